Context: an optimization exercise on an open-source flow, tuned for small area, a short achievable clock period and few clock cycles per item. The choices shown serve that exercise and are no tape-out recipe. At most, simulation tests tie the RTL to the original design; equivalence was not proved. Runs are listed by start time; runs that overlapped did not see each other's results, and the first one shown may already differ from the original design. The series may have gaps, and a smaller design here may also do less where the tests do not look. For runs 3 to 5, 7 and 8, only the layout was checked, not whether the RTL still works.

`config.mk`:
```
export PLATFORM = sky130hd
export DESIGN_NAME = viterDecode
export DESIGN_NICKNAME = viterDecode
export VERILOG_FILES = /design/flow/design.v
export SDC_FILE = /design/flow/constraint.sdc
export NUM_CORES = 4
export LEC_CHECK = 0
export CAP_MARGIN = 20
export CORE_MARGIN = 2
export CORE_UTILIZATION = 40
export SLEW_MARGIN = 20
```
`constraint.sdc`:
```
create_clock -name core_clock -period 11.0 [get_ports {clk}]
set_input_delay 2.2000 -clock core_clock [delete_from_list [all_inputs] [get_ports {clk}]]
set_output_delay 2.2000 -clock core_clock [all_outputs]
set_load 0.01 [all_outputs]
```
`design.v`:
```
`timescale 1ns / 1ps
module serialToVector( input bitIn,
							  input clk,
							  input reset,
							  input en,
							  input [3:0]rate,
							  output reg [1:0]vecOut,
							  output reg punct,
							  output reg done
    );
	reg [1:0] counter;
	reg m;
	always @(posedge clk)
	begin
		if (reset)
		begin
			counter <= 0;
			done <= 0;
		end
		else
			begin
				done <= 1'b0;
				if (en)
				case (counter)
					2'b00 : begin
									m <= bitIn;
									counter <= 2'b01;
							  end
					2'b01 : begin
									vecOut <= {bitIn, m};
									punct <= 1'b0;
									done <= 1'b1;
									counter <= 2'b10;
							  end
					2'b10 : begin
									if ( rate == 4'b1001)
									begin
										vecOut <= {1'b0, bitIn};
										punct <= 1'b1;
										done <= 1'b1;
										counter <= 2'b00;
									end
									else
									begin
										m <= bitIn;
										counter <= 2'b11;
									end
							  end
					2'b11 : begin
									vecOut <= {bitIn, m};
									punct <= 1'b0;
									done <= 1'b1;
									counter <= 2'b00;
							  end
				endcase
			end
	end
endmodule
`timescale 1ns / 1ps
module branchMetric(input [1:0]vecBits,
						  input clk,
						  input reset,
						  input dataReady,
						  input punct,
						  output reg [7:0]metrics,
						  output reg done
    );
		always @(posedge clk)
		begin
			if (reset)
				done <= 1'b0;
			else if (dataReady)
				begin
					if (punct)
						begin
							metrics[1:0] <= {1'b0, 1'b0 ^ vecBits[0]};
							metrics[3:2] <= {1'b0, 1'b1 ^ vecBits[0]};
							metrics[5:4] <= {1'b0, 1'b0 ^ vecBits[0]};
							metrics[7:6] <= {1'b0, 1'b1 ^ vecBits[0]};
						end
					else
						begin
							metrics[1:0] <= (1'b0 ^ vecBits[0]) + (1'b0 ^ vecBits[1]);
							metrics[3:2] <= (1'b1 ^ vecBits[0]) + (1'b0 ^ vecBits[1]);
							metrics[5:4] <= (1'b0 ^ vecBits[0]) + (1'b1 ^ vecBits[1]);
							metrics[7:6] <= (1'b1 ^ vecBits[0]) + (1'b1 ^ vecBits[1]);
						end
					done <= 1'b1;
				end
			else
				done <= 1'b0;
		end
endmodule
`timescale 1ns / 1ps
module stateDecider(input [6:0]cost1,
						  input [6:0]cost0,
						  input [1:0]mcost1,
						  input [1:0]mcost0,
						  output [6:0] cost,
						  output decision
    );
	 wire [6:0] sum1, sum0;
	 assign sum1 = cost1 + mcost1;
	 assign sum0 = cost0 + mcost0;
	 assign decision = sum0 > sum1 ? 1'b1 : 1'b0;
	 assign cost = decision ? sum1 : sum0;
endmodule
`timescale 1ns / 1ps
module pathDecider(input [7:0] metrics,
						 input clk,
						 input reset,
						 input dataReady,
						 output [63:0]decisions,
						 output [447:0] costs,
						 output reg done
    );
			reg [447:0]pathCost;
			wire [447:0]tempCost;
			assign costs = pathCost;
			always @(posedge clk)
			begin
				if (reset)
					begin
						pathCost <= 448'd0;
						done <= 1'b0;
					end
				else
					begin
						if (dataReady)
							begin
									done <= 1'b1;
									pathCost <= tempCost;
							end
						else
							done <= 1'b0;
					end
			end
			genvar i;
			generate
				for (i = 0; i < 64; i = i + 1) begin : deciders
						stateDecider sd (
							.cost1(pathCost[{1'b1,i[5:1]}*7+6:{1'b1,i[5:1]}*7]),
							.cost0(pathCost[{1'b0,i[5:1]}*7+6:{1'b0,i[5:1]}*7]),
							.mcost1(metrics[{i[0]^i[1]^i[2]^i[3]^1'b1,i[0]^i[2]^i[3]^i[5]^1'b1}*2+1:{i[0]^i[1]^i[2]^i[3]^1'b1,i[0]^i[2]^i[3]^i[5]^1'b1}*2]),
							.mcost0(metrics[{i[0]^i[1]^i[2]^i[3]^1'b0,i[0]^i[2]^i[3]^i[5]^1'b0}*2+1:{i[0]^i[1]^i[2]^i[3]^1'b0,i[0]^i[2]^i[3]^i[5]^1'b0}*2]),
							.cost(tempCost[i*7+6:i*7]),
							.decision(decisions[i])
						);
					end
			endgenerate
endmodule
`timescale 1ns / 1ps
module pathMemory(input [63:0]decisions,
						input clk,
						input memRst,
						input we,
						input [4:0] raddr,
						output [63:0]memOut,
						output reg ready
    );
	 reg [63:0]pathMem[0:31];
	 reg [4:0] counter;
	 assign memOut = pathMem[raddr];
	 always @(posedge clk)
		begin
			if (we)
				pathMem[counter] <= decisions;
		end
	 always @(posedge clk)
		begin
			if (memRst)
				begin
					counter <= 5'd0;
					ready <= 1'b0;
				end
			else if (we)
				begin
					counter <= counter + 1'b1;
					if (&counter == 1'b1)
						ready <= 1'b1;
				end
		end
endmodule
`timescale 1ns / 1ps
module minCost( input [447:0]costs,
					 output [5:0] index
    );
	 wire [5:0] in1[0:31];		 
	 wire [5:0] in2[0:15];		 
	 wire [5:0] in3[0:7];		 
	 wire [5:0] in4[0:3];		 
	 wire [5:0] in5[0:1];		 
	 wire [6:0] value1 [0:31];
	 wire [6:0] value2 [0:15];
	 wire [6:0] value3 [0:7];
	 wire [6:0] value4 [0:3];
	 wire [6:0] value5 [0:1];
		genvar i;
		generate
			for (i = 0; i < 32; i = i + 1) begin: comparators_32
				assign in1[i] = costs[(2*(i+1))*7-1:(2*(i+1)-1)*7] < costs[(2*(i+1)-1)*7-1:2*i*7]? 2*(i+1)-1 : 2*i;
				assign value1[i] = costs[(2*(i+1))*7-1:(2*(i+1)-1)*7] < costs[(2*(i+1)-1)*7-1:2*i*7]? costs[(2*(i+1))*7-1:(2*(i+1)-1)*7] : costs[(2*(i+1)-1)*7-1:2*i*7];
			end
			for (i = 0; i < 16; i = i + 1) begin: comparators_16
				assign in2[i] =  value1[(2*i)+1] < value1[2*i] ? in1[(2*i)+1] : in1[2*i];
				assign value2[i] = value1[(2*i)+1] < value1[2*i] ? value1[(2*i)+1] :value1[2*i];
			end
			for (i = 0; i < 8; i = i + 1) begin: comparators_8
				assign in3[i] =  value2[(2*i)+1] < value2[2*i] ? in2[(2*i)+1] : in2[2*i];
				assign value3[i] = value2[(2*i)+1] < value2[2*i] ? value2[(2*i)+1] :value2[2*i];
			end
			for (i = 0; i < 4; i = i + 1) begin: comparators_4
				assign in4[i] =  value3[(2*i)+1] < value3[2*i] ? in3[(2*i)+1] : in3[2*i];
				assign value4[i] = value3[(2*i)+1] < value3[2*i] ? value3[(2*i)+1] :value3[2*i];
			end
			for (i = 0; i < 2; i = i + 1) begin: comparators_2
				assign in5[i] =  value4[(2*i)+1] < value4[2*i] ? in4[(2*i)+1] : in4[2*i];
				assign value5[i] = value4[(2*i)+1] < value4[2*i] ? value4[(2*i)+1] :value4[2*i];
			end
		endgenerate
		assign index = value5[1] < value5[0] ? in5[1] : in5[0];
endmodule
`timescale 1ns / 1ps
module restoreBits(input [63:0] decisions,
						 input clk,
						 input reset,
						 input [5:0]minCost,
						 input start,
						 output [4:0] row,
						 output last,
						 output reg[31:0] bitOut,
						 output reg done
    );
	 reg [4:0] counter;
	 reg [5:0] state;
	 reg busy;
	 assign row = counter;
	 assign last = busy & (counter == 5'd0);
	 always @(posedge clk)
		begin
			if (reset)
				begin
					busy <= 1'b0;
					done <= 1'b0;
				end
			else if (start)
				begin
					busy <= 1'b1;
					done <= 1'b0;
					state <= minCost;
					counter <= 5'b11111;
				end
			else if (busy)
				begin
					bitOut[counter] <= state[0];
					state <= {decisions[state], state[5:1]};
					counter <= counter - 1'b1;
					if (counter == 5'd0)
						begin
							busy <= 1'b0;
							done <= 1'b1;
						end
					else
						done <= 1'b0;
				end
			else
				done <= 1'b0;
		end
endmodule
`timescale 1ns / 1ps
module viterDecode(input bitIn,
						 input clk,
						 input reset,
						 input [3:0]rate,
						 output [31:0]bitsOut,
						 output done,
						 output reg ready
    );
	 wire [1:0] vecOut;
     wire SVdone, SVpunct, BMdone, PDdone, RBlast, memReady;
	  wire rst;
	  reg tbStart;
     wire [7:0] metrics;
     wire [63:0]decisions, memOut;
     wire [447:0]costs;
     wire [5:0]index;
     wire [4:0]row;
	 localparam RECV = 2'd0, WAIT = 2'd1, TB = 2'd2;
	 reg [1:0] phase;
	 reg [5:0] counter;
	 wire lastBit = (rate == 4'b1001) ? (counter == 6'd47) : (counter == 6'd63);
	 assign rst = ~reset;
	 always @(posedge clk)
		begin
			if (rst)
				begin
					counter <= 6'd0;
					ready <= 1'b0;
					tbStart <= 1'b0;
					phase <= RECV;
				end
			else
				begin
					tbStart <= 1'b0;
					case (phase)
						RECV : begin
									if (ready)
										begin
											counter <= counter + 1'b1;
											if (lastBit)
												begin
													ready <= 1'b0;
													phase <= WAIT;
												end
										end
									else
										ready <= 1'b1;
								 end
						WAIT : begin
									if (memReady)
										begin
											tbStart <= 1'b1;
											phase <= TB;
										end
								 end
						default : begin
									if (RBlast)
										begin
											counter <= 6'd0;
											ready <= 1'b1;
											phase <= RECV;
										end
								 end
					endcase
				end
		end
	 serialToVector SV (
    .bitIn(bitIn),
    .clk(clk),
    .reset(rst),
    .en(ready),
    .rate(rate), 				 
    .vecOut(vecOut),        
    .punct(SVpunct),
    .done(SVdone)
    );
	 branchMetric BM (
    .vecBits(vecOut), 		 
    .clk(clk),
    .reset(rst),
    .dataReady(SVdone),
    .punct(SVpunct),
    .metrics(metrics), 		 
    .done(BMdone)
    );
	 pathDecider PD (
    .metrics(metrics), 		 
    .clk(clk),
    .reset(rst | tbStart),
    .dataReady(BMdone),
    .decisions(decisions),  
    .costs(costs), 			 
    .done(PDdone)
    );
	 pathMemory PM (
    .decisions(decisions),  
    .clk(clk),
    .memRst(rst | tbStart),
    .we(BMdone),
    .raddr(row),
    .memOut(memOut),         
	 .ready(memReady)
    );
	 minCost MC (
    .costs(costs), 			 
    .index(index) 			 
    );
	 restoreBits RB (
    .decisions(memOut),  
    .clk(clk),
    .reset(rst),
    .minCost(index), 		 
    .start(tbStart),
    .row(row),
    .last(RBlast),
    .bitOut(bitsOut), 		 
    .done(done)
    );
endmodule
```
`run.sh`:
```
#!/bin/bash
# synth_recipe.tcl (not shown) runs the flow's synth.tcl, then flattens the netlist and writes it again
# the make line also repeats each setting of config.mk as NAME=value (left out here)
make -C /OpenROAD-flow-scripts/flow DESIGN_CONFIG=/design/flow/config.mk WORK_HOME=/design/flow/orfs CLKGATE_MAP_FILE= SYNTH_SCRIPT=/design/flow/synth_recipe.tcl finish
```
==> results.cfg, run 1 <==
[run_status]
outcome = no timing/DRC/antenna violations

[worst_setup_path]
rr_worst_depth = 52
worst_path_largest_cell_delay_ns = 0.49
critPathSlowestCell = mux2i_1
worstPathMaxFanout = 8
timing_worst_setup_path_type = reg -> reg
critical_path_rt_ns = 11.55
start_kind = flop
endpoint_type_of_the_worst_setup_path = flop
crit_top_cell = ha_1
worstPathArrival_ns = 11.16

[timing]
hold-worst-slack_ns = 0.460
period_share = 0.965
final_hold_viol_count = 0
finalWorstPathRequiredPeriod_ns = 10.61
worst_slew_margin_rel = 0.248
final_setup_vio_count = 0
timing_worst_slew_pin_value_ns = 1.12
finalMaxSlewViolations = 0
max_freq_ghz = 0.0942
setup-tns-final_ns = 0
fin_worst_skew_ns = 0.0890

[cells_and_area]
fin_cells = 16900
layout.nets = 13100
layout-area-overhead-vs-synth_pct = 14.7
drive_above_1_share = 0.181
fin_util = 0.460
fill_cells = 31800

[routing]
met2RoutedLength_mm = 219
drcViolationCount = 0
detailedRoute.firstIterationViolations = 8599
via_count = 97700
drt_pass1_iterations = 5
wl_met3_mm = 27.7
detail_route.wirelength_mm = 460
routedWlPerCell_um = 27.1
ant_nets = 0
top_layer_used = met5
drt-met1-wl_mm = 193
viasPerCell = 5.76

[synthesis]
synth_simple_gate_area_frac = 0.0987
synthMostInstantiatedCell = edfxtp_1
synthTopCellsByCount = edfxtp_1 (2,103), nor2_1 (1,179), ha_1 (1,027)
synthArstFlopShare = 0
flip_flop_and_latch_count_after_synthesis = 2578
synthFlopType = edfxtp_1
ys_seq_area_frac = 0.505
top_cell_type_s_share_of_synthesized_area = 0.439
netlist_instances = 11400
synth_compound_gate_area_share = 0.0844
synth_xor_xnor_area_share = 0.0404
synth_edf_count = 2103
synthDistinctLibCells = 99
synth_top_cells_by_area = edfxtp_1 (44%), mux4_2 (11%), ha_1 (8.9%)
number_of_warnings_reported_in_the_yosys_synthesis_log = 7
yosys.area_share.adder = 0.108
synth_top_family_by_area = multiplexers
syn-mean-instance-area_um2 = 12.6
postSynthNetCount = 12600
muxShareOfSynthArea = 0.135
yosys.area.top_type = edfxtp_1
syn-cell-area_um2 = 144000

[global_routing]
global_route.overflow_total = 0
first_global_vias = 98400
grt_start_max_net_pins = 167
grt_antenna_before_repair = 12
grt_first_pass_wirelength_mm = 666
grt_util_all_layers = 0.248

[place]
dp.cells = 16400
hpwlAfterDp_mm = 318
port_buffers = 40
rd_place_congestion = 0.971

[clocking]
clk_transition_reported_paths_ns = 0.06
clock_sink_total = 2578
h-tree-depth = 5
number_of_buffers_inserted_during_clock_tree_synthesis = 285
cts_buffer_depth = 4
cts_hold_buffers = 0
cts_root_buf = clkbuf_16
clock_tree_from_tritoncts = yes
clk-insertion-delay-late_ns = 0.91

[min_path]
timing.hold.worst.class = reg -> reg
holdPathStages = 1

[floorplan]
floorplan.die_area_um2 = 364000
row_count = 220
pin_count = 41
die_y_um = 603
core_area_um2 = 358000
die_width_um = 603
floorplan.initialDensity = 0.401

[run]
cap_violations = 0
==> flip-flops by register name, indices dropped and copies added (netlist names), 5 cells and up, named ones only <==
| signal | cells |
|---|---|
| BM.metrics | 8 |
| PD.pathCost | 448 |
| PM.counter | 5 |
| PM.pathMem | 2048 |
| RB.bitOut | 32 |
| RB.counter | 5 |
| RB.state | 6 |
| counter | 6 |
==> final timing paths <==
check / slack, ns / end / start
setup / recovery: 0.39 / RB.state[2] / PD.pathCost[436]
hold / removal: 0.46 / BM.done / SV.done
hold reg to reg: 0.46 / BM.done / SV.done
setup reg to reg: 0.39 / RB.state[2] / PD.pathCost[436]
==> per-layer routing <==
metal,track usage,vias to the layer above
met3,0.0294,791
met4,0.0968,6
met5,0,-
met2,0.413,3237
li1,-,43900
met1,0.330,49800
==> worst max-delay path, delay by kind of cell (launching register included) <==
family / cells / cell delay [ns]
flops: 1 / 0.33
simple gates: 11 / 1.23
fa+ha+maj: 6 / 1.81
buf+inv: 7 / 0.98
mux: 4 / 1.22
compound gates: 24 / 4.69
==> through the flow <==
step / area (um^2) / setup WS (ns)
5_1_grt: 165000 / -0.140
6_report: 165000 / 0.389
4_1_cts: 164000 / 0.0114
3_5_place_dp: 154000 / -0.521
3_3_place_gp: 154000 / -0.463
2_1_floorplan: 144000 / 0.0407
==> cells in the final DEF (no fill, tap or decap), types with 40 or more instances in the layout <==
cell type / Yosys / final
a21oi_1: 475 / 439
clkinv_1: 1 / 50
o21a_1: 56 / 55
nor2_1: 1179 / 1141
clkdlybuf4s50_1: 0 / 40
clkbuf_16: 0 / 291
a21o_1: 130 / 128
and2_1: 295 / 294
dfxtp_1: 475 / 462
clkbuf_1: 530 / 47
ha_1: 1027 / 1023
o21ai_0: 405 / 381
clkinv_2: 0 / 48
nand2b_1: 115 / 115
mux4_2: 682 / 682
a211oi_1: 155 / 149
mux2i_1: 306 / 283
buf_4: 0 / 747
nor2b_1: 166 / 165
nor3_1: 48 / 48
xnor2_1: 500 / 500
and3_1: 44 / 44
o31a_1: 283 / 283
nand2_1: 713 / 710
and4_1: 50 / 49
xor2_1: 163 / 163
mux2_2: 88 / 88
nand3_1: 332 / 331
fa_1: 128 / 128
nand4_1: 62 / 62
inv_1: 462 / 455
edfxtp_1: 2103 / 2103
==> timing repair <==
item,4_1_cts,5_1_grt
buffers inserted,4,23
cloned,0,3
setup endpoints to repair,6,6
gates resized for setup,23,154
pin swaps,3,31
==> final cells by class <==
type                       instances  area (um^2)  area share
sequential                      2578        72700       0.441
multi-input combinational       7801        68600       0.416
clock buffer                     346         7570      0.0459
timing repair buffer             810         6500      0.0395
tap                             4773         5970      0.0362
clock inverter                   163         1760      0.0107
inverter                         464         1750      0.0106
antenna                            8         20.0    0.000121
==> cell families after synthesis <==
group | Yosys count
xor gates and xnor gates | 663
and+or+nand+nor | 3071
buffers and inverters | 1071
DFF | 2578
AOI/OAI and AO/OA | 1823
adders and majority gates | 1165
muxes | 1077
Testbench counts, summed over its fixed seeds: cycles 61,488, items 640.
Power of run 1 is not shown: the default activity estimate is doubtful for this run.
==> run 2: changes to the inputs <==
==> design.v (replaced) <==
`timescale 1ns / 1ps
module serialToVector( input bitIn,
							  input clk,
							  input reset,
							  input en,
							  input punctMode,
							  output reg valid,
							  output reg a,
							  output reg b,
							  output reg punct,
							  output reg [4:0] t
    );
	reg ph;
	reg m;
	reg [4:0] tin;
	always @(posedge clk)
	begin
		if (en)
			begin
				if (!ph)
					m <= bitIn;
				a <= ph ? m : bitIn;
				b <= bitIn;
				punct <= ~ph;
				t <= tin;
			end
		if (reset)
			begin
				ph <= 1'b0;
				tin <= 5'd0;
				valid <= 1'b0;
			end
		else
			begin
				valid <= 1'b0;
				if (en)
					begin
						if (ph)
							begin
								ph <= 1'b0;
								tin <= tin + 1'b1;
								valid <= 1'b1;
							end
						else if (punctMode & tin[0])
							begin
								tin <= tin + 1'b1;
								valid <= 1'b1;
							end
						else
							ph <= 1'b1;
					end
			end
	end
endmodule
`timescale 1ns / 1ps
module branchMetric(input clk,
						  input reset,
						  input valid,
						  input a,
						  input b,
						  input punct,
						  input [4:0] t,
						  output reg bmValid,
						  output reg [7:0] bmA,
						  output reg [7:0] bmB,
						  output reg [19:0] eSel,
						  output reg first,
						  output reg last,
						  output reg we,
						  output reg [4:0] wa,
						  output reg wdir
    );
	 integer c;
	 reg xa, xb;
	 reg [1:0] da, db;
	 reg [2:0] e;
	 always @(posedge clk)
		begin
			if (valid)
				begin
					for (c = 0; c < 4; c = c + 1)
						begin
							xa = c[1] ^ a;
							xb = ~punct & (c[0] ^ b);
							da = xa + xb;
							db = !xa + (~punct & !xb);
							bmA[2*c +: 2] <= da;
							bmB[2*c +: 2] <= db;
							e = {1'b0, db} - {1'b0, da};
							eSel[5*c +: 5] <= 5'b00001 << (e + 3'd2);
						end
					first <= (t == 5'd0);
					last <= (t == 5'd31);
					we <= (t >= 5'd6);
					wa <= wdir ? (5'd31 - t) : (t - 5'd6);
				end
			if (reset)
				begin
					bmValid <= 1'b0;
					wdir <= 1'b0;
				end
			else
				begin
					bmValid <= valid;
					if (valid & (t == 5'd31))
						wdir <= ~wdir;
				end
		end
endmodule
`timescale 1ns / 1ps
module stateDecider(input [4:0]cost0,
						  input [4:0]cost1,
						  input [1:0]bmA,
						  input [1:0]bmB,
						  input [4:0]eSel,
						  output [4:0] costEven,
						  output [4:0] costOdd,
						  output decEven,
						  output decOdd
    );
	 wire [4:0] d = cost0 - cost1;
	 wire pos = ~d[4];
	 wire [4:0] g;	 
	 assign g[0] = pos | (&d);
	 assign g[1] = pos;
	 assign g[2] = pos & (|d[3:0]);
	 assign g[3] = pos & (|d[3:1]);
	 assign g[4] = pos & ((|d[3:2]) | (d[1] & d[0]));
	 assign decEven = |(eSel & g);
	 assign decOdd = |(eSel & {g[0], g[1], g[2], g[3], g[4]});
	 wire [4:0] s0A = cost0 + bmA;
	 wire [4:0] s0B = cost0 + bmB;
	 wire [4:0] s1A = cost1 + bmA;
	 wire [4:0] s1B = cost1 + bmB;
	 assign costEven = decEven ? s1B : s0A;
	 assign costOdd = decOdd ? s1A : s0B;
endmodule
`timescale 1ns / 1ps
module pathDecider(input clk,
						 input en,
						 input first,
						 input [7:0] bmA,
						 input [7:0] bmB,
						 input [19:0] eSel,
						 output [63:0] decisions,
						 output [319:0] costs
    );
			reg [4:0] pm [0:63];
			wire [4:0] npm [0:63];
			genvar i;
			generate
				for (i = 0; i < 64; i = i + 1) begin : regs
					assign costs[5*i +: 5] = pm[i];
					always @(posedge clk)
						if (en)
							pm[i] <= npm[i];
				end
				for (i = 0; i < 32; i = i + 1) begin : butterflies
					localparam [1:0] C = {i[1]^i[2]^i[4], i[0]^i[1]^i[2]};
					stateDecider sd (
						.cost0(first ? 5'd0 : pm[i]),
						.cost1(first ? 5'd0 : pm[i+32]),
						.bmA(bmA[2*C +: 2]),
						.bmB(bmB[2*C +: 2]),
						.eSel(eSel[5*C +: 5]),
						.costEven(npm[2*i]),
						.costOdd(npm[2*i+1]),
						.decEven(decisions[2*i]),
						.decOdd(decisions[2*i+1])
					);
				end
			endgenerate
endmodule
`timescale 1ns / 1ps
module pathMemory(input clk,
						input [63:0] decisions,
						input we,
						input [4:0] waddr,
						input [4:0] raddr,
						output reg [63:0] rowOut
    );
	 reg [63:0] pathMem [0:25];
	 genvar r;
	 generate
		for (r = 0; r < 26; r = r + 1) begin : rows
			always @(posedge clk)
				if (we && waddr == r)
					pathMem[r] <= decisions;
		end
	 endgenerate
	 always @(posedge clk)
		rowOut <= pathMem[raddr];
endmodule
`timescale 1ns / 1ps
module minCost( input clk,
					 input [319:0] costs,
					 output [5:0] index
    );
	 function automatic rless(input [4:0] l, input [4:0] r);
		reg [4:0] df;
		begin
			df = r - l;
			rless = df[4];
		end
	 endfunction
	 reg [4:0] v1 [0:15];
	 reg [1:0] x1 [0:15];
	 reg [4:0] v2 [0:3];
	 reg [3:0] x2 [0:3];
	 genvar g;
	 generate
		for (g = 0; g < 16; g = g + 1) begin : st1
			wire [4:0] c0 = costs[5*(4*g)   +: 5];
			wire [4:0] c1 = costs[5*(4*g+1) +: 5];
			wire [4:0] c2 = costs[5*(4*g+2) +: 5];
			wire [4:0] c3 = costs[5*(4*g+3) +: 5];
			wire l0 = rless(c0, c1);
			wire l1 = rless(c2, c3);
			wire [4:0] a = l0 ? c1 : c0;
			wire [4:0] b = l1 ? c3 : c2;
			wire l2 = rless(a, b);
			always @(posedge clk)
				begin
					v1[g] <= l2 ? b : a;
					x1[g] <= l2 ? {1'b1, l1} : {1'b0, l0};
				end
		end
		for (g = 0; g < 4; g = g + 1) begin : st2
			wire l0 = rless(v1[4*g], v1[4*g+1]);
			wire l1 = rless(v1[4*g+2], v1[4*g+3]);
			wire [4:0] a = l0 ? v1[4*g+1] : v1[4*g];
			wire [4:0] b = l1 ? v1[4*g+3] : v1[4*g+2];
			wire [3:0] xa = l0 ? {2'd1, x1[4*g+1]} : {2'd0, x1[4*g]};
			wire [3:0] xb = l1 ? {2'd3, x1[4*g+3]} : {2'd2, x1[4*g+2]};
			wire l2 = rless(a, b);
			always @(posedge clk)
				begin
					v2[g] <= l2 ? b : a;
					x2[g] <= l2 ? xb : xa;
				end
		end
	 endgenerate
	 wire m0 = rless(v2[0], v2[1]);
	 wire m1 = rless(v2[2], v2[3]);
	 wire [4:0] fa = m0 ? v2[1] : v2[0];
	 wire [4:0] fb = m1 ? v2[3] : v2[2];
	 wire [5:0] ia = m0 ? {2'd1, x2[1]} : {2'd0, x2[0]};
	 wire [5:0] ib = m1 ? {2'd3, x2[3]} : {2'd2, x2[2]};
	 assign index = rless(fa, fb) ? ib : ia;
endmodule
`timescale 1ns / 1ps
module restoreBits(input clk,
						 input reset,
						 input portReset,
						 input load,
						 input start,
						 input wdir,
						 input [5:0] minCost,
						 input [63:0] row,
						 output reg [4:0] raddr,
						 output reg [31:0] bitOut,
						 output reg done
    );
	 reg [5:0] state;
	 reg [4:0] counter;
	 reg down;
	 reg busy;
	 wire nb = row[state];
	 always @(posedge clk)
		begin
			if (load)
				begin
					raddr <= wdir ? 5'd25 : 5'd0;
					down <= wdir;
				end
			else
				raddr <= down ? raddr - 1'b1 : raddr + 1'b1;
			bitOut[31:6] <= bitOut[30:5];
			if (start)
				begin
					state <= minCost;
					bitOut[5:0] <= {minCost[0], minCost[1], minCost[2], minCost[3], minCost[4], minCost[5]};
				end
			else
				begin
					state <= {nb, state[5:1]};
					bitOut[5:0] <= {bitOut[4:0], nb};
				end
			counter <= start ? 5'd0 : counter + 1'b1;
			if (reset)
				begin
					busy <= 1'b0;
					done <= 1'b0;
				end
			else
				begin
					done <= portReset & busy & (counter == 5'd25);
					if (start)
						busy <= 1'b1;
					else if (counter == 5'd25)
						busy <= 1'b0;
				end
		end
endmodule
`timescale 1ns / 1ps
module viterDecode(input bitIn,
						 input clk,
						 input reset,
						 input [3:0]rate,
						 output [31:0]bitsOut,
						 output done,
						 output reg ready
    );
	 reg rst;
	 reg is23;
	 always @(posedge clk)
		begin
			rst <= ~reset;
			is23 <= (rate == 4'b1001);
			ready <= reset & (rst | ready);
		end
	 wire symValid, symA, symB, symPunct;
	 wire [4:0] symT;
	 serialToVector SV (
    .bitIn(bitIn),
    .clk(clk),
    .reset(rst),
    .en(ready),
    .punctMode(is23),
    .valid(symValid),
    .a(symA),
    .b(symB),
    .punct(symPunct),
    .t(symT)
    );
	 wire bmValid, bmFirst, bmLast, bmWe, wdir;
	 wire [4:0] bmWa;
	 wire [7:0] bmA, bmB;
	 wire [19:0] eSel;
	 branchMetric BM (
    .clk(clk),
    .reset(rst),
    .valid(symValid),
    .a(symA),
    .b(symB),
    .punct(symPunct),
    .t(symT),
    .bmValid(bmValid),
    .bmA(bmA),
    .bmB(bmB),
    .eSel(eSel),
    .first(bmFirst),
    .last(bmLast),
    .we(bmWe),
    .wa(bmWa),
    .wdir(wdir)
    );
	 wire [63:0] decisions;
	 wire [319:0] costs;
	 pathDecider PD (
    .clk(clk),
    .en(bmValid),
    .first(bmFirst),
    .bmA(bmA),
    .bmB(bmB),
    .eSel(eSel),
    .decisions(decisions),
    .costs(costs)
    );
	 reg f1, f2, f3;
	 always @(posedge clk)
		begin
			if (rst)
				begin
					f1 <= 1'b0;
					f2 <= 1'b0;
					f3 <= 1'b0;
				end
			else
				begin
					f1 <= bmValid & bmLast;
					f2 <= f1;
					f3 <= f2;
				end
		end
	 wire [63:0] row;
	 wire [4:0] ra;
	 pathMemory PM (
    .clk(clk),
    .decisions(decisions),
    .we(bmValid & bmWe),
    .waddr(bmWa),
    .raddr(ra),
    .rowOut(row)
    );
	 wire [5:0] best;
	 minCost MC (
    .clk(clk),
    .costs(costs),
    .index(best)
    );
	 restoreBits RB (
    .clk(clk),
    .reset(rst),
    .portReset(reset),
    .load(f2),
    .start(f3),
    .wdir(wdir),
    .minCost(best),
    .row(row),
    .raddr(ra),
    .bitOut(bitsOut),
    .done(done)
    );
endmodule
==> run 2 against run 1 <==
  * Sequential share of layout area up 6.9 points
  * Register-to-register slack better by 5.0 ns
  * Clock skew up 0.031 ns
  * Global-route usage up 4.7 points
  * Count of clock-buffer cells in the layout down 28
  * Setup slack better by 5.0 ns
  * Maximum frequency up 91%
  * Routed wire length down 3.3%
  * Worst hold slack worse by 0.12 ns
  * Core utilization down 0.87 points
  * Critical path type unchanged
  * Highest routed layer unchanged
==> results.cfg, run 2 <==
[worst_setup_path]
rr_worst_depth = 12
critical_path.cell_chain = buf_12 > buf_12 > buf_4 > nor2b_1 > ha_1 > inv_1 > ha_1 > maj3_1 > nor3_1 > nor3_1 > a211oi_4 > inv_1
worstPathArrival_ns = 6.06
worst_path_largest_cell_delay_ns = 0.91
critical_path_rt_ns = 11.49
start_kind = flop
worstPathMaxFanout = 120
timing_worst_setup_path_type = reg -> reg
reg2reg_setup_slack_ns = 5.43
critPathSlowestCell = a211oi_4
endpoint_type_of_the_worst_setup_path = flop

[clocking]
cts_buffer_depth = 4
cts_root_buf = clkbuf_16
post_cts_buffers = 0
clk-insertion-delay-late_ns = 0.96
clock_sink_total = 2300
h-tree-depth = 4
clock_tree_from_tritoncts = yes
cts_hold_buffers = 0
post_cts.resized_instances = 0
clk_transition_reported_paths_ns = 0.06
number_of_buffers_inserted_during_clock_tree_synthesis = 239

[synthesis]
synth_edf_count = 2029
ys_seq_area_frac = 0.571
top_cell_type_s_share_of_synthesized_area = 0.525
synthTopCellsByCount = edfxtp_1 (2,029), nor2_1 (622), ha_1 (595)
number_of_warnings_reported_in_the_yosys_synthesis_log = 14
synthArstFlopShare = 0
synthDistinctLibCells = 110
netlist_instances = 9188
synth_top_cells_by_area = edfxtp_1 (52%), ha_1 (6.4%), mux2i_1 (5.0%)
syn-mean-instance-area_um2 = 12.6
synthMostInstantiatedCell = edfxtp_1
synthFlopType = edfxtp_1
flip_flop_and_latch_count_after_synthesis = 2300
syn-cell-area_um2 = 116000
postSynthNetCount = 9854
yosys.area.top_type = edfxtp_1

[routing]
viasPerCell = 6.22
routedWlPerCell_um = 33.5
detail_route.wirelength_mm = 444
detailedRoute.firstIterationViolations = 11000
drt_pass1_iterations = 8
via_count = 82500
ant_nets = 0
drcViolationCount = 0

[floorplan]
floorplan.die_area_um2 = 295000
row_count = 197
die_width_um = 543
die_y_um = 543
pin_count = 41
floorplan.initialDensity = 0.403
core_area_um2 = 288000

[timing]
timing_worst_slew_pin_value_ns = 1.29
hold-worst-slack_ns = 0.344
final_setup_vio_count = 0
worst_slew_margin_rel = 0.142
period_share = 0.506
max_freq_ghz = 0.180
setup-tns-final_ns = 0
fin_worst_skew_ns = 0.120
finalWorstPathRequiredPeriod_ns = 5.57
finalMaxSlewViolations = 0
final_hold_viol_count = 0
unrepaired_setup_endpoints_after_global_routing = no

[cells_and_area]
mostFrequentLayoutCell = edfxtp_1
drive_above_1_share = 0.102
largest_register_ff_count = 1664
mostFrequentLayoutCells = edfxtp_1 (2,029), ha_1 (593), mux2i_1 (582), nand2_1 (575), nor2_1 (562)
top_regs = PM.pathMem x1664, PD.pm x320, MC.v1 x80
layout-area-overhead-vs-synth_pct = 12.0
layout.nets = 9924
registers.top_by_ff_count = PM.pathMem

[place]
port_buffers = 40
rd_place_congestion = 0.944
hpwlAfterDp_mm = 283

[global_routing]
first_global_vias = 78800
grt_first_pass_wirelength_mm = 612
global_route.overflow_total = 0
grt_util_all_layers = 0.294
grt_antenna_before_repair = 33
grt_start_max_net_pins = 136

[min_path]
timing.hold.worst.class = reg -> reg
holdPathStages = 0

[run]
cap_violations = 0

[run_status]
outcome = no timing/DRC/antenna violations
==> run 2: cell types whose count changed after synthesis, moves of 252 or more <==
cell     delta
mux4_2    -657
and2_1    -286
mux2i_1   +276
ha_1      -432
o31a_1    -280
nand3_1   -252
nor2_1    -557
a22oi_1   +265
==> run 2: path summary, 6_finish.rpt <==
path / startpoint / endpoint
max reg2reg: BM.first / PM.pathMem[11][54]
min reg2reg: RB.bitOut[6] / RB.bitOut[7]
min: RB.bitOut[6] / RB.bitOut[7]
max: BM.first / PM.pathMem[11][54]
==> run 2: area by class of cell <==
| type | count | area, um^2 |
|---|---|---|
| antenna | 21 | 52.6 |
| clock buffer | 318 | 6650 |
| clock inverter | 126 | 1330 |
| fill | 25700 | 158000 |
| inverter | 525 | 1980 |
| multi-input combinational | 5933 | 46800 |
| sequential | 2300 | 66400 |
| tap | 3781 | 4730 |
| timing repair buffer | 259 | 2250 |
==> run 2: metal layers <==
metal / track usage / part of all wire / vias up / wire (um)
met3: 0.0577 / 0.11 / 1220 / 47300
met5: 0 / 0.00011 / - / 51
met1: 0.383 / 0.38 / 41400 / 168000
met4: 0.172 / 0.071 / 8 / 31400
met2: 0.458 / 0.44 / 5199 / 197000
li1: - / - / 34700 / -
==> run 2: critical path, delay by kind of cell (launching register included) <==
family,cells,cell delay [ns]
simple gates,3,0.54
fa+ha+maj,3,0.88
flops,1,0.38
buf+inv,5,2.29
compound gates,1,0.91
==> run 2: metrics by stage <==
step,area [um^2],cells,worst slack (ns),utilization
after floorplan,116000,9188,1.25,-
after global placement,122000,12800,5.57,0.423
after detailed placement,122000,12800,5.52,0.423
after CTS,130000,13200,5.50,0.450
after global routing,130000,13200,5.14,0.451
final,130000,13300,5.43,0.451
==> run 2: cells by family after synthesis <==
kind of cell,after synthesis,synth area share
flops,2300,0.571
compound gates,1969,0.122
simple gates,1885,0.0750
buf+inv,955,0.0319
fa+ha+maj,737,0.0819
mux,714,0.0654
xor+xnor,628,0.0529
Testbench counts for the RTL of run 2, summed over its fixed seeds: cycles 39,192, items 640.
Power of run 2 is not shown: the default activity estimate is doubtful for this run.
==> run 3: changes to the inputs <==
--- a/design.v
+++ b/design.v
@@ -65,5 +65,4 @@
 						  output reg [7:0] bmB,
 						  output reg [19:0] eSel,
-						  output reg first,
 						  output reg last,
 						  output reg we,
@@ -90,5 +89,4 @@
 							eSel[5*c +: 5] <= 5'b00001 << (e + 3'd2);
 						end
-					first <= (t == 5'd0);
 					last <= (t == 5'd31);
 					we <= (t >= 5'd6);
@@ -139,13 +137,16 @@
 module pathDecider(input clk,
 						 input en,
-						 input first,
+						 input clr,
 						 input [7:0] bmA,
 						 input [7:0] bmB,
 						 input [19:0] eSel,
-						 output [63:0] decisions,
+						 output reg [63:0] decisions,
 						 output [319:0] costs
     );
 			reg [4:0] pm [0:63];
 			wire [4:0] npm [0:63];
+			wire [63:0] dec;
+			always @(posedge clk)
+				decisions <= dec;
 			genvar i;
 			generate
@@ -153,5 +154,7 @@
 					assign costs[5*i +: 5] = pm[i];
 					always @(posedge clk)
-						if (en)
+						if (clr)
+							pm[i] <= 5'd0;
+						else if (en)
 							pm[i] <= npm[i];
 				end
@@ -159,6 +162,6 @@
 					localparam [1:0] C = {i[1]^i[2]^i[4], i[0]^i[1]^i[2]};
 					stateDecider sd (
-						.cost0(first ? 5'd0 : pm[i]),
-						.cost1(first ? 5'd0 : pm[i+32]),
+						.cost0(pm[i]),
+						.cost1(pm[i+32]),
 						.bmA(bmA[2*C +: 2]),
 						.bmB(bmB[2*C +: 2]),
@@ -166,6 +169,6 @@
 						.costEven(npm[2*i]),
 						.costOdd(npm[2*i+1]),
-						.decEven(decisions[2*i]),
-						.decOdd(decisions[2*i+1])
+						.decEven(dec[2*i]),
+						.decOdd(dec[2*i+1])
 					);
 				end
@@ -177,5 +180,5 @@
 						input we,
 						input [4:0] waddr,
-						input [4:0] raddr,
+						input [25:0] rsel,
 						output reg [63:0] rowOut
     );
@@ -189,6 +192,14 @@
 		end
 	 endgenerate
+	 reg [63:0] rd;
+	 integer k;
+	 always @*
+		begin
+			rd = 64'd0;
+			for (k = 0; k < 26; k = k + 1)
+				rd = rd | (pathMem[k] & {64{rsel[k]}});
+		end
 	 always @(posedge clk)
-		rowOut <= pathMem[raddr];
+		rowOut <= rd;
 endmodule
 `timescale 1ns / 1ps
@@ -258,5 +269,5 @@
 						 input [5:0] minCost,
 						 input [63:0] row,
-						 output reg [4:0] raddr,
+						 output reg [25:0] rsel,
 						 output reg [31:0] bitOut,
 						 output reg done
@@ -271,9 +282,9 @@
 			if (load)
 				begin
-					raddr <= wdir ? 5'd25 : 5'd0;
+					rsel <= wdir ? 26'h2000000 : 26'h1;
 					down <= wdir;
 				end
 			else
-				raddr <= down ? raddr - 1'b1 : raddr + 1'b1;
+				rsel <= down ? rsel >> 1 : rsel << 1;
 			bitOut[31:6] <= bitOut[30:5];
 			if (start)
@@ -334,5 +345,5 @@
     .t(symT)
     );
-	 wire bmValid, bmFirst, bmLast, bmWe, wdir;
+	 wire bmValid, bmLast, bmWe, wdir;
 	 wire [4:0] bmWa;
 	 wire [7:0] bmA, bmB;
@@ -350,5 +361,4 @@
     .bmB(bmB),
     .eSel(eSel),
-    .first(bmFirst),
     .last(bmLast),
     .we(bmWe),
@@ -361,5 +371,5 @@
     .clk(clk),
     .en(bmValid),
-    .first(bmFirst),
+    .clr(rst | f1),
     .bmA(bmA),
     .bmB(bmB),
@@ -384,12 +394,19 @@
 				end
 		end
+	 reg memWe;
+	 reg [4:0] memWa;
+	 always @(posedge clk)
+		begin
+			memWe <= bmValid & bmWe;
+			memWa <= bmWa;
+		end
 	 wire [63:0] row;
-	 wire [4:0] ra;
+	 wire [25:0] rsel;
 	 pathMemory PM (
     .clk(clk),
     .decisions(decisions),
-    .we(bmValid & bmWe),
-    .waddr(bmWa),
-    .raddr(ra),
+    .we(memWe),
+    .waddr(memWa),
+    .rsel(rsel),
     .rowOut(row)
     );
@@ -409,5 +426,5 @@
     .minCost(best),
     .row(row),
-    .raddr(ra),
+    .rsel(rsel),
     .bitOut(bitsOut),
     .done(done)
==> run 3 against run 2 <==
  * Via count down 3.4%
  * Core utilization down 0.18 points
  * Routed wire length down 7.2%
  * Global-route usage down 1.9 points
  * Flip-flop and latch count up 90
  * Critical path depth down 10
  * Die area down 0.99%
==> results.cfg, run 3 <==
[run_status]
outcome = no timing/DRC/antenna violations

[worst_setup_path]
critical-path-top-delay-family = buffers and inverters
count_of_cell_instances_traversed_by_the_critical_path = 2
setup.worst_path.start = RB.bitOut[5]
worst_path_largest_cell_delay_ns = 0.65
endpoint_type_of_the_worst_setup_path = output pin
critical_path_rt_ns = 8.80
worstPathMaxFanout = 13
worstReg2RegEnd = MC.v1[3][2]
critical_path.cell_chain = buf_4 > clkdlybuf4s50_1
crit-reg2reg-launch = PD.pm[14][1]
path_buf_inv = 2
timing_worst_setup_path_type = reg -> out
reg2reg_setup_slack_ns = 6.35
crit_path_end = bitsOut[5]
rr_worst_depth = 13
critPathSlowestCell = clkdlybuf4s50_1
worstPathArrival_ns = 2.63
start_kind = flop

[synthesis]
synthDistinctLibCells = 92
synthFlopType = edfxtp_1
yosys.area.top_type = edfxtp_1
synth_edf_count = 1708
synth_top_cells_by_area = edfxtp_1 (45%), dfxtp_1 (12%), ha_1 (6.4%)
syn-mean-instance-area_um2 = 12.7
synthArstFlopShare = 0
ys_seq_area_frac = 0.565
synthMostInstantiatedCell = edfxtp_1
number_of_warnings_reported_in_the_yosys_synthesis_log = 14
flip_flop_and_latch_count_after_synthesis = 2390
netlist_instances = 9022
postSynthNetCount = 9778
syn-cell-area_um2 = 115000
synthTopCellsByCount = edfxtp_1 (1,708), dfxtp_1 (682), ha_1 (589)
top_cell_type_s_share_of_synthesized_area = 0.446

[clocking]
cts_buffer_depth = 4
cts_root_buf = clkbuf_16
clock_tree_from_tritoncts = yes
post_cts.resized_instances = 0
number_of_buffers_inserted_during_clock_tree_synthesis = 266
cts_hold_buffers = 0
clk_transition_reported_paths_ns = 0.06
clock_sink_total = 2390
post_cts_buffers = 0
clk-insertion-delay-late_ns = 0.89
h-tree-depth = 5

[routing]
via_count = 79700
viasPerCell = 6.13
met2RoutedLength_mm = 187
drt_pass1_iterations = 6
routedWlPerCell_um = 31.7
detailedRoute.firstIterationViolations = 8972
ant_nets = 0
drcViolationCount = 0
wl_met3_mm = 39.6
detail_route.wirelength_mm = 412
top_layer_used = met5
drt-met1-wl_mm = 165

[cells_and_area]
drive_above_1_share = 0.0876
mostFrequentLayoutCell = edfxtp_1
mostFrequentLayoutCells = edfxtp_1 (1,708), dfxtp_1 (652), ha_1 (589), mux2i_1 (574), inv_1 (542)
layout-area-overhead-vs-synth_pct = 11.6
layout.nets = 9777
largest_register_ff_count = 1664
top_regs = PM.pathMem x1664, PD.pm x320, MC.v1 x80
fin_util = 0.449
registers.top_by_ff_count = PM.pathMem
fill_cells = 25500

[min_path]
timing.hold.worst.class = reg -> reg
holdCritStartpoint = RB.bitOut[24]

[floorplan]
floorplan.initialDensity = 0.403
die_width_um = 540
core_area_um2 = 285000
row_count = 196
die_y_um = 540
floorplan.die_area_um2 = 292000
pin_count = 41

[timing]
max_freq_ghz = 0.207
finalWorstSetupSlack_ns = 6.17
finalMaxSlewViolations = 0
final_hold_viol_count = 0
final_setup_vio_count = 0
fin_worst_skew_ns = 0.105
setup-tns-final_ns = 0
unrepaired_setup_endpoints_after_global_routing = no
finalWorstPathRequiredPeriod_ns = 4.83
timing_worst_slew_pin_value_ns = 1.21
worst_slew_margin_rel = 0.196
period_share = 0.439

[run]
cap_violations = 0

[place]
rd_place_congestion = 0.933
port_buffers = 40
dp_worst_setup_slack_ns = 6.48
hpwlAfterDp_mm = 250

[global_routing]
grt_util_all_layers = 0.275
first_global_vias = 77300
grt_antenna_before_repair = 27
grt_first_pass_wirelength_mm = 578
global_route.overflow_total = 0
grt_start_max_net_pins = 83
[run 3: routing by layer]
metal | vias up | global-route usage
li1 | 33900 | -
met2 | 4261 | 0.438
met4 | 14 | 0.115
met3 | 867 | 0.0517
met1 | 40600 | 0.369
met5 | - | 0
[run 3: worst min-delay path by stage]
stage                                to  slack [ns]  cells after the start
final                     RB.bitOut[25]        0.34                      0
after global routing      RB.bitOut[28]        0.35                      0
after CTS                 RB.bitOut[25]        0.35                      0
after detailed placement  RB.bitOut[25]        0.34                      0
after global placement    RB.bitOut[19]        0.33                      0
after floorplan                memWa[0]        0.32                      0
[run 3: layout make-up]
class | instances | area (um^2) | share of cell area
Antenna cell | 14 | 35.0 | 0.000273
Clock buffer | 370 | 7420 | 0.0578
Clock inverter | 100 | 1010 | 0.00787
Inverter | 546 | 2050 | 0.0160
Multi-Input combinational cell | 5618 | 46400 | 0.362
Sequential cell | 2390 | 65000 | 0.507
Tap cell | 3762 | 4710 | 0.0367
Timing Repair Buffer | 199 | 1620 | 0.0126
[run 3: worst register-to-register path: cells and delay by family, from the launching register on]
family | cells | cell delay, ns
AOI/OAI and AO/OA | 4 | 0.93
muxes | 2 | 1.11
DFF | 1 | 0.57
xor gates and xnor gates | 2 | 0.73
adders and majority gates | 2 | 0.67
buffers and inverters | 2 | 0.28
and+or+nand+nor | 1 | 0.18
[run 3: cell families after synthesis]
group	Yosys count	share of synthesized area
flops	2390	0.565
compound gates	2151	0.140
mux	612	0.0558
simple gates	1479	0.0615
xor+xnor	621	0.0515
fa+ha+maj	755	0.0925
buf+inv	1014	0.0337
[run 3: through the flow]
| stage | std cells | area (um^2) | hold slack (ns) |
|---|---|---|---|
| 4_1_cts | 13000 | 128000 | 0.347 |
| 3_3_place_gp | 12500 | 120000 | 0.330 |
| 6_report | 13000 | 128000 | 0.345 |
| 3_5_place_dp | 12500 | 120000 | 0.335 |
| 5_1_grt | 13000 | 128000 | 0.355 |
| 2_1_floorplan | 9022 | 115000 | 0.323 |
Power of run 3 is not shown: the default activity estimate is doubtful for this run.
==> run 4: changes to the inputs <==
==> flow/run.sh (new file) <==
#!/bin/bash
# The standard layout (standard.sh: ORFS synthesis to final layout)
# with a larger setup-slack margin for ORFS's timing repair, so repair keeps
# working below the 11 ns clock. The clock, constraints and every other
# setting are the standard flow's own.
set -euo pipefail
bash standard.sh SETUP_SLACK_MARGIN=7.5 finish > standard_flow.log 2>&1
==> standard.sh (new file) <==
#!/bin/bash
# synth_recipe.tcl (not shown) runs the flow's synth.tcl, then flattens the netlist and writes it again
# the make line also repeats each setting of config.mk as NAME=value (left out here)
make -C /OpenROAD-flow-scripts/flow DESIGN_CONFIG=/design/flow/config.mk WORK_HOME=/design/flow/orfs CLKGATE_MAP_FILE= SYNTH_SCRIPT=/design/flow/synth_recipe.tcl "${@:-finish}"
removed: run.sh
==> run 4 against run 3 <==
  * Still clean
  * Count of clock-buffer cells in the layout decreased by 2
  * Flip-flop and latch count did not move
  * Sequential share of layout area shrank 1.2 points
  * Design area grew 2.9%
  * Global-route usage is 0.12 points higher
  * Non-clock buffer count is 155 higher
  * Via count grew 0.41%
==> results.cfg, run 4 <==
[worst_setup_path]
start_kind = flop
worstPathMaxFanout = 2
worstPathArrival_ns = 1.47
timing_worst_setup_path_type = reg -> out
endpoint_type_of_the_worst_setup_path = output pin
critical_path_rt_ns = 8.80

[routing]
detailedRoute.firstIterationViolations = 9604
routedWlPerCell_um = 31.6
via_count = 80000
drcViolationCount = 0
detail_route.wirelength_mm = 416
drt_pass1_iterations = 6
ant_nets = 0
viasPerCell = 6.07

[run_status]
outcome = no timing/DRC/antenna violations

[floorplan]
die_width_um = 540
floorplan.initialDensity = 0.403
die_y_um = 540
pin_count = 41
floorplan.die_area_um2 = 292000
row_count = 196
core_area_um2 = 285000

[synthesis]
flip_flop_and_latch_count_after_synthesis = 2390
synthDistinctLibCells = 92
synthArstFlopShare = 0
synthFlopType = edfxtp_1
yosys.area.top_type = edfxtp_1
synth_top_cells_by_area = edfxtp_1 (45%), dfxtp_1 (12%), ha_1 (6.4%)
netlist_instances = 9022
number_of_warnings_reported_in_the_yosys_synthesis_log = 14
top_cell_type_s_share_of_synthesized_area = 0.446
synthTopCellsByCount = edfxtp_1 (1,708), dfxtp_1 (682), ha_1 (589)
syn-cell-area_um2 = 115000
synth_edf_count = 1708
synthMostInstantiatedCell = edfxtp_1
postSynthNetCount = 9778
syn-mean-instance-area_um2 = 12.7
ys_seq_area_frac = 0.565

[clocking]
number_of_buffers_inserted_during_clock_tree_synthesis = 270
cts_buffer_depth = 4
cts_root_buf = clkbuf_16
cts_hold_buffers = 0
clk-insertion-delay-late_ns = 0.91
clk_transition_reported_paths_ns = 0.06
h-tree-depth = 5
clock_tree_from_tritoncts = yes
clock_sink_total = 2390

[global_routing]
grt_util_all_layers = 0.277
grt_first_pass_wirelength_mm = 580
first_global_vias = 77900
grt_antenna_before_repair = 34
global_route.overflow_total = 0
grt_start_max_net_pins = 120

[timing]
period_share = 0.334
finalMaxSlewViolations = 0
worst_slew_margin_rel = 0.221
finalWorstPathRequiredPeriod_ns = 3.67
final_hold_viol_count = 0
unrepaired_setup_endpoints_after_global_routing = yes
setup-tns-final_ns = 0
timing_worst_slew_pin_value_ns = 1.16
final_setup_vio_count = 0
fin_worst_skew_ns = 0.121
max_freq_ghz = 0.272

[place]
port_buffers = 40
hpwlAfterDp_mm = 252
place_area_um2 = 120000
dp.cells = 12500
rd_place_congestion = 0.950

[cells_and_area]
top_regs = PM.pathMem x1664, PD.pm x320, MC.v1 x80
fin_cells = 13200
fin_util = 0.463
largest_register_ff_count = 1664
drive_above_1_share = 0.149
registers.top_by_ff_count = PM.pathMem
mostFrequentLayoutCells = edfxtp_1 (1,708), ha_1 (577), mux2i_1 (522), inv_1 (512), nor2_1 (507)
layout-area-overhead-vs-synth_pct = 14.8
layout.nets = 9937
mostFrequentLayoutCell = edfxtp_1
final_cell_area_um2 = 132000

[run]
cap_violations = 0

[min_path]
timing.hold.worst.class = reg -> reg
-- run 4: path summary, 6_finish.rpt --
| kind | from | end | slack, ns | cells after the start |
|---|---|---|---|---|
| setup / recovery | RB.bitOut[5] | bitsOut[5] | 7.33 | 2 |
| hold / removal | RB.bitOut[13] | RB.bitOut[14] | 0.34 | 0 |
| setup reg to reg | BM.eSel[2] | PD.pm[16][4] | 7.43 | 7 |
| hold reg to reg | RB.bitOut[13] | RB.bitOut[14] | 0.34 | 0 |
-- run 4: stage by stage --
stage                     hold slack, ns  worst slack [ns]
after CTS                          0.334              7.27
after global placement             0.329              6.64
after floorplan                    0.323              6.80
after global routing               0.351              7.31
after detailed placement           0.327              6.53
final                              0.341              7.33
-- run 4: worst max-delay path, cell delays in order, from the launching register on --
cell and delay, ns:
dfxtp_2 0.35, buf_12 0.16, buf_6 0.11
-- run 4: area by class of cell --
| type | instances | area (um^2) |
|---|---|---|
| fillers | 25200 | 153000 |
| flip-flops and latches | 2390 | 65300 |
| multi-input cells | 5619 | 47800 |
| clock buffers | 368 | 7590 |
| well taps | 3762 | 4710 |
| repair buffers | 354 | 2980 |
| inverters | 546 | 2100 |
| clock inverters | 109 | 1410 |
| diodes | 31 | 77.6 |
-- run 4: cells by family (layout without fill, tap and decap cells) --
kind of cell | after synthesis | after routing | synth area share
buffers and inverters | 1014 | 1377 | 0.0337
DFF | 2390 | 2390 | 0.565
xor gates and xnor gates | 621 | 621 | 0.0515
and+or+nand+nor | 1479 | 1479 | 0.0615
adders and majority gates | 755 | 755 | 0.0925
muxes | 612 | 612 | 0.0558
AOI/OAI and AO/OA | 2151 | 2152 | 0.140
other | 0 | 31 | 0
-- run 4: routing by layer --
layer | wire length, um | track usage
met5 | 156 | 0
met4 | 20600 | 0.120
met3 | 40400 | 0.0545
met2 | 189000 | 0.441
met1 | 166000 | 0.366
-- run 4: repair_timing --
action	CTS	global route
resized for setup	352	350
cloned	1	0
setup endpoints to repair	294	392
hold endpoints to repair	0	0
buffers inserted	60	100
pin swaps	40	82
Power of run 4 is not shown: the default activity estimate is doubtful for this run.
==> run 5: changes to the inputs <==
--- a/design.v
+++ b/design.v
@@ -66,4 +66,5 @@
 						  output reg [19:0] eSel,
 						  output reg last,
+						  output reg keep,
 						  output reg we,
 						  output reg [4:0] wa,
@@ -90,6 +91,7 @@
 						end
 					last <= (t == 5'd31);
-					we <= (t >= 5'd6);
-					wa <= wdir ? (5'd31 - t) : (t - 5'd6);
+					keep <= (t >= 5'd6);
+					we <= (t >= 5'd6) && (t != 5'd31);
+					wa <= wdir ? (5'd30 - t) : (t - 5'd6);
 				end
 			if (reset)
@@ -138,4 +140,5 @@
 						 input en,
 						 input clr,
+						 input keep,
 						 input [7:0] bmA,
 						 input [7:0] bmB,
@@ -148,5 +151,6 @@
 			wire [63:0] dec;
 			always @(posedge clk)
-				decisions <= dec;
+				if (en & keep)
+					decisions <= dec;
 			genvar i;
 			generate
@@ -183,8 +187,8 @@
 						output reg [63:0] rowOut
     );
-	 reg [63:0] pathMem [0:25];
+	 reg [63:0] pathMem [0:24];
 	 genvar r;
 	 generate
-		for (r = 0; r < 26; r = r + 1) begin : rows
+		for (r = 0; r < 25; r = r + 1) begin : rows
 			always @(posedge clk)
 				if (we && waddr == r)
@@ -196,6 +200,6 @@
 	 always @*
 		begin
-			rd = 64'd0;
-			for (k = 0; k < 26; k = k + 1)
+			rd = decisions & {64{rsel[25]}};
+			for (k = 0; k < 25; k = k + 1)
 				rd = rd | (pathMem[k] & {64{rsel[k]}});
 		end
@@ -209,8 +213,11 @@
     );
 	 function automatic rless(input [4:0] l, input [4:0] r);
-		reg [4:0] df;
+		reg b;
+		integer k;
 		begin
-			df = r - l;
-			rless = df[4];
+			b = 1'b0;
+			for (k = 0; k < 4; k = k + 1)
+				b = (~r[k] & l[k]) | (~(r[k] ^ l[k]) & b);
+			rless = r[4] ^ l[4] ^ b;
 		end
 	 endfunction
@@ -274,4 +281,5 @@
     );
 	 reg [5:0] state;
+	 reg [5:0] lo;
 	 reg [4:0] counter;
 	 reg down;
@@ -282,20 +290,22 @@
 			if (load)
 				begin
-					rsel <= wdir ? 26'h2000000 : 26'h1;
+					rsel <= 26'h2000000;
 					down <= wdir;
 				end
 			else
-				rsel <= down ? rsel >> 1 : rsel << 1;
-			bitOut[31:6] <= bitOut[30:5];
+				rsel <= down ? rsel >> 1 : {rsel[24:0], rsel[25]};
+			bitOut[31:6] <= {bitOut[30:6], lo[5]};
 			if (start)
 				begin
 					state <= minCost;
-					bitOut[5:0] <= {minCost[0], minCost[1], minCost[2], minCost[3], minCost[4], minCost[5]};
+					lo <= {minCost[0], minCost[1], minCost[2], minCost[3], minCost[4], minCost[5]};
 				end
 			else
 				begin
 					state <= {nb, state[5:1]};
-					bitOut[5:0] <= {bitOut[4:0], nb};
+					lo <= {lo[4:0], nb};
 				end
+			if (counter == 5'd25)
+				bitOut[5:0] <= {lo[4:0], nb};
 			counter <= start ? 5'd0 : counter + 1'b1;
 			if (reset)
@@ -345,5 +355,5 @@
     .t(symT)
     );
-	 wire bmValid, bmLast, bmWe, wdir;
+	 wire bmValid, bmLast, bmKeep, bmWe, wdir;
 	 wire [4:0] bmWa;
 	 wire [7:0] bmA, bmB;
@@ -362,4 +372,5 @@
     .eSel(eSel),
     .last(bmLast),
+    .keep(bmKeep),
     .we(bmWe),
     .wa(bmWa),
@@ -372,4 +383,5 @@
     .en(bmValid),
     .clr(rst | f1),
+    .keep(bmKeep),
     .bmA(bmA),
     .bmB(bmB),
--- a/flow/run.sh
+++ b/flow/run.sh
@@ -5,3 +5,3 @@
 # setting are the standard flow's own.
 set -euo pipefail
-bash standard.sh SETUP_SLACK_MARGIN=7.5 finish > standard_flow.log 2>&1
+bash standard.sh SETUP_SLACK_MARGIN=7.8 finish > standard_flow.log 2>&1
--- a/config.mk
+++ b/config.mk
@@ -8,4 +8,7 @@
 export CAP_MARGIN = 20
 export CORE_MARGIN = 2
-export CORE_UTILIZATION = 40
+export CORE_UTILIZATION = 55
+export CTS_CLUSTER_DIAMETER = 100
+export CTS_CLUSTER_SIZE = 30
+export PLACE_DENSITY = 0.65
 export SLEW_MARGIN = 20
==> run 5 against run 4 <==
  * The layout now fails its checks (antenna violations)
  * Count of clock-buffer cells in the layout shrank 213
  * First-iteration DRC count grew 4.6%
  * Non-clock buffer count increased by 367
  * Design area fell by 1.0%
  * Die area shrank 28%
  * Via count up 3.8%
  * Critical endpoint is now bitsOut[0]
==> results.cfg, run 5 <==
[synthesis]
synthFlopType = edfxtp_1
syn-mean-instance-area_um2 = 12.4
top_cell_type_s_share_of_synthesized_area = 0.454
yosys.area.top_type = edfxtp_1
ys_seq_area_frac = 0.564
yosys.area_share.adder = 0.0944
synthMostInstantiatedCell = edfxtp_1
synth_compound_gate_area_share = 0.143
number_of_warnings_reported_in_the_yosys_synthesis_log = 14
muxShareOfSynthArea = 0.0446
synth_xor_xnor_area_share = 0.0480
synth_top_cells_by_area = edfxtp_1 (45%), dfxtp_1 (11%), ha_1 (6.5%)
synth_simple_gate_area_frac = 0.0713
synth_edf_count = 1715
synthArstFlopShare = 0
synthDistinctLibCells = 91
synth_top_family_by_area = compound AO/OA/AOI/OAI gates
flip_flop_and_latch_count_after_synthesis = 2333
synthTopCellsByCount = edfxtp_1 (1,715), nor2_1 (623), dfxtp_1 (618)
syn-cell-area_um2 = 113000
postSynthNetCount = 9913
netlist_instances = 9154

[global_routing]
grt_start_max_net_pins = 140
first_global_vias = 78700
global_route.overflow_total = 0
grt_antenna_before_repair = 21
grt_first_pass_wirelength_mm = 562
grt_util_all_layers = 0.371

[timing]
max_freq_ghz = 0.265
finalMaxSlewViolations = 0
unrepaired_setup_endpoints_after_global_routing = yes
timing_worst_slew_pin_value_ns = 1.17
hold-worst-slack_ns = 0.358
setup-tns-final_ns = 0
period_share = 0.343
fin_worst_skew_ns = 0.0772
worst_slew_margin_rel = 0.220
final_hold_viol_count = 0
finalWorstPathRequiredPeriod_ns = 3.77
final_setup_vio_count = 0

[routing]
drcViolationCount = 0
drt_pass1_iterations = 6
viasPerCell = 6.75
ant_nets = 1
detailedRoute.firstIterationViolations = 10000
via_count = 83100
detail_route.wirelength_mm = 403
routedWlPerCell_um = 32.7

[cells_and_area]
fill_cells = 15500
top_regs = PM.pathMem x1600, PD.pm x320, MC.v1 x80
multiInputGateArea_um2 = 50900
final_cell_area_um2 = 131000
layout.nets = 10300
sequential_area_um2 = 64700
largest_register_ff_count = 1600
drive_above_1_share = 0.218
layout-area-overhead-vs-synth_pct = 15.3
mostFrequentLayoutCell = edfxtp_1
registers.top_by_ff_count = PM.pathMem
mostFrequentLayoutCells = edfxtp_1 (1,715), buf_4 (592), ha_1 (538), nor2_1 (529), a22oi_1 (448)

[place]
rd_place_congestion = 0.961
place_area_um2 = 118000
hpwlAfterDp_mm = 242
port_buffers = 40

[run_status]
outcome = finished with violations
check.faults = antenna violations

[worst_setup_path]
worst_path_largest_cell_delay_ns = 0.58
timing_worst_setup_path_type = reg -> out
path_buf_inv = 1
critPathSlowestCell = edfxtp_1
critical_path_rt_ns = 8.80
endpoint_type_of_the_worst_setup_path = output pin
worstPathMaxFanout = 1
critical-path-top-delay-family = flip-flops
critical_path.cell_chain = buf_2
worstPathArrival_ns = 1.57
start_kind = flop

[clocking]
clock_tree_from_tritoncts = yes
cts_buffer_depth = 3
cts_root_buf = clkbuf_16
cts_hold_buffers = 0
clk_transition_reported_paths_ns = 0.11
clk-insertion-delay-late_ns = 0.84
clock_sink_total = 2333
number_of_buffers_inserted_during_clock_tree_synthesis = 100
h-tree-depth = 3

[floorplan]
core_area_um2 = 205000
die_y_um = 458
row_count = 166
floorplan.initialDensity = 0.553
die_width_um = 458
pin_count = 41
floorplan.die_area_um2 = 210000

[run]
cap_violations = 0

[min_path]
timing.hold.worst.class = reg -> reg
[run 5: layout make-up]
type / instances / share of cell area
Antenna cell: 16 / 0.000306
Clock buffer: 155 / 0.0209
Clock inverter: 34 / 0.00455
Inverter: 581 / 0.0189
Multi-Input combinational cell: 5782 / 0.389
Sequential cell: 2333 / 0.495
Tap cell: 2688 / 0.0257
Timing Repair Buffer: 721 / 0.0456
[run 5: metal layers]
layer,GRT usage,vias to the layer above,share of wire
li1,-,35300,-
met1,0.486,41900,0.37
met2,0.600,4757,0.46
met3,0.0649,1084,0.10
met4,0.183,12,0.063
met5,0,-,0.00023
[run 5: path summary, 6_finish.rpt]
path            startpoint       endpoint  slack (ns)  cells after the start
max reg2reg   PD.pm[53][4]   MC.v1[13][0]        7.50                     13
max           RB.bitOut[0]     bitsOut[0]        7.23                      1
min reg2reg  RB.bitOut[29]  RB.bitOut[30]        0.36                      0
min          RB.bitOut[29]  RB.bitOut[30]        0.36                      0
[run 5: what timing repair did]
item | CTS | global route
buffers inserted | 250 | 261
pin swaps | 161 | 263
gates resized for setup | 945 | 707
endpoints found under the setup margin | 943 | 681
[run 5: kinds of logic after synthesis]
family,after synthesis
DFF,2333
AOI/OAI and AO/OA,2297
and+or+nand+nor,1644
buffers and inverters,1039
adders and majority gates,761
xor gates and xnor gates,604
muxes,476
[run 5: stage by stage]
step	worst slack, ns	instances	util
final	7.23	12300	0.638
after detailed placement	6.73	11600	0.574
after floorplan	6.88	9154	-
after global routing	7.24	12300	0.638
after CTS	7.20	12000	0.614
after global placement	6.84	11600	0.574
Power of run 5 is not shown: the default activity estimate is doubtful for this run.
==> run 6: changes to the inputs <==
--- a/design.v
+++ b/design.v
@@ -66,5 +66,4 @@
 						  output reg [19:0] eSel,
 						  output reg last,
-						  output reg keep,
 						  output reg we,
 						  output reg [4:0] wa,
@@ -91,7 +90,6 @@
 						end
 					last <= (t == 5'd31);
-					keep <= (t >= 5'd6);
-					we <= (t >= 5'd6) && (t != 5'd31);
-					wa <= wdir ? (5'd30 - t) : (t - 5'd6);
+					we <= (t >= 5'd6);
+					wa <= wdir ? (5'd31 - t) : (t - 5'd6);
 				end
 			if (reset)
@@ -140,5 +138,4 @@
 						 input en,
 						 input clr,
-						 input keep,
 						 input [7:0] bmA,
 						 input [7:0] bmB,
@@ -151,6 +148,5 @@
 			wire [63:0] dec;
 			always @(posedge clk)
-				if (en & keep)
-					decisions <= dec;
+				decisions <= dec;
 			genvar i;
 			generate
@@ -187,8 +183,8 @@
 						output reg [63:0] rowOut
     );
-	 reg [63:0] pathMem [0:24];
+	 reg [63:0] pathMem [0:25];
 	 genvar r;
 	 generate
-		for (r = 0; r < 25; r = r + 1) begin : rows
+		for (r = 0; r < 26; r = r + 1) begin : rows
 			always @(posedge clk)
 				if (we && waddr == r)
@@ -200,6 +196,6 @@
 	 always @*
 		begin
-			rd = decisions & {64{rsel[25]}};
-			for (k = 0; k < 25; k = k + 1)
+			rd = 64'd0;
+			for (k = 0; k < 26; k = k + 1)
 				rd = rd | (pathMem[k] & {64{rsel[k]}});
 		end
@@ -290,9 +286,9 @@
 			if (load)
 				begin
-					rsel <= 26'h2000000;
+					rsel <= wdir ? 26'h2000000 : 26'h1;
 					down <= wdir;
 				end
 			else
-				rsel <= down ? rsel >> 1 : {rsel[24:0], rsel[25]};
+				rsel <= down ? rsel >> 1 : rsel << 1;
 			bitOut[31:6] <= {bitOut[30:6], lo[5]};
 			if (start)
@@ -355,5 +351,5 @@
     .t(symT)
     );
-	 wire bmValid, bmLast, bmKeep, bmWe, wdir;
+	 wire bmValid, bmLast, bmWe, wdir;
 	 wire [4:0] bmWa;
 	 wire [7:0] bmA, bmB;
@@ -372,5 +368,4 @@
     .eSel(eSel),
     .last(bmLast),
-    .keep(bmKeep),
     .we(bmWe),
     .wa(bmWa),
@@ -383,5 +378,4 @@
     .en(bmValid),
     .clr(rst | f1),
-    .keep(bmKeep),
     .bmA(bmA),
     .bmB(bmB),
--- a/flow/run.sh
+++ b/flow/run.sh
@@ -5,3 +5,3 @@
 # setting are the standard flow's own.
 set -euo pipefail
-bash standard.sh SETUP_SLACK_MARGIN=7.8 finish > standard_flow.log 2>&1
+bash standard.sh SETUP_SLACK_MARGIN=7.5 finish > standard_flow.log 2>&1
--- a/config.mk
+++ b/config.mk
@@ -8,7 +8,4 @@
 export CAP_MARGIN = 20
 export CORE_MARGIN = 2
-export CORE_UTILIZATION = 55
-export CTS_CLUSTER_DIAMETER = 100
-export CTS_CLUSTER_SIZE = 30
-export PLACE_DENSITY = 0.65
+export CORE_UTILIZATION = 40
 export SLEW_MARGIN = 20
==> run 6 against run 5 <==
  * The run now finishes clean
  * Critical path type unchanged
  * Count of clock-buffer cells in the layout grew 193
  * Sequential share of layout area increased by 0.19 points
  * Highest routed layer unchanged
  * Largest cell class unchanged
  * Die area increased by 38%
==> results.cfg, run 6 <==
[synthesis]
flip_flop_and_latch_count_after_synthesis = 2396
synth_edf_count = 1714
syn-cell-area_um2 = 114000
synth_top_cells_by_area = edfxtp_1 (45%), dfxtp_1 (12%), ha_1 (6.4%)
syn-mean-instance-area_um2 = 12.4
postSynthNetCount = 9987
synthFlopType = edfxtp_1
netlist_instances = 9231
top_cell_type_s_share_of_synthesized_area = 0.450
synthArstFlopShare = 0
yosys.area.top_type = edfxtp_1
synthTopCellsByCount = edfxtp_1 (1,714), dfxtp_1 (682), nor2_1 (601)
number_of_warnings_reported_in_the_yosys_synthesis_log = 14
synthMostInstantiatedCell = edfxtp_1
synthDistinctLibCells = 86
ys_seq_area_frac = 0.569

[worst_setup_path]
critical_path_rt_ns = 8.80
critical_path.cell_chain = buf_2
critical-path-top-delay-family = flip-flops
path_buf_inv = 1
timing_worst_setup_path_type = reg -> out
endpoint_type_of_the_worst_setup_path = output pin
critPathSlowestCell = edfxtp_1
worstPathArrival_ns = 1.51
worstPathMaxFanout = 1
start_kind = flop
worst_path_largest_cell_delay_ns = 0.46

[cells_and_area]
registers.top_by_ff_count = PM.pathMem
drive_above_1_share = 0.148
largest_register_ff_count = 1664
layout.nets = 10200
final_cell_area_um2 = 132000
mostFrequentLayoutCells = edfxtp_1 (1,714), ha_1 (579), nor2_1 (565), inv_1 (509), dfxtp_1 (487)
mostFrequentLayoutCell = edfxtp_1
layout-area-overhead-vs-synth_pct = 15.3
top_regs = PM.pathMem x1664, PD.pm x320, MC.v1 x80

[clocking]
cts_hold_buffers = 0
cts_root_buf = clkbuf_16
clock_sink_total = 2396
clk_transition_reported_paths_ns = 0.06
h-tree-depth = 5
clock_tree_from_tritoncts = yes
clk-insertion-delay-late_ns = 0.90
number_of_buffers_inserted_during_clock_tree_synthesis = 265
cts_buffer_depth = 4

[routing]
drcViolationCount = 0
detailedRoute.firstIterationViolations = 9448
drt_pass1_iterations = 6
via_count = 82400
routedWlPerCell_um = 31.1
viasPerCell = 6.15
detail_route.wirelength_mm = 416
ant_nets = 0

[place]
rd_place_congestion = 0.926
hpwlAfterDp_mm = 248
port_buffers = 40
place_area_um2 = 119000

[global_routing]
grt_start_max_net_pins = 164
grt_util_all_layers = 0.277
global_route.overflow_total = 0
grt_antenna_before_repair = 17
grt_first_pass_wirelength_mm = 582
first_global_vias = 79700

[timing]
final_setup_vio_count = 0
hold-worst-slack_ns = 0.337
max_freq_ghz = 0.269
unrepaired_setup_endpoints_after_global_routing = yes
finalMaxSlewViolations = 0
fin_worst_skew_ns = 0.0610
finalWorstPathRequiredPeriod_ns = 3.71
period_share = 0.337
timing_worst_slew_pin_value_ns = 1.38
final_hold_viol_count = 0
setup-tns-final_ns = 0
worst_slew_margin_rel = 0.0830

[floorplan]
die_y_um = 539
core_area_um2 = 285000
pin_count = 41
floorplan.initialDensity = 0.402
floorplan.die_area_um2 = 290000
die_width_um = 539
row_count = 196

[run]
cap_violations = 0

[min_path]
timing.hold.worst.class = reg -> reg

[run_status]
outcome = no timing/DRC/antenna violations
## run 6: final timing paths
kind | start | end | slack [ns] | depth (start not counted)
hold reg to reg | BM.wa[3] | memWa[3] | 0.34 | 0
hold / removal | BM.wa[3] | memWa[3] | 0.34 | 0
setup / recovery | RB.bitOut[3] | bitsOut[3] | 7.29 | 1
setup reg to reg | PD.pm[13][1] | MC.v1[3][1] | 7.49 | 15
## run 6: stage by stage
stage / instances / util / setup WS, ns
floorplan: 9231 / - / 6.80
global route: 13400 / 0.463 / 7.28
global placement: 12700 / 0.419 / 6.70
detailed placement: 12700 / 0.419 / 6.66
CTS: 13300 / 0.456 / 7.25
finish: 13400 / 0.463 / 7.29
## run 6: what timing repair did
action | 4_1_cts | 5_1_grt
setup endpoints to repair | 440 | 376
endpoints found under the hold margin | 0 | 0
pin swaps | 45 | 97
setup buffers | 83 | 94
gates resized for setup | 424 | 378
## run 6: final cells by class
cell class / instances / area [um^2]
Tap cell: 3762 / 4710
Timing Repair Buffer: 383 / 3090
Antenna cell: 10 / 25.0
Clock inverter: 132 / 1480
Multi-Input combinational cell: 5788 / 47500
Clock buffer: 348 / 7270
Sequential cell: 2396 / 65500
Inverter: 577 / 2250
Fill cell: 25200 / 153000
## run 6: logic make-up (layout without fill, tap and decap cells)
group	after synthesis	count (layout)	share of synthesized area
AOI/OAI and AO/OA	2243	2243	0.139
adders and majority gates	756	756	0.0931
other	0	10	0
buffers and inverters	1047	1440	0.0347
DFF	2396	2396	0.569
xor gates and xnor gates	631	631	0.0496
and+or+nand+nor	1729	1729	0.0740
muxes	429	429	0.0401
## run 6: routing by layer
layer  track usage  up-vias  share of wire
met2         0.445     4354           0.46
met4         0.124        6          0.051
met3        0.0518      936          0.096
li1              -    35200              -
met1         0.363    41900           0.39
met5             0        -       0.000098
Testbench counts for the RTL of run 6, summed over its fixed seeds: cycles 39,192, items 640.
Power of run 6 is not shown: the default activity estimate is doubtful for this run.
==> run 7: changes to the inputs <==
--- a/design.v
+++ b/design.v
@@ -66,4 +66,5 @@
 						  output reg [19:0] eSel,
 						  output reg last,
+						  output reg keep,
 						  output reg we,
 						  output reg [4:0] wa,
@@ -90,6 +91,7 @@
 						end
 					last <= (t == 5'd31);
-					we <= (t >= 5'd6);
-					wa <= wdir ? (5'd31 - t) : (t - 5'd6);
+					keep <= (t >= 5'd6);
+					we <= (t >= 5'd6) && (t != 5'd31);
+					wa <= wdir ? (5'd30 - t) : (t - 5'd6);
 				end
 			if (reset)
@@ -138,4 +140,5 @@
 						 input en,
 						 input clr,
+						 input keep,
 						 input [7:0] bmA,
 						 input [7:0] bmB,
@@ -148,5 +151,6 @@
 			wire [63:0] dec;
 			always @(posedge clk)
-				decisions <= dec;
+				if (en & keep)
+					decisions <= dec;
 			genvar i;
 			generate
@@ -183,8 +187,8 @@
 						output reg [63:0] rowOut
     );
-	 reg [63:0] pathMem [0:25];
+	 reg [63:0] pathMem [0:24];
 	 genvar r;
 	 generate
-		for (r = 0; r < 26; r = r + 1) begin : rows
+		for (r = 0; r < 25; r = r + 1) begin : rows
 			always @(posedge clk)
 				if (we && waddr == r)
@@ -196,6 +200,6 @@
 	 always @*
 		begin
-			rd = 64'd0;
-			for (k = 0; k < 26; k = k + 1)
+			rd = decisions & {64{rsel[25]}};
+			for (k = 0; k < 25; k = k + 1)
 				rd = rd | (pathMem[k] & {64{rsel[k]}});
 		end
@@ -286,9 +290,9 @@
 			if (load)
 				begin
-					rsel <= wdir ? 26'h2000000 : 26'h1;
+					rsel <= 26'h2000000;
 					down <= wdir;
 				end
 			else
-				rsel <= down ? rsel >> 1 : rsel << 1;
+				rsel <= down ? rsel >> 1 : {rsel[24:0], rsel[25]};
 			bitOut[31:6] <= {bitOut[30:6], lo[5]};
 			if (start)
@@ -300,8 +304,8 @@
 				begin
 					state <= {nb, state[5:1]};
-					lo <= {lo[4:0], nb};
+					if (busy)
+						lo <= {lo[4:0], nb};
 				end
-			if (counter == 5'd25)
-				bitOut[5:0] <= {lo[4:0], nb};
+			bitOut[5:0] <= {lo[4:0], nb};
 			counter <= start ? 5'd0 : counter + 1'b1;
 			if (reset)
@@ -335,5 +339,5 @@
 			rst <= ~reset;
 			is23 <= (rate == 4'b1001);
-			ready <= reset & (rst | ready);
+			ready <= reset;
 		end
 	 wire symValid, symA, symB, symPunct;
@@ -343,5 +347,5 @@
     .clk(clk),
     .reset(rst),
-    .en(ready),
+    .en(~rst),
     .punctMode(is23),
     .valid(symValid),
@@ -351,5 +355,5 @@
     .t(symT)
     );
-	 wire bmValid, bmLast, bmWe, wdir;
+	 wire bmValid, bmLast, bmKeep, bmWe, wdir;
 	 wire [4:0] bmWa;
 	 wire [7:0] bmA, bmB;
@@ -368,4 +372,5 @@
     .eSel(eSel),
     .last(bmLast),
+    .keep(bmKeep),
     .we(bmWe),
     .wa(bmWa),
@@ -378,4 +383,5 @@
     .en(bmValid),
     .clr(rst | f1),
+    .keep(bmKeep),
     .bmA(bmA),
     .bmB(bmB),
--- a/flow/run.sh
+++ b/flow/run.sh
@@ -5,3 +5,3 @@
 # setting are the standard flow's own.
 set -euo pipefail
-bash standard.sh SETUP_SLACK_MARGIN=7.5 finish > standard_flow.log 2>&1
+bash standard.sh SETUP_SLACK_MARGIN=7.6 finish > standard_flow.log 2>&1
==> run 7 against run 6 <==
  * Still clean
  * Maximum frequency is 3.4% higher
  * Synthesized cell count is 0.11% lower
  * First-iteration DRC count is 1.3% lower
  * Highest routed layer unchanged
==> results.cfg, run 7 <==
[run_status]
outcome = no timing/DRC/antenna violations

[cells_and_area]
mostFrequentLayoutCell = edfxtp_1
layout.nets = 10300
mostFrequentLayoutCells = edfxtp_1 (1,715), ha_1 (572), nor2_1 (550), inv_1 (501), a22oi_1 (450)
largest_register_ff_count = 1600
layout-area-overhead-vs-synth_pct = 16.5
top_regs = PM.pathMem x1600, PD.pm x320, MC.v1 x80
fin_cells = 13500
registers.top_by_ff_count = PM.pathMem
drive_above_1_share = 0.175

[synthesis]
postSynthNetCount = 9980
synthMostInstantiatedCell = edfxtp_1
ys_seq_area_frac = 0.563
synth_edf_count = 1715
synthArstFlopShare = 0
synth_top_cells_by_area = edfxtp_1 (45%), dfxtp_1 (11%), ha_1 (6.5%)
yosys.area.top_type = edfxtp_1
syn-mean-instance-area_um2 = 12.3
top_cell_type_s_share_of_synthesized_area = 0.453
synthTopCellsByCount = edfxtp_1 (1,715), dfxtp_1 (624), nor2_1 (600)
netlist_instances = 9221
synthFlopType = edfxtp_1
flip_flop_and_latch_count_after_synthesis = 2339
synthDistinctLibCells = 97
syn-cell-area_um2 = 114000
number_of_warnings_reported_in_the_yosys_synthesis_log = 14

[worst_setup_path]
critical_path_rt_ns = 8.80
endpoint_type_of_the_worst_setup_path = output pin
worstPathMaxFanout = 2
critPathSlowestCell = dfxtp_4
worst_path_largest_cell_delay_ns = 0.36
critical_path.cell_chain = buf_6
critical-path-top-delay-family = flip-flops
crit-reg2reg-launch = PD.pm[35][1]
worstPathArrival_ns = 1.39
count_of_cell_instances_traversed_by_the_critical_path = 1
timing_worst_setup_path_type = reg -> out
setup.worst_path.start = RB.bitOut[28]
rr_worst_depth = 16
start_kind = flop
path_buf_inv = 1

[clocking]
number_of_buffers_inserted_during_clock_tree_synthesis = 237
cts_buffer_depth = 4
clock_tree_from_tritoncts = yes
h-tree-depth = 4
clk-insertion-delay-late_ns = 0.94
cts_hold_buffers = 0
cts_root_buf = clkbuf_16
clock_sink_total = 2339
clk_transition_reported_paths_ns = 0.06

[timing]
hold-worst-slack_ns = 0.253
finalMaxSlewViolations = 0
max_freq_ghz = 0.279
unrepaired_setup_endpoints_after_global_routing = yes
final_setup_vio_count = 0
timing_worst_slew_pin_value_ns = 1.17
final_hold_viol_count = 0
period_share = 0.326
finalWorstPathRequiredPeriod_ns = 3.59
setup-tns-final_ns = 0
fin_worst_skew_ns = 0.105
finalWorstSetupSlack_ns = 7.41
worst_slew_margin_rel = 0.221

[routing]
detailedRoute.firstIterationViolations = 9321
drcViolationCount = 0
viasPerCell = 6.17
routedWlPerCell_um = 31.4
ant_nets = 0
via_count = 83000
drt_pass1_iterations = 6
detail_route.wirelength_mm = 423

[floorplan]
floorplan.die_area_um2 = 289000
die_width_um = 537
pin_count = 41
row_count = 195
die_y_um = 537
core_area_um2 = 283000
floorplan.initialDensity = 0.403

[global_routing]
grt_util_all_layers = 0.285
global_route.overflow_total = 0
grt_antenna_before_repair = 32
grt_start_max_net_pins = 118
grt_first_pass_wirelength_mm = 591
first_global_vias = 79800

[place]
rd_place_congestion = 0.970
dp.cells = 12700
port_buffers = 40
hpwlAfterDp_mm = 256
dp_worst_setup_slack_ns = 6.51

[min_path]
timing.hold.worst.class = reg -> reg
holdPathStages = 0
holdCritStartpoint = BM.wa[2]

[run]
cap_violations = 0
[run 7: cell types whose count changed after synthesis, moves of 18 or more]
| cell | before | now |
|---|---|---|
| or3_1 | 123 | 144 |
| dfxtp_1 | 682 | 624 |
| nor3_1 | 133 | 187 |
| xor2_1 | 183 | 151 |
| clkbuf_1 | 388 | 365 |
| a31oi_1 | 33 | 15 |
| o211ai_1 | 53 | 11 |
| o21ai_0 | 297 | 252 |
| a221oi_1 | 218 | 197 |
| o21a_1 | 99 | 70 |
| mux2i_1 | 384 | 442 |
| o31ai_1 | 47 | 69 |
| nand3_1 | 248 | 281 |
| buf_2 | 28 | 50 |
[run 7: what timing repair did]
item / CTS / global route
resized for setup: 577 / 448
cloned: 1 / 0
setup buffers: 156 / 138
pin swaps: 100 / 120
endpoints found under the setup margin: 608 / 465
[run 7: layout make-up]
cell class,instances,area [um^2]
Tap cell,3743,4680
Inverter,594,2370
Clock inverter,119,1160
Fill cell,25000,150000
Sequential cell,2339,64500
Multi-Input combinational cell,5819,48900
Antenna cell,14,35.0
Clock buffer,315,6460
Timing Repair Buffer,515,4370
[run 7: cell families (layout without fill, tap and decap cells)]
group                      count (synthesis)  in the layout  synth area share
adders and majority gates                753            753            0.0934
buffers and inverters                   1064           1543            0.0357
other                                      0             14                 0
and+or+nand+nor                         1852           1853            0.0803
DFF                                     2339           2339             0.563
muxes                                    485            485            0.0452
AOI/OAI and AO/OA                       2109           2109             0.133
xor gates and xnor gates                 619            619            0.0493
[run 7: metal layers]
layer	part of all wire	vias to the layer above	GRT usage
li1	-	35300	-
met1	0.39	42200	0.367
met2	0.46	4359	0.456
met3	0.094	1079	0.0554
met4	0.062	26	0.147
met5	0.00044	-	0
[run 7: worst paths after layout]
| check | to | slack [ns] |
|---|---|---|
| max | bitsOut[28] | 7.41 |
| min reg2reg | memWa[2] | 0.25 |
| min | memWa[2] | 0.25 |
| max reg2reg | MC.v1[8][2] | 7.42 |
[run 7: stage by stage]
step | utilization | cell area (um^2)
final | 0.469 | 132000
after global routing | 0.469 | 132000
after CTS | 0.459 | 130000
after detailed placement | 0.421 | 119000
after global placement | 0.421 | 119000
after floorplan | - | 114000
Power of run 7 is not shown: the default activity estimate is doubtful for this run.
==> run 8: changes to the inputs <==
--- a/design.v
+++ b/design.v
@@ -222,48 +222,54 @@
 		end
 	 endfunction
-	 reg [4:0] v1 [0:15];
-	 reg [1:0] x1 [0:15];
-	 reg [4:0] v2 [0:3];
-	 reg [3:0] x2 [0:3];
+	 wire [4:0] a1 [0:31];
+	 wire [0:0] i1 [0:31];
+	 wire [4:0] a2 [0:15];
+	 wire [1:0] i2 [0:15];
+	 wire [4:0] a3 [0:7];
+	 wire [2:0] i3 [0:7];
+	 reg [4:0] v3 [0:7];
+	 reg [2:0] x3 [0:7];
 	 genvar g;
 	 generate
-		for (g = 0; g < 16; g = g + 1) begin : st1
-			wire [4:0] c0 = costs[5*(4*g)   +: 5];
-			wire [4:0] c1 = costs[5*(4*g+1) +: 5];
-			wire [4:0] c2 = costs[5*(4*g+2) +: 5];
-			wire [4:0] c3 = costs[5*(4*g+3) +: 5];
-			wire l0 = rless(c0, c1);
-			wire l1 = rless(c2, c3);
-			wire [4:0] a = l0 ? c1 : c0;
-			wire [4:0] b = l1 ? c3 : c2;
-			wire l2 = rless(a, b);
+		for (g = 0; g < 32; g = g + 1) begin : lv1
+			wire [4:0] c0 = costs[5*(2*g)   +: 5];
+			wire [4:0] c1 = costs[5*(2*g+1) +: 5];
+			wire l = rless(c0, c1);
+			assign a1[g] = l ? c1 : c0;
+			assign i1[g] = l;
+		end
+		for (g = 0; g < 16; g = g + 1) begin : lv2
+			wire l = rless(a1[2*g], a1[2*g+1]);
+			assign a2[g] = l ? a1[2*g+1] : a1[2*g];
+			assign i2[g] = l ? {1'b1, i1[2*g+1]} : {1'b0, i1[2*g]};
+		end
+		for (g = 0; g < 8; g = g + 1) begin : lv3
+			wire l = rless(a2[2*g], a2[2*g+1]);
+			assign a3[g] = l ? a2[2*g+1] : a2[2*g];
+			assign i3[g] = l ? {1'b1, i2[2*g+1]} : {1'b0, i2[2*g]};
 			always @(posedge clk)
 				begin
-					v1[g] <= l2 ? b : a;
-					x1[g] <= l2 ? {1'b1, l1} : {1'b0, l0};
+					v3[g] <= a3[g];
+					x3[g] <= i3[g];
 				end
 		end
-		for (g = 0; g < 4; g = g + 1) begin : st2
-			wire l0 = rless(v1[4*g], v1[4*g+1]);
-			wire l1 = rless(v1[4*g+2], v1[4*g+3]);
-			wire [4:0] a = l0 ? v1[4*g+1] : v1[4*g];
-			wire [4:0] b = l1 ? v1[4*g+3] : v1[4*g+2];
-			wire [3:0] xa = l0 ? {2'd1, x1[4*g+1]} : {2'd0, x1[4*g]};
-			wire [3:0] xb = l1 ? {2'd3, x1[4*g+3]} : {2'd2, x1[4*g+2]};
-			wire l2 = rless(a, b);
-			always @(posedge clk)
-				begin
-					v2[g] <= l2 ? b : a;
-					x2[g] <= l2 ? xb : xa;
-				end
+	 endgenerate
+	 wire [4:0] a4 [0:3];
+	 wire [3:0] i4 [0:3];
+	 wire [4:0] a5 [0:1];
+	 wire [4:0] i5 [0:1];
+	 generate
+		for (g = 0; g < 4; g = g + 1) begin : lv4
+			wire l = rless(v3[2*g], v3[2*g+1]);
+			assign a4[g] = l ? v3[2*g+1] : v3[2*g];
+			assign i4[g] = l ? {1'b1, x3[2*g+1]} : {1'b0, x3[2*g]};
+		end
+		for (g = 0; g < 2; g = g + 1) begin : lv5
+			wire l = rless(a4[2*g], a4[2*g+1]);
+			assign a5[g] = l ? a4[2*g+1] : a4[2*g];
+			assign i5[g] = l ? {1'b1, i4[2*g+1]} : {1'b0, i4[2*g]};
 		end
 	 endgenerate
-	 wire m0 = rless(v2[0], v2[1]);
-	 wire m1 = rless(v2[2], v2[3]);
-	 wire [4:0] fa = m0 ? v2[1] : v2[0];
-	 wire [4:0] fb = m1 ? v2[3] : v2[2];
-	 wire [5:0] ia = m0 ? {2'd1, x2[1]} : {2'd0, x2[0]};
-	 wire [5:0] ib = m1 ? {2'd3, x2[3]} : {2'd2, x2[2]};
-	 assign index = rless(fa, fb) ? ib : ia;
+	 assign index = rless(a5[0], a5[1]) ? {1'b1, i5[1]} : {1'b0, i5[0]};
 endmodule
 `timescale 1ns / 1ps
@@ -390,5 +396,5 @@
     .costs(costs)
     );
-	 reg f1, f2, f3;
+	 reg f1, f2;
 	 always @(posedge clk)
 		begin
@@ -397,5 +403,4 @@
 					f1 <= 1'b0;
 					f2 <= 1'b0;
-					f3 <= 1'b0;
 				end
 			else
@@ -403,5 +408,4 @@
 					f1 <= bmValid & bmLast;
 					f2 <= f1;
-					f3 <= f2;
 				end
 		end
@@ -433,6 +437,6 @@
     .reset(rst),
     .portReset(reset),
-    .load(f2),
-    .start(f3),
+    .load(f1),
+    .start(f2),
     .wdir(wdir),
     .minCost(best),
==> run 8 against run 7 <==
  * Non-clock buffer count grew 114
  * Synthesized cell count shrank 2.7%
  * Critical path depth grew 19
  * Count of clock-buffer cells in the layout shrank 15
  * Design area grew 1.0%
  * Setup slack lost 1.4 ns
  * Via count shrank 3.6%
  * Synthesized area shrank 0.99%
  * Worst hold slack gained 0.079 ns
  * First-iteration DRC count shrank 2.2%
==> results.cfg, run 8 <==
[synthesis]
postSynthNetCount = 9732
yosys.area_share.adder = 0.0948
synth_simple_gate_area_frac = 0.0655
synthArstFlopShare = 0
syn-mean-instance-area_um2 = 12.6
syn-cell-area_um2 = 113000
yosys.area.top_type = edfxtp_1
synthDistinctLibCells = 80
synth_edf_count = 1715
netlist_instances = 8973
number_of_warnings_reported_in_the_yosys_synthesis_log = 12
flip_flop_and_latch_count_after_synthesis = 2254
synthMostInstantiatedCell = edfxtp_1
synth_top_cells_by_area = edfxtp_1 (46%), dfxtp_1 (9.6%), ha_1 (6.6%)
synth_top_family_by_area = compound AO/OA/AOI/OAI gates
synth_xor_xnor_area_share = 0.0507
synth_compound_gate_area_share = 0.134
ys_seq_area_frac = 0.553
top_cell_type_s_share_of_synthesized_area = 0.457
synthTopCellsByCount = edfxtp_1 (1,715), nor2_1 (819), mux2i_1 (609)
muxShareOfSynthArea = 0.0683
synthFlopType = edfxtp_1

[worst_setup_path]
critical-path-top-delay-family = compound AO/OA/AOI/OAI gates
timing_worst_setup_path_type = reg -> reg
critPathSlowestCell = dfxtp_4
worstPathMaxFanout = 6
critical_path.cell_chain = inv_6 > ha_4 > and3b_1 > o211ai_4 > nand2_4 > xnor2_4 > mux2i_4 > ha_4 > inv_2 > or3_4 > o2111ai_4 > a211oi_4 > o2bb2ai_4 > mux2i_4 > inv_1 > ha_1 > a311oi_4 > o21bai_4 > xnor2_4 > mux2_4
start_kind = flop
critical_path_rt_ns = 11.71
worst_path_largest_cell_delay_ns = 0.39
endpoint_type_of_the_worst_setup_path = flop
worstPathArrival_ns = 5.69
path_buf_inv = 3

[cells_and_area]
mostFrequentLayoutCell = edfxtp_1
drive_above_1_share = 0.218
layout.nets = 10100
top_regs = PM.pathMem x1600, PD.pm x320
layout-area-overhead-vs-synth_pct = 18.8
registers.top_by_ff_count = PM.pathMem
largest_register_ff_count = 1600
fill_cells = 24500
fin_util = 0.479
mostFrequentLayoutCells = edfxtp_1 (1,715), nor2_1 (779), ha_1 (527), buf_4 (512), mux2i_1 (494)

[timing]
unrepaired_setup_endpoints_after_global_routing = yes
setup-tns-final_ns = 0
finalMaxSlewViolations = 0
final_hold_viol_count = 0
final_setup_vio_count = 0
max_freq_ghz = 0.201
timing_worst_slew_pin_value_ns = 1.27
worst_slew_margin_rel = 0.151
finalWorstPathRequiredPeriod_ns = 4.98
fin_worst_skew_ns = 0.109
period_share = 0.453

[routing]
detailedRoute.firstIterationViolations = 9116
routedWlPerCell_um = 30.0
top_layer_used = met5
met2RoutedLength_mm = 187
drt-met1-wl_mm = 159
wl_met3_mm = 33.8
detail_route.wirelength_mm = 398
viasPerCell = 6.02
ant_nets = 0
drcViolationCount = 0
drt_pass1_iterations = 6
via_count = 80000

[floorplan]
pin_count = 41
floorplan.die_area_um2 = 286000
floorplan.initialDensity = 0.403
die_y_um = 535
row_count = 194
die_width_um = 535
core_area_um2 = 280000

[clocking]
clock_sink_total = 2254
clk-insertion-delay-late_ns = 0.91
cts_root_buf = clkbuf_16
h-tree-depth = 4
cts_buffer_depth = 4
clk_transition_reported_paths_ns = 0.06
number_of_buffers_inserted_during_clock_tree_synthesis = 228
clock_tree_from_tritoncts = yes

[global_routing]
grt_start_max_net_pins = 166
grt_antenna_before_repair = 16
grt_util_all_layers = 0.270
grt_first_pass_wirelength_mm = 561
first_global_vias = 77200
global_route.overflow_total = 0

[run]
cap_violations = 0

[place]
rd_place_congestion = 0.913
port_buffers = 40
hpwlAfterDp_mm = 239

[run_status]
outcome = no timing/DRC/antenna violations

[min_path]
timing.hold.worst.class = reg -> reg
## run 8: final cells by class
cell class	instances	area [um^2]	share of cell area
Sequential cell	2254	62900	0.470
Multi-Input combinational cell	5720	51300	0.384
Clock buffer	300	6280	0.0469
Timing Repair Buffer	629	5270	0.0394
Tap cell	3724	4660	0.0348
Inverter	537	2140	0.0160
Clock inverter	119	1240	0.00927
Antenna cell	8	20.0	0.000150
## run 8: worst reg2reg max path: stages (launching register included)
cell       delay (ns)
dfxtp_4          0.39
inv_6            0.05
ha_4             0.20
and3b_1          0.20
o211ai_4         0.23
nand2_4          0.10
xnor2_4          0.25
mux2i_4          0.35
ha_4             0.19
inv_2            0.05
or3_4            0.39
o2111ai_4        0.30
a211oi_4         0.11
o2bb2ai_4        0.28
mux2i_4          0.37
inv_1            0.08
ha_1             0.24
a311oi_4         0.31
o21bai_4         0.12
xnor2_4          0.28
mux2_4           0.33
## run 8: kinds of logic (layout without fill, tap and decap cells)
kind of cell	Yosys count	count (layout)
buffers and inverters	999	1585
other	0	8
and+or+nand+nor	1626	1626
AOI/OAI and AO/OA	2000	2000
muxes	716	716
DFF	2254	2254
adders and majority gates	759	759
xor gates and xnor gates	619	619
## run 8: what timing repair did
action,4_1_cts,5_1_grt
endpoints found under the setup margin,540,457
gates cloned,0,0
buffers inserted,304,121
pin swaps,231,182
resized for setup,915,360
hold buffers,0,0
## run 8: layer usage
metal,GRT usage,vias up
li1,-,34400
met1,0.362,40900
met5,0,-
met2,0.444,3914
met3,0.0373,773
met4,0.102,10
## run 8: path summary, 6_finish.rpt
check,from,to,slack (ns),cells after the start
setup / recovery,PD.pm[23][1],MC.v3[2][3],6.02,20
hold / removal,RB.bitOut[7],RB.bitOut[8],0.33,0
setup reg to reg,PD.pm[23][1],MC.v3[2][3],6.02,20
hold reg to reg,RB.bitOut[7],RB.bitOut[8],0.33,0
## run 8: stage by stage
step,cells,area (um^2),worst slack [ns],hold slack [ns]
2_1_floorplan,8973,114000,6.23,0.323
3_3_place_gp,12400,118000,4.89,0.327
3_5_place_dp,12400,118000,5.01,0.327
4_1_cts,13200,131000,6.09,0.339
5_1_grt,13300,134000,5.89,0.346
6_report,13300,134000,6.02,0.332
Power of run 8 is not shown: the default activity estimate is doubtful for this run.
==> run 9: changes to the inputs <==
--- a/design.v
+++ b/design.v
@@ -64,5 +64,4 @@
 						  output reg [7:0] bmA,
 						  output reg [7:0] bmB,
-						  output reg [19:0] eSel,
 						  output reg last,
 						  output reg keep,
@@ -74,5 +73,4 @@
 	 reg xa, xb;
 	 reg [1:0] da, db;
-	 reg [2:0] e;
 	 always @(posedge clk)
 		begin
@@ -87,6 +85,4 @@
 							bmA[2*c +: 2] <= da;
 							bmB[2*c +: 2] <= db;
-							e = {1'b0, db} - {1'b0, da};
-							eSel[5*c +: 5] <= 5'b00001 << (e + 3'd2);
 						end
 					last <= (t == 5'd31);
@@ -113,5 +109,4 @@
 						  input [1:0]bmA,
 						  input [1:0]bmB,
-						  input [4:0]eSel,
 						  output [4:0] costEven,
 						  output [4:0] costOdd,
@@ -119,18 +114,20 @@
 						  output decOdd
     );
-	 wire [4:0] d = cost0 - cost1;
-	 wire pos = ~d[4];
-	 wire [4:0] g;	 
-	 assign g[0] = pos | (&d);
-	 assign g[1] = pos;
-	 assign g[2] = pos & (|d[3:0]);
-	 assign g[3] = pos & (|d[3:1]);
-	 assign g[4] = pos & ((|d[3:2]) | (d[1] & d[0]));
-	 assign decEven = |(eSel & g);
-	 assign decOdd = |(eSel & {g[0], g[1], g[2], g[3], g[4]});
+	 function automatic rless(input [4:0] l, input [4:0] r);
+		reg b;
+		integer k;
+		begin
+			b = 1'b0;
+			for (k = 0; k < 4; k = k + 1)
+				b = (~r[k] & l[k]) | (~(r[k] ^ l[k]) & b);
+			rless = r[4] ^ l[4] ^ b;
+		end
+	 endfunction
 	 wire [4:0] s0A = cost0 + bmA;
 	 wire [4:0] s0B = cost0 + bmB;
 	 wire [4:0] s1A = cost1 + bmA;
 	 wire [4:0] s1B = cost1 + bmB;
+	 assign decEven = rless(s0A, s1B);
+	 assign decOdd = rless(s0B, s1A);
 	 assign costEven = decEven ? s1B : s0A;
 	 assign costOdd = decOdd ? s1A : s0B;
@@ -143,5 +140,4 @@
 						 input [7:0] bmA,
 						 input [7:0] bmB,
-						 input [19:0] eSel,
 						 output reg [63:0] decisions,
 						 output [319:0] costs
@@ -170,5 +166,4 @@
 						.bmA(bmA[2*C +: 2]),
 						.bmB(bmB[2*C +: 2]),
-						.eSel(eSel[5*C +: 5]),
 						.costEven(npm[2*i]),
 						.costOdd(npm[2*i+1]),
@@ -222,54 +217,48 @@
 		end
 	 endfunction
-	 wire [4:0] a1 [0:31];
-	 wire [0:0] i1 [0:31];
-	 wire [4:0] a2 [0:15];
-	 wire [1:0] i2 [0:15];
-	 wire [4:0] a3 [0:7];
-	 wire [2:0] i3 [0:7];
-	 reg [4:0] v3 [0:7];
-	 reg [2:0] x3 [0:7];
+	 reg [4:0] v1 [0:15];
+	 reg [1:0] x1 [0:15];
+	 reg [4:0] v2 [0:3];
+	 reg [3:0] x2 [0:3];
 	 genvar g;
 	 generate
-		for (g = 0; g < 32; g = g + 1) begin : lv1
-			wire [4:0] c0 = costs[5*(2*g)   +: 5];
-			wire [4:0] c1 = costs[5*(2*g+1) +: 5];
-			wire l = rless(c0, c1);
-			assign a1[g] = l ? c1 : c0;
-			assign i1[g] = l;
-		end
-		for (g = 0; g < 16; g = g + 1) begin : lv2
-			wire l = rless(a1[2*g], a1[2*g+1]);
-			assign a2[g] = l ? a1[2*g+1] : a1[2*g];
-			assign i2[g] = l ? {1'b1, i1[2*g+1]} : {1'b0, i1[2*g]};
-		end
-		for (g = 0; g < 8; g = g + 1) begin : lv3
-			wire l = rless(a2[2*g], a2[2*g+1]);
-			assign a3[g] = l ? a2[2*g+1] : a2[2*g];
-			assign i3[g] = l ? {1'b1, i2[2*g+1]} : {1'b0, i2[2*g]};
+		for (g = 0; g < 16; g = g + 1) begin : st1
+			wire [4:0] c0 = costs[5*(4*g)   +: 5];
+			wire [4:0] c1 = costs[5*(4*g+1) +: 5];
+			wire [4:0] c2 = costs[5*(4*g+2) +: 5];
+			wire [4:0] c3 = costs[5*(4*g+3) +: 5];
+			wire l0 = rless(c0, c1);
+			wire l1 = rless(c2, c3);
+			wire [4:0] a = l0 ? c1 : c0;
+			wire [4:0] b = l1 ? c3 : c2;
+			wire l2 = rless(a, b);
 			always @(posedge clk)
 				begin
-					v3[g] <= a3[g];
-					x3[g] <= i3[g];
+					v1[g] <= l2 ? b : a;
+					x1[g] <= l2 ? {1'b1, l1} : {1'b0, l0};
 				end
 		end
-	 endgenerate
-	 wire [4:0] a4 [0:3];
-	 wire [3:0] i4 [0:3];
-	 wire [4:0] a5 [0:1];
-	 wire [4:0] i5 [0:1];
-	 generate
-		for (g = 0; g < 4; g = g + 1) begin : lv4
-			wire l = rless(v3[2*g], v3[2*g+1]);
-			assign a4[g] = l ? v3[2*g+1] : v3[2*g];
-			assign i4[g] = l ? {1'b1, x3[2*g+1]} : {1'b0, x3[2*g]};
-		end
-		for (g = 0; g < 2; g = g + 1) begin : lv5
-			wire l = rless(a4[2*g], a4[2*g+1]);
-			assign a5[g] = l ? a4[2*g+1] : a4[2*g];
-			assign i5[g] = l ? {1'b1, i4[2*g+1]} : {1'b0, i4[2*g]};
+		for (g = 0; g < 4; g = g + 1) begin : st2
+			wire l0 = rless(v1[4*g], v1[4*g+1]);
+			wire l1 = rless(v1[4*g+2], v1[4*g+3]);
+			wire [4:0] a = l0 ? v1[4*g+1] : v1[4*g];
+			wire [4:0] b = l1 ? v1[4*g+3] : v1[4*g+2];
+			wire [3:0] xa = l0 ? {2'd1, x1[4*g+1]} : {2'd0, x1[4*g]};
+			wire [3:0] xb = l1 ? {2'd3, x1[4*g+3]} : {2'd2, x1[4*g+2]};
+			wire l2 = rless(a, b);
+			always @(posedge clk)
+				begin
+					v2[g] <= l2 ? b : a;
+					x2[g] <= l2 ? xb : xa;
+				end
 		end
 	 endgenerate
-	 assign index = rless(a5[0], a5[1]) ? {1'b1, i5[1]} : {1'b0, i5[0]};
+	 wire m0 = rless(v2[0], v2[1]);
+	 wire m1 = rless(v2[2], v2[3]);
+	 wire [4:0] fa = m0 ? v2[1] : v2[0];
+	 wire [4:0] fb = m1 ? v2[3] : v2[2];
+	 wire [5:0] ia = m0 ? {2'd1, x2[1]} : {2'd0, x2[0]};
+	 wire [5:0] ib = m1 ? {2'd3, x2[3]} : {2'd2, x2[2]};
+	 assign index = rless(fa, fb) ? ib : ia;
 endmodule
 `timescale 1ns / 1ps
@@ -364,5 +353,4 @@
 	 wire [4:0] bmWa;
 	 wire [7:0] bmA, bmB;
-	 wire [19:0] eSel;
 	 branchMetric BM (
     .clk(clk),
@@ -376,5 +364,4 @@
     .bmA(bmA),
     .bmB(bmB),
-    .eSel(eSel),
     .last(bmLast),
     .keep(bmKeep),
@@ -392,9 +379,8 @@
     .bmA(bmA),
     .bmB(bmB),
-    .eSel(eSel),
     .decisions(decisions),
     .costs(costs)
     );
-	 reg f1, f2;
+	 reg f1, f2, f3;
 	 always @(posedge clk)
 		begin
@@ -403,4 +389,5 @@
 					f1 <= 1'b0;
 					f2 <= 1'b0;
+					f3 <= 1'b0;
 				end
 			else
@@ -408,4 +395,5 @@
 					f1 <= bmValid & bmLast;
 					f2 <= f1;
+					f3 <= f2;
 				end
 		end
@@ -437,6 +425,6 @@
     .reset(rst),
     .portReset(reset),
-    .load(f1),
-    .start(f2),
+    .load(f2),
+    .start(f3),
     .wdir(wdir),
     .minCost(best),
--- a/config.mk
+++ b/config.mk
@@ -9,3 +9,4 @@
 export CORE_MARGIN = 2
 export CORE_UTILIZATION = 40
+export CTS_BUF_LIST = sky130_fd_sc_hd__clkbuf_8 sky130_fd_sc_hd__clkbuf_16
 export SLEW_MARGIN = 20
==> run 9 against run 8 <==
  * Still clean on timing, DRC and antenna
  * Die area decreased by 2.3%
  * Register-to-register slack improved by 1.5 ns
  * Worst hold slack better by 0.017 ns
  * Design area is 2.6% lower
  * Core utilization decreased by 0.22 points
  * Sequential share of layout area is 2.1 points higher
  * Global-route usage down 1.5 points
  * Count of clock-buffer cells in the layout is 39 lower
==> results.cfg, run 9 <==
[run_status]
outcome = no timing/DRC/antenna violations

[place]
hpwlAfterDp_mm = 220
dp_worst_setup_slack_ns = 6.62
rd_place_congestion = 0.906
port_buffers = 40

[clocking]
clock_sink_total = 2319
clk_transition_reported_paths_ns = 0.06
clock_tree_from_tritoncts = yes
cts_hold_buffers = 0
h-tree-depth = 4
number_of_buffers_inserted_during_clock_tree_synthesis = 233
clk-insertion-delay-late_ns = 0.95
cts_buffer_depth = 4
cts_root_buf = clkbuf_16

[timing]
unrepaired_setup_endpoints_after_global_routing = yes
finalWorstSetupSlack_ns = 7.38
max_freq_ghz = 0.277
timing_worst_slew_pin_value_ns = 1.16
period_share = 0.329
final_hold_viol_count = 0
finalMaxSlewViolations = 0
finalWorstPathRequiredPeriod_ns = 3.62
final_setup_vio_count = 0
setup-tns-final_ns = 0
fin_worst_skew_ns = 0.125
worst_slew_margin_rel = 0.228

[synthesis]
synthArstFlopShare = 0
syn-cell-area_um2 = 110000
netlist_instances = 8585
ys_seq_area_frac = 0.576
synth_edf_count = 1695
top_cell_type_s_share_of_synthesized_area = 0.463
postSynthNetCount = 9368
number_of_warnings_reported_in_the_yosys_synthesis_log = 15
syn-mean-instance-area_um2 = 12.8
synthDistinctLibCells = 62
synthMostInstantiatedCell = edfxtp_1
flip_flop_and_latch_count_after_synthesis = 2319
synthTopCellsByCount = edfxtp_1 (1,695), nor2_1 (830), ha_1 (648)
synth_top_cells_by_area = edfxtp_1 (46%), dfxtp_1 (11%), ha_1 (7.4%)
yosys.area.top_type = edfxtp_1
synthFlopType = edfxtp_1

[routing]
routedWlPerCell_um = 29.4
detailedRoute.firstIterationViolations = 8448
detail_route.wirelength_mm = 375
drcViolationCount = 0
via_count = 74900
viasPerCell = 5.88
drt_pass1_iterations = 6
ant_nets = 0

[global_routing]
grt_first_pass_wirelength_mm = 517
first_global_vias = 71800
global_route.overflow_total = 0
grt_util_all_layers = 0.255
grt_antenna_before_repair = 15
grt_start_max_net_pins = 74

[floorplan]
floorplan.initialDensity = 0.402
floorplan.die_area_um2 = 279000
die_y_um = 528
core_area_um2 = 274000
die_width_um = 528
row_count = 192
pin_count = 41

[worst_setup_path]
worstPathMaxFanout = 1
endpoint_type_of_the_worst_setup_path = output pin
critical-path-top-delay-family = flip-flops
critPathSlowestCell = dfxtp_4
critical_path.cell_chain = buf_6
worst_path_largest_cell_delay_ns = 0.39
critical_path_rt_ns = 8.80
timing_worst_setup_path_type = reg -> out
start_kind = flop
worstPathArrival_ns = 1.42
path_buf_inv = 1

[run]
cap_violations = 0

[min_path]
timing.hold.worst.class = reg -> reg

[cells_and_area]
mostFrequentLayoutCells = edfxtp_1 (1,695), nor2_1 (767), ha_1 (591), mux2i_1 (516), a22oi_1 (451)
layout-area-overhead-vs-synth_pct = 18.6
top_regs = PM.pathMem x1600, PD.pm x320, MC.v1 x80
drive_above_1_share = 0.200
fill_cells = 23600
registers.top_by_ff_count = PM.pathMem
layout.nets = 9731
largest_register_ff_count = 1600
mostFrequentLayoutCell = edfxtp_1
[run 9: cell type report]
type                            instances  area, um^2  area share
Inverter                              450        1840      0.0141
Timing Repair Buffer                  540        5070      0.0389
Tap cell                             3589        4490      0.0344
Antenna cell                            5        12.5   0.0000960
Clock buffer                          261        6240      0.0479
Multi-Input combinational cell       5404       47200       0.362
Clock inverter                        167        1500      0.0115
Sequential cell                      2319       64000       0.491
[run 9: routing by layer]
| metal | vias to the layer above | track usage | share of wire |
|---|---|---|---|
| met5 | - | 0 | 0.000045 |
| met4 | 2 | 0.0842 | 0.042 |
| met3 | 692 | 0.0325 | 0.083 |
| met2 | 3455 | 0.428 | 0.48 |
| met1 | 38000 | 0.341 | 0.40 |
| li1 | 32700 | - | - |
[run 9: path summary, 6_finish.rpt]
check / from / end / slack, ns / depth (start not counted)
max: RB.bitOut[2] / bitsOut[2] / 7.38 / 1
min reg2reg: BM.wa[0] / memWa[0] / 0.35 / 0
min: BM.wa[0] / memWa[0] / 0.35 / 0
max reg2reg: PD.pm[49][1] / MC.v1[12][1] / 7.52 / 15
[run 9: metrics by stage]
step | instance area [um^2] | hold slack, ns | std cells | utilization
6_report | 130000 | 0.349 | 12700 | 0.476
5_1_grt | 130000 | 0.357 | 12700 | 0.476
4_1_cts | 126000 | 0.339 | 12500 | 0.461
3_5_place_dp | 116000 | 0.334 | 11900 | 0.423
3_3_place_gp | 116000 | 0.331 | 11900 | 0.423
2_1_floorplan | 111000 | 0.323 | 8585 | -
[run 9: logic make-up (layout without fill, tap and decap cells)]
logic type	after synthesis	after routing	share of synthesized area
xor gates and xnor gates	647	647	0.0560
buffers and inverters	863	1418	0.0297
AOI/OAI and AO/OA	1717	1717	0.115
other	0	5	0
adders and majority gates	776	776	0.0970
and+or+nand+nor	1661	1662	0.0685
muxes	602	602	0.0576
DFF	2319	2319	0.576
[run 9: timing repair]
action / CTS / global route
setup endpoints to repair: 805 / 394
cloned: 1 / 9
resized for setup: 563 / 525
setup buffers: 117 / 229
pin swaps: 87 / 176
Testbench counts for the RTL of run 9, summed over its fixed seeds: cycles 39,192, items 640.
Power of run 9 is not shown: the default activity estimate is doubtful for this run.
==> run 10: changes to the inputs <==
--- a/config.mk
+++ b/config.mk
@@ -9,4 +9,3 @@
 export CORE_MARGIN = 2
 export CORE_UTILIZATION = 40
-export CTS_BUF_LIST = sky130_fd_sc_hd__clkbuf_8 sky130_fd_sc_hd__clkbuf_16
 export SLEW_MARGIN = 20
==> run 10 against run 9 <==
  * Die area unchanged
  * Critical path depth unchanged
  * First-iteration DRC count up 0.58%
  * Worst hold slack worse by 0.0017 ns
  * Still clean on timing, DRC and antenna
  * Critical path type unchanged
  * Synthesized area unchanged
  * Critical endpoint unchanged
==> results.cfg, run 10 <==
[run_status]
outcome = no timing/DRC/antenna violations

[worst_setup_path]
rr_worst_depth = 15
worstPathMaxFanout = 1
crit-reg2reg-launch = PD.pm[49][1]
start_kind = flop
critical_path_rt_ns = 8.80
worstReg2RegEnd = MC.v1[12][1]
path_buf_inv = 1
critical-path-top-delay-family = flip-flops
timing_worst_setup_path_type = reg -> out
worstPathArrival_ns = 1.42
critPathSlowestCell = dfxtp_4
critical_path.cell_chain = buf_6
worst_path_largest_cell_delay_ns = 0.39
reg2reg_setup_slack_ns = 7.53
endpoint_type_of_the_worst_setup_path = output pin

[place]
port_buffers = 40
rd_place_congestion = 0.906
hpwlAfterDp_mm = 220

[timing]
period_share = 0.329
finalWorstPathRequiredPeriod_ns = 3.62
worst_slew_margin_rel = 0.232
final_hold_viol_count = 0
final_setup_vio_count = 0
fin_worst_skew_ns = 0.122
finalMaxSlewViolations = 0
setup-tns-final_ns = 0
unrepaired_setup_endpoints_after_global_routing = yes
timing_worst_slew_pin_value_ns = 1.15
max_freq_ghz = 0.277

[routing]
detail_route.wirelength_mm = 374
drt_pass1_iterations = 6
routedWlPerCell_um = 29.4
drcViolationCount = 0
via_count = 74800
detailedRoute.firstIterationViolations = 8497
viasPerCell = 5.88
ant_nets = 0

[synthesis]
synth_top_cells_by_area = edfxtp_1 (46%), dfxtp_1 (11%), ha_1 (7.4%)
top_cell_type_s_share_of_synthesized_area = 0.463
synthFlopType = edfxtp_1
postSynthNetCount = 9368
synth_edf_count = 1695
ys_seq_area_frac = 0.576
syn-cell-area_um2 = 110000
yosys.area.top_type = edfxtp_1
synthTopCellsByCount = edfxtp_1 (1,695), nor2_1 (830), ha_1 (648)
synthDistinctLibCells = 62
netlist_instances = 8585
flip_flop_and_latch_count_after_synthesis = 2319
number_of_warnings_reported_in_the_yosys_synthesis_log = 15
synthMostInstantiatedCell = edfxtp_1
syn-mean-instance-area_um2 = 12.8
synthArstFlopShare = 0

[floorplan]
floorplan.initialDensity = 0.402
pin_count = 41
die_y_um = 528
floorplan.die_area_um2 = 279000
core_area_um2 = 274000
row_count = 192
die_width_um = 528

[clocking]
cts_buffer_depth = 4
clk_transition_reported_paths_ns = 0.06
h-tree-depth = 4
clock_tree_from_tritoncts = yes
number_of_buffers_inserted_during_clock_tree_synthesis = 233
clk-insertion-delay-late_ns = 0.95
cts_hold_buffers = 0
cts_root_buf = clkbuf_16
clock_sink_total = 2319

[cells_and_area]
largest_register_ff_count = 1600
layout.nets = 9723
drive_above_1_share = 0.199
mostFrequentLayoutCells = edfxtp_1 (1,695), nor2_1 (767), ha_1 (591), mux2i_1 (516), a22oi_1 (451)
registers.top_by_ff_count = PM.pathMem
layout-area-overhead-vs-synth_pct = 18.5
mostFrequentLayoutCell = edfxtp_1
top_regs = PM.pathMem x1600, PD.pm x320, MC.v1 x80

[run]
cap_violations = 0

[min_path]
timing.hold.worst_endpoint = memWa[2]
holdPathStages = 0
timing.hold.worst.class = reg -> reg
holdCritStartpoint = BM.wa[2]

[global_routing]
first_global_vias = 71800
grt_util_all_layers = 0.255
grt_first_pass_wirelength_mm = 517
grt_start_max_net_pins = 74
global_route.overflow_total = 0
grt_antenna_before_repair = 16
==> run 10: worst max-delay path by stage <==
| stage | from | to | slack, ns | cells after the start |
|---|---|---|---|---|
| after floorplan | BM.bmB[1] | PD.pm[63][2] | 6.31 | 11 |
| after detailed placement | PD.pm[5][1] | MC.x1[1][0] | 6.62 | 15 |
| after CTS | RB.bitOut[2] | bitsOut[2] | 7.33 | 1 |
| after global placement | PD.pm[5][1] | MC.v1[1][0] | 6.77 | 15 |
| after global routing | RB.bitOut[2] | bitsOut[2] | 7.35 | 1 |
| final | RB.bitOut[2] | bitsOut[2] | 7.38 | 1 |
==> run 10: cells by family (layout without fill, tap and decap cells) <==
family / count (synthesis) / in the layout / synth area share
DFF: 2319 / 2319 / 0.576
AOI/OAI and AO/OA: 1717 / 1717 / 0.115
and+or+nand+nor: 1661 / 1662 / 0.0685
buffers and inverters: 863 / 1410 / 0.0297
adders and majority gates: 776 / 776 / 0.0970
xor gates and xnor gates: 647 / 647 / 0.0560
muxes: 602 / 602 / 0.0576
other: 0 / 4 / 0
==> run 10: worst reg2reg max path, stage by stage (launching register included) <==
cell and delay, ns:
dfxtp_4 0.42, clkinvlp_4 0.22, ha_4 0.31, nand3b_1 0.12, o2bb2ai_4 0.20, xnor2_4 0.25
nor2_2 0.07, a21oi_2 0.17, inv_2 0.06, ha_4 0.27, nand3b_1 0.07, mux2_4 0.30
a21oi_2 0.12, o22a_2 0.22, xor2_4 0.30, mux2i_1 0.23
==> run 10: cell type report <==
cell class / count / area, um^2
fillers: 23600 / 143000
flip-flops and latches: 2319 / 64000
multi-input cells: 5404 / 47200
clock buffers: 309 / 6420
repair buffers: 532 / 5000
well taps: 3589 / 4490
inverters: 450 / 1840
clock inverters: 119 / 1320
diodes: 4 / 10.0
==> run 10: metrics by stage <==
stage / setup slack, ns / cell area [um^2] / utilization / hold slack [ns] / instances
2_1_floorplan: 6.31 / 111000 / - / 0.323 / 8585
3_3_place_gp: 6.77 / 116000 / 0.423 / 0.331 / 11900
3_5_place_dp: 6.62 / 116000 / 0.423 / 0.334 / 11900
4_1_cts: 7.33 / 126000 / 0.461 / 0.339 / 12500
5_1_grt: 7.35 / 130000 / 0.476 / 0.357 / 12700
6_report: 7.38 / 130000 / 0.476 / 0.347 / 12700
==> run 10: per-layer routing <==
| layer | track usage | wire length (um) |
|---|---|---|
| met2 | 0.428 | 178000 |
| met1 | 0.341 | 150000 |
| met5 | 0 | 17 |
| met3 | 0.0325 | 30700 |
| met4 | 0.0842 | 15600 |
==> run 10: what timing repair did <==
action                                  CTS  global route
cloned                                    1             8
buffers inserted                        117           222
pin swaps                                87           167
endpoints found under the setup margin  805           394
resized for setup                       563           526
Power of run 10 is not shown: the default activity estimate is doubtful for this run.
==> run 11: changes to the inputs <==
--- a/flow/run.sh
+++ b/flow/run.sh
@@ -5,3 +5,3 @@
 # setting are the standard flow's own.
 set -euo pipefail
-bash standard.sh SETUP_SLACK_MARGIN=7.6 finish > standard_flow.log 2>&1
+bash standard.sh SETUP_SLACK_MARGIN=7.45 finish > standard_flow.log 2>&1
==> run 11 against run 10 <==
  * Still clean on timing, DRC and antenna
  * Setup slack improved by 0.019 ns
  * First-iteration DRC count decreased by 6.5%
  * Critical path depth unchanged
  * Via count decreased by 1.3%
  * Critical path type unchanged
==> results.cfg, run 11 <==
[run_status]
outcome = no timing/DRC/antenna violations

[routing]
routedWlPerCell_um = 28.9
ant_nets = 0
detail_route.wirelength_mm = 363
drt_pass1_iterations = 6
drcViolationCount = 0
viasPerCell = 5.88
via_count = 73800
detailedRoute.firstIterationViolations = 7946

[worst_setup_path]
start_kind = flop
worstPathMaxFanout = 1
critical_path.cell_chain = buf_6
path_buf_inv = 1
endpoint_type_of_the_worst_setup_path = output pin
timing_worst_setup_path_type = reg -> out
critical_path_rt_ns = 8.80
worstPathArrival_ns = 1.40
worst_path_largest_cell_delay_ns = 0.40
critical-path-top-delay-family = flip-flops
critPathSlowestCell = dfxtp_4

[synthesis]
top_cell_type_s_share_of_synthesized_area = 0.463
synthFlopType = edfxtp_1
synth_xor_xnor_area_share = 0.0560
yosys.area.top_type = edfxtp_1
synth_edf_count = 1695
synth_simple_gate_area_frac = 0.0685
synthMostInstantiatedCell = edfxtp_1
muxShareOfSynthArea = 0.0576
flip_flop_and_latch_count_after_synthesis = 2319
synth_top_family_by_area = compound AO/OA/AOI/OAI gates
syn-mean-instance-area_um2 = 12.8
synthTopCellsByCount = edfxtp_1 (1,695), nor2_1 (830), ha_1 (648)
number_of_warnings_reported_in_the_yosys_synthesis_log = 15
ys_seq_area_frac = 0.576
synth_compound_gate_area_share = 0.115
syn-cell-area_um2 = 110000
postSynthNetCount = 9368
synthDistinctLibCells = 62
synth_top_cells_by_area = edfxtp_1 (46%), dfxtp_1 (11%), ha_1 (7.4%)
netlist_instances = 8585
synthArstFlopShare = 0
yosys.area_share.adder = 0.0970

[run]
cap_violations = 0

[place]
hpwlAfterDp_mm = 219
rd_place_congestion = 0.883
port_buffers = 40

[timing]
final_hold_viol_count = 0
period_share = 0.327
final_setup_vio_count = 0
max_freq_ghz = 0.278
unrepaired_setup_endpoints_after_global_routing = yes
setup-tns-final_ns = 0
fin_worst_skew_ns = 0.0800
worst_slew_margin_rel = 0.156
timing_worst_slew_pin_value_ns = 1.27
finalMaxSlewViolations = 0
finalWorstPathRequiredPeriod_ns = 3.60

[global_routing]
first_global_vias = 71300
grt_start_max_net_pins = 88
grt_util_all_layers = 0.254
grt_antenna_before_repair = 15
global_route.overflow_total = 0
grt_first_pass_wirelength_mm = 513

[cells_and_area]
mostFrequentLayoutCells = edfxtp_1 (1,695), nor2_1 (788), ha_1 (632), mux2i_1 (527), a22oi_1 (451)
drive_above_1_share = 0.158
top_regs = PM.pathMem x1600, PD.pm x320, MC.v1 x80
largest_register_ff_count = 1600
layout.nets = 9547
fill_cells = 24000
registers.top_by_ff_count = PM.pathMem
layout-area-overhead-vs-synth_pct = 15.5
mostFrequentLayoutCell = edfxtp_1

[clocking]
number_of_buffers_inserted_during_clock_tree_synthesis = 222
clock_sink_total = 2319
clock_tree_from_tritoncts = yes
h-tree-depth = 4
cts_root_buf = clkbuf_16
clk-insertion-delay-late_ns = 0.90
clk_transition_reported_paths_ns = 0.06
cts_hold_buffers = 0
cts_buffer_depth = 3

[floorplan]
row_count = 192
floorplan.initialDensity = 0.402
core_area_um2 = 274000
die_y_um = 528
floorplan.die_area_um2 = 279000
die_width_um = 528
pin_count = 41

[min_path]
timing.hold.worst.class = reg -> reg
## run 11: final timing paths
check / cells after the start / startpoint / slack (ns) / to
max: 1 / RB.bitOut[3] / 7.40 / bitsOut[3]
min: 0 / BM.wa[2] / 0.31 / memWa[2]
max reg2reg: 18 / PD.pm[29][3] / 7.43 / MC.x1[7][0]
min reg2reg: 0 / BM.wa[2] / 0.31 / memWa[2]
## run 11: cells by family (layout without fill, tap and decap cells)
kind of cell,after synthesis,after routing
DFF,2319,2319
AOI/OAI and AO/OA,1717,1717
adders and majority gates,776,776
xor gates and xnor gates,647,647
muxes,602,602
buffers and inverters,863,1242
and+or+nand+nor,1661,1661
other,0,3
## run 11: repair_timing
item	CTS	global route
gates resized for setup	480	286
buffers inserted	83	113
pin swaps	41	79
setup endpoints to repair	781	338
## run 11: through the flow
step                hold WS (ns)   util  area [um^2]  setup slack, ns  std cells
floorplan                  0.323      -       111000             6.31       8585
global route               0.332  0.464       127000             7.35      12600
finish                     0.305  0.464       127000             7.40      12600
CTS                        0.310  0.457       125000             7.36      12400
detailed placement         0.329  0.422       115000             6.62      11900
global placement           0.327  0.422       115000             6.72      11900
## run 11: area by class of cell
class	count	area [um^2]	area share
Tap cell	3589	4490	0.0354
Antenna cell	3	7.51	0.0000591
Inverter	450	1760	0.0139
Timing Repair Buffer	368	3310	0.0261
Clock inverter	110	1390	0.0110
Sequential cell	2319	63800	0.503
Multi-Input combinational cell	5403	45900	0.361
Clock buffer	314	6300	0.0496
## run 11: worst reg2reg max path: stages (launching register included)
cell and delay (ns):
dfxtp_4 0.39, clkinvlp_4 0.17, ha_4 0.30, o21ai_2 0.05
a21oi_2 0.14, nor2_2 0.08, xor2_2 0.25, nor2_2 0.07
a21oi_2 0.15, inv_2 0.06, ha_4 0.23, nand2_1 0.06
nor2_1 0.04, mux2i_1 0.18, a31oi_1 0.14, o41a_4 0.48
xnor2_4 0.28, buf_6 0.15, mux2i_2 0.24
## run 11: layer usage
layer | GRT usage | vias up | routed length, um
met5 | 0 | - | 13
met4 | 0.0876 | 2 | 14100
met3 | 0.0329 | 609 | 29000
met2 | 0.423 | 3211 | 172000
met1 | 0.339 | 37600 | 148000
li1 | - | 32400 | -
Power of run 11 is not shown: the default activity estimate is doubtful for this run.

[separate check: timing with driven ports]
How much do the figures lean on ideal ports? The routed layouts below were timed once more, with nothing changed but the port constraints.
Step 1: set_driving_cell puts a clkbuf_16 on clk and a buf_2 on each other input, an assumption about the parent block.
Step 2, shift: input delay + t, output delay - t, t = (earliest + latest rising clock arrival at the registers) / 2. This alone moves slack from input paths to output paths.
Slacks: ideal / step 1 / step 2; pairs: ideal / step 1.
run | t (ns) | slack for setup (ns) | latest minus earliest clock arrival (ns) | pins driven straight from the clock port
run 1 | 0.964 | 0.389 / 0.389 / 0.389 | 0.093 / 0.093 | 1
run 2 | 0.989 | 5.431 / 5.431 / 5.431 | 0.121 / 0.122 | 1
run 3 | 0.934 | 6.167 / 6.070 / 6.354 | 0.108 / 0.109 | 1
run 4 | 0.932 | 7.325 / 7.236 / 7.426 | 0.125 / 0.125 | 1
run 5 | 0.900 | 7.227 / 7.134 / 7.501 | 0.081 / 0.080 | 1
run 6 | 0.960 | 7.288 / 7.201 / 7.491 | 0.077 / 0.077 | 1
run 7 | 0.984 | 7.411 / 7.314 / 7.420 | 0.113 / 0.113 | 1
run 8 | 0.952 | 6.022 / 6.022 / 6.022 | 0.115 / 0.114 | 1
run 9 | 0.981 | 7.384 / 7.289 / 7.516 | 0.130 / 0.130 | 1
run 10 | 0.978 | 7.385 / 7.291 / 7.527 | 0.127 / 0.127 | 1
run 11 | 0.957 | 7.404 / 7.311 / 7.429 | 0.085 / 0.086 | 1
